What follows belongs to an exercise in optimizing a design on an open flow for small area; a production flow would make more cautious choices.
In this exercise RTL edits were held to simulation tests only and were not proved equivalent to the original.
The runs stand in the order in which they began. Some may have run side by side, so a run need not build on the results above it, and the first need not be the original design.
The series may have gaps, and a smaller design here may also do less where the tests do not look.
The flow treats the clock pin as an ideal source, which a real chip does not have.

<file path="design/flow/run.sh">
#!/bin/bash
# synth_recipe.tcl (not shown) runs the flow's synth.tcl, then flattens the netlist and writes it again
# the make line also repeats each setting of config.mk as NAME=value (left out here)
make -C /OpenROAD-flow-scripts/flow DESIGN_CONFIG=/design/flow/config.mk WORK_HOME=/design/flow/orfs CLKGATE_MAP_FILE= SYNTH_SCRIPT=/design/flow/synth_recipe.tcl finish
</file>
<file path="design/flow/config.mk">
export PLATFORM = sky130hd
export DESIGN_NAME = SlaveFPGA
export DESIGN_NICKNAME = SlaveFPGA
export VERILOG_FILES = /design/flow/design.v
export SDC_FILE = /design/flow/constraint.sdc
export NUM_CORES = 4
export LEC_CHECK = 0
export CAP_MARGIN = 20
export CORE_MARGIN = 2
export CORE_UTILIZATION = 45
export SLEW_MARGIN = 20
</file>
<file path="design/flow/constraint.sdc">
create_clock -name core_clock -period 8.0 [get_ports {clk}]
set_input_delay 1.6000 -clock core_clock [delete_from_list [all_inputs] [get_ports {clk}]]
set_output_delay 1.6000 -clock core_clock [all_outputs]
set_load 0.01 [all_outputs]
</file>
<file path="design/flow/design.v">
module ReadoutConfigurator(
           SMT_MD, PDZ, NAPZ, ENTRI, INTUPZ, PGA
       );
output SMT_MD, PDZ, NAPZ, ENTRI, INTUPZ;
output [2:0] PGA;
assign SMT_MD = 0;  
assign PDZ = 1;  
assign NAPZ = 1;  
assign ENTRI = 0;  
assign INTUPZ = 0;  
assign PGA = 3;  
endmodule
module AdcController(
           clk, reset, start_acquisition, data_enable, is_error, data_out,
           SCLK, CNVST, RD, CS, RESET, OB2C, PD, SDOUT, RDERROR, BUSY
       );
localparam T2 = 100;
localparam T9 = 3;
localparam MODE_ERROR_RDERROR = 0;
localparam MODE_ERROR_NOT_READY = 1;
localparam MODE_RESETTING = 2;
localparam MODE_RESET_WAIT_BUSY_UP = 3;
localparam MODE_RESET_WAIT_BUSY_DOWN = 4;
localparam MODE_READY = 5;
localparam MODE_CONV_WAIT_BUSY_UP = 6;
localparam MODE_CONV_WAIT_BUSY_DOWN = 7;
localparam MODE_ACQUISITION = 8;
localparam MODE_AFTER_ACQUISITION = 9;
input clk, reset, start_acquisition;
input RDERROR, BUSY, SDOUT;
output data_enable, is_error;
output [15:0] data_out;
reg [17:0] data;
output reg SCLK, CNVST, CS, RESET;
output RD, OB2C, PD;
reg [31:0] counter;
reg counter_on;
reg [31:0] reset_counter;
reg [4:0] data_index;
reg [3:0] mode;
always @(posedge clk) begin
    if (reset) begin
        data <= 0;
        SCLK <= 1;  
        CNVST <= 1;
        CS <= 1;
        counter <= 0;
        counter_on <= 0;
        data_index <= 17;
        RESET <= 1;
        mode <= MODE_RESETTING;
        reset_counter <= 1;
    end else if (RDERROR) begin
        mode <= MODE_ERROR_RDERROR;
    end else if (mode == !MODE_READY && start_acquisition) begin
        mode <= MODE_ERROR_NOT_READY;
    end else begin
        if (mode == MODE_RESETTING) begin
            reset_counter <= reset_counter + 1;
            if (reset_counter == T9) begin
                RESET <= 0;
                mode <= MODE_RESET_WAIT_BUSY_UP;
            end
        end
        if (mode == MODE_RESET_WAIT_BUSY_UP) begin
            if (BUSY) begin
                mode <= MODE_RESET_WAIT_BUSY_DOWN;
            end
        end
        if (mode == MODE_RESET_WAIT_BUSY_DOWN) begin
            if (!BUSY) begin
                mode <= MODE_READY;
            end
        end
        if (mode == MODE_READY) begin
            if (start_acquisition) begin
                CNVST <= 0;
                counter <= 0;
                counter_on <= 1;
                mode <= MODE_CONV_WAIT_BUSY_UP;
            end
        end
        if (mode == MODE_CONV_WAIT_BUSY_UP) begin
            if (BUSY) begin
                mode <= MODE_CONV_WAIT_BUSY_DOWN;
            end
        end
        if (mode == MODE_CONV_WAIT_BUSY_DOWN) begin
            if (!BUSY) begin
                mode <= MODE_ACQUISITION;
                CS <= 0;  
                data_index <= 17;  
            end
        end
        if (mode == MODE_ACQUISITION) begin
            SCLK <= !SCLK;  
            if (SCLK == 0) begin
                data[data_index] <= SDOUT;
                if (data_index >= 1) begin
                    data_index <= data_index - 1;
                end else begin
                    mode <= MODE_AFTER_ACQUISITION;
                    CS <= 1;
                end
            end
        end
        if (mode == MODE_AFTER_ACQUISITION) begin
            if (counter >= T2) begin
                mode <= MODE_READY;
                counter_on <= 0;
            end
        end
        if (counter_on) begin
            counter <= counter + 1;
        end
    end
end
assign data_out = data[17:2];
assign data_enable = (mode == MODE_AFTER_ACQUISITION);
assign is_error = (mode == MODE_ERROR_NOT_READY || mode == MODE_ERROR_RDERROR);
assign RD = 0;
assign OB2C = 0;  
assign PD = 0;
endmodule
module DataSerializer(
           clk, reset, lower_adc_data, upper_adc_data,
           lower_adc_data_enable, upper_adc_data_enable, out_bit
       );
localparam MODE_WAIT_ADC_DATA_ENABLE_UP = 0;
localparam MODE_NOTIFY_START_SERIALIZING = 1;
localparam MODE_NOTIFY_CHANNEL = 2;
localparam MODE_SERIALIZING = 3;
localparam MODE_AFTER_SERIALIZING = 4;
input clk, reset, lower_adc_data_enable, upper_adc_data_enable;
input [15:0] lower_adc_data, upper_adc_data;
output reg out_bit;
reg [15:0] data;
reg [3:0] data_index;
reg [2:0] mode;
reg channel;  
reg lower_adc_data_next_ready;
reg upper_adc_data_next_ready;
always @(posedge clk) begin
    if (reset) begin
        out_bit <= 0;  
        data <= 0;
        data_index <= 0;
        mode <= MODE_WAIT_ADC_DATA_ENABLE_UP;
        channel <= 0;
        lower_adc_data_next_ready <= 1;
        upper_adc_data_next_ready <= 1;
    end else begin
        if (mode == MODE_WAIT_ADC_DATA_ENABLE_UP) begin
            if ((lower_adc_data_enable && lower_adc_data_next_ready) || (upper_adc_data_enable && upper_adc_data_next_ready)) begin
                mode <= MODE_NOTIFY_START_SERIALIZING;
                out_bit <= 1;
            end
            if (lower_adc_data_enable && lower_adc_data_next_ready) begin
                data <= lower_adc_data;
                channel <= 0;
                lower_adc_data_next_ready <= 0;
            end else if (upper_adc_data_enable && upper_adc_data_next_ready) begin
                data <= upper_adc_data;
                channel <= 1;
                upper_adc_data_next_ready <= 0;
            end
        end
        if (mode == MODE_NOTIFY_START_SERIALIZING) begin
            out_bit <= channel;
            mode <= MODE_NOTIFY_CHANNEL;
            data_index <= 15;
        end
        if (mode == MODE_NOTIFY_CHANNEL) begin
            out_bit <= data[data_index];
            data_index <= data_index - 1;
            mode <= MODE_SERIALIZING;
        end
        if (mode == MODE_SERIALIZING) begin
            out_bit <= data[data_index];
            if (data_index >= 1) begin
                data_index <= data_index - 1;
            end else begin
                mode <= MODE_AFTER_SERIALIZING;
            end
        end
        if (mode == MODE_AFTER_SERIALIZING) begin
            out_bit <= 0;
            mode <= MODE_WAIT_ADC_DATA_ENABLE_UP;
        end
        if (!lower_adc_data_next_ready && !lower_adc_data_enable) begin
            lower_adc_data_next_ready <= 1;
        end
        if (!upper_adc_data_next_ready && !upper_adc_data_enable) begin
            upper_adc_data_next_ready <= 1;
        end
    end
end
endmodule
module SlaveFPGA(
           clk, reset, start_lower_adc, start_upper_adc, serial_data_out,
           lower_adc_error, upper_adc_error,
           SMT_MD, PDZ, NAPZ, ENTRI, INTUPZ, PGA,
           SCLK0, CNVST0, RD0, CS0, RESET0, OB2C0, PD0, SDOUT0, RDERROR0, BUSY0,
           SCLK1, CNVST1, RD1, CS1, RESET1, OB2C1, PD1, SDOUT1, RDERROR1, BUSY1
       );
input clk, reset;
input start_lower_adc, start_upper_adc;
output serial_data_out;
output lower_adc_error, upper_adc_error;
output SMT_MD, PDZ, NAPZ, ENTRI, INTUPZ;
output [2:0] PGA;
output SCLK0, CNVST0, RD0, CS0, RESET0, OB2C0, PD0;
input SDOUT0, RDERROR0, BUSY0;
output SCLK1, CNVST1, RD1, CS1, RESET1, OB2C1, PD1;
input SDOUT1, RDERROR1, BUSY1;
wire [15:0] lower_adc_data_wire, upper_adc_data_wire;
wire lower_adc_data_enable_wire, upper_adc_data_enable_wire;
ReadoutConfigurator readout_configurator(
                        SMT_MD, PDZ, NAPZ, ENTRI, INTUPZ, PGA
                    );
AdcController lower_adc_controller(
                  clk, reset, start_lower_adc, lower_adc_data_enable_wire, lower_adc_error, lower_adc_data_wire,
                  SCLK0, CNVST0, RD0, CS0, RESET0, OB2C0, PD0, SDOUT0, RDERROR0, BUSY0
              );
AdcController upper_adc_controller(
                  clk, reset, start_upper_adc, upper_adc_data_enable_wire, upper_adc_error, upper_adc_data_wire,
                  SCLK1, CNVST1, RD1, CS1, RESET1, OB2C1, PD1, SDOUT1, RDERROR1, BUSY1
              );
DataSerializer data_serializer(
                   clk, reset, lower_adc_data_wire, upper_adc_data_wire, lower_adc_data_enable_wire,
                   upper_adc_data_enable_wire, serial_data_out
               );
endmodule
</file>
==> notes.md, run 1 <==
* Post-Layout Cell Count at 1607
* TritonCTS Buffers at 25
* Total of max-cap violations at 0
* Critical Path Sink Type: register
* FP Rows at 56
* Tot GR Track Use at 0.187
* Crit Path Category: input port to register
* HPWL Detailed at 16000 um
* CP arrival at 4.49 ns
* Slew margin rel. at 0.289
* Post-DRT Antenna Nets at 0
* Register area share after synthesis at 0.400
* First-pass GRT wire length at 39600 um
* RSZ-0062 raised after global routing: false
* Routed WL at 23700 um
* Initial Utilization at 0.458
* Hold depth at 2
* Skew final at 0.0227 ns
* Vias in the first global route at 8184
* Via-per-instance ratio at 5.63
* CTS H-tree lvls at 1
* Ys Warns at 2
* Antenna cells at 0
* Die Ht at 159 um
* Die ar. at 0.0252 mm^2
* Via count at 9048
* Reg area at 0.00430 mm^2
* Synth top area share at 0.400
* Number of detailed-route iterations in the first pass at 5
* Post-synth EDFFs at 0
* Synthesis-to-finish area growth at 10.5%
* Fin util at 0.506
* Final worst-path cycle share at 0.509
* Multi-input gate area at 0.00604 mm^2
* IO buf count at 20
* Setup bufs post-CTS at 0
* Synthesis-stage register bit count at 215
* Slew Limit Fails at 0
* CTS max path bufs at 3
* Largest net degree at the start of global routing at 65
* CP Launch Type: input port
* # resized after CTS at 0
* CTS tree: built
* DP Cell Count at 1565
* CP required at 8.42 ns
* CTS root buf: clkbuf_16
* Placeable Area at 0.0235 mm^2
* DRC at 0
* Setup violators final at 0
* GRT Residual Overflow at 0
* Antenna violations before repair at 0
* Initial DRC Count at 498
* Crit-path max FO at 21
* Nets at 1300
* Post-synth ARST share at 0
* Synth unique cells at 74
* Worst min-delay path class: register to register
* Status: no timing/DRC/antenna violations
* Syn Inst Count at 1289
* Synth Area per Inst at 8.35 um^2
* Main area contributors after synthesis: dfxtp_1 40%, nor2_1 4.3%, nand2_1 4.2%
* Fmax at 246 MHz
* Setup TNS at 0 ns
* Die width at 159 um
* Mapped Area at 0.0108 mm^2
* Main synth FF type: dfxtp_1
* IO Count at 35
* Share of cells above drive strength 1 at 0.0613
* Clock Latency Late Sink at 0.54 ns
* Fill count at 2268
* CTS Sinks at 215
* Most common cell in the netlist: dfxtp_1
* GP Congestion at 0.852
* CTS clk-pin slew, worst paths at 0.06 ns
* Slew of the pin with the lowest slew margin at 1.05 ns
* Reg2Reg Depth at 5
* Tmin final at 4.07 ns
* Routed len/inst at 14.7 um
* Hold buffer count at CTS at 0
* Area leader, netlist: dfxtp_1
* Post-synth top cells: 215 x dfxtp_1, 122 x nor2_1, 121 x nand2_1
* Final Hold Fails at 0
-- critical path: stages --
cell and delay (ns):
clkdlybuf4s50_1 0.48, nor4bb_1 0.42, nand3_1 0.63, a2111oi_0 1.00, nand4_1 0.20, mux2i_1 0.16
-- area by class of cell --
type                    count  area share
inverters                  36      0.0114
repair buffers             27      0.0211
clock buffers              38      0.0609
multi-input cells         968       0.508
flip-flops and latches    215       0.362
well taps                 319      0.0336
clock inverters             4     0.00295
-- cell families (layout without fill, tap and decap cells) --
group,after synthesis,in the layout,synth area share
other,2,14,0.000698
adder cells (fa/ha/maj),17,17,0.0198
buffers and inverters,118,105,0.0463
AO/OA/AOI/OAI,256,256,0.158
multiplexers,35,35,0.0387
XOR/XNOR,75,75,0.0611
AND/OR/NAND/NOR,571,571,0.275
flip-flops,215,215,0.400
-- sequential cells by signal (all words and copies together) (netlist names), 3 cells and up --
name                                count
upper_adc_controller.data              16
lower_adc_controller.reset_counter     32
data_serializer.mode                    3
upper_adc_controller.reset_counter     32
data_serializer.data_index              4
upper_adc_controller.data_index         5
upper_adc_controller.mode               4
lower_adc_controller.counter           32
lower_adc_controller.data_index         5
upper_adc_controller.counter           32
lower_adc_controller.data              16
data_serializer.data                   16
lower_adc_controller.mode               4
-- per-stage QoR --
stage / instance area [um^2] / setup slack [ns] / hold WS [ns]
2_1_floorplan: 10800 / 4.31 / 0.438
3_3_place_gp: 11100 / 3.37 / 0.438
3_5_place_dp: 11100 / 3.38 / 0.439
4_1_cts: 11900 / 3.93 / 0.447
5_1_grt: 11900 / 3.60 / 0.463
6_report: 11900 / 3.93 / 0.447
-- layer usage --
metal / GRT usage / share of wire / up-vias
li1: - / - / 4646
met1: 0.272 / 0.52 / 4271
met2: 0.299 / 0.44 / 98
met3: 0.0250 / 0.029 / 33
met4: 0.0373 / 0.018 / 0
met5: 0 / 0 / -
-- placed cells by master, fill, tap and decap left out, drive strengths merged, types with 7 or more instances in the layout --
cell type      count
a211oi            29
a21oi             74
a32o              20
and2               9
and3              16
and4              11
buf                8
clkbuf            38
clkdlybuf4s50     19
conb              14
dfxtp            215
ha                17
inv               37
mux2i             27
nand2            121
nand2b            12
nand3             61
nand4             38
nor2             122
nor3              49
nor4              35
o2111ai            7
o21ai             60
or2                8
or3               40
or4               11
xnor2             35
xor2              40
-- path summary, 6_finish.rpt --
path         slack, ns                          endpoint                          from
min               0.45        upper_adc_controller.CNVST    upper_adc_controller.CNVST
max               3.93  lower_adc_controller.counter[25]               start_lower_adc
max reg2reg       4.82  lower_adc_controller.counter[25]  lower_adc_controller.mode[0]
min reg2reg       0.45        upper_adc_controller.CNVST    upper_adc_controller.CNVST
Power of run 1 is not shown: the default activity estimate is doubtful for this run.
==> inputs of run 2 (changes only) <==
==> design/flow/design.v (replaced) <==
module ReadoutConfigurator(
           SMT_MD, PDZ, NAPZ, ENTRI, INTUPZ, PGA
       );
output SMT_MD, PDZ, NAPZ, ENTRI, INTUPZ;
output [2:0] PGA;
assign SMT_MD = 0;  
assign PDZ = 1;  
assign NAPZ = 1;  
assign ENTRI = 0;
assign INTUPZ = 0;
assign PGA = 3;
endmodule
module AdcController(
           clk, reset, start_acquisition, data_enable, is_error, data_out,
           SCLK, CNVST, RD, CS, RESET, OB2C, PD, SDOUT, RDERROR, BUSY
       );
localparam T2 = 100;
localparam M_ERROR     = 4'd0;
localparam M_RESETTING = 4'd2;
localparam M_RST_UP    = 4'd3;
localparam M_RST_DOWN  = 4'd4;
localparam M_READY     = 4'd5;
localparam M_CONV_UP   = 4'd6;
localparam M_CONV_DOWN = 4'd7;
localparam M_ACQ       = 4'd8;
localparam M_AFTER     = 4'd9;
input clk, reset, start_acquisition;
input RDERROR, BUSY, SDOUT;
output data_enable, is_error;
output [15:0] data_out;
output reg SCLK, CNVST, CS, RESET;
output RD, OB2C, PD;
reg [15:0] data;
reg [6:0] counter;
reg [1:0] reset_counter;
reg [4:0] data_index;
reg [3:0] mode;
wire counter_done = (counter >= T2);
always @(posedge clk) begin
    if (mode == M_READY && start_acquisition)
        counter <= 0;
    else if (!counter_done)
        counter <= counter + 1'b1;
end
integer i;
always @(posedge clk) begin
    if (mode == M_ACQ && !SCLK)
        for (i = 0; i < 16; i = i + 1)
            if (data_index == i + 2) data[i] <= SDOUT;
end
always @(posedge clk) begin
    if (reset) begin
        SCLK <= 1;
        CNVST <= 1;
        CS <= 1;
        RESET <= 1;
        mode <= M_RESETTING;
        reset_counter <= 1;
    end else if (RDERROR) begin
        mode <= M_ERROR;
    end else begin
        case (mode)
        M_RESETTING: begin
            reset_counter <= reset_counter + 1'b1;
            if (reset_counter == 3) begin
                RESET <= 0;
                mode <= M_RST_UP;
            end
        end
        M_RST_UP:   if (BUSY) mode <= M_RST_DOWN;
        M_RST_DOWN: if (!BUSY) mode <= M_READY;
        M_READY: if (start_acquisition) begin
            CNVST <= 0;
            mode <= M_CONV_UP;
        end
        M_CONV_UP:   if (BUSY) mode <= M_CONV_DOWN;
        M_CONV_DOWN: if (!BUSY) begin
            mode <= M_ACQ;
            CS <= 0;
            data_index <= 17;
        end
        M_ACQ: begin
            SCLK <= !SCLK;
            if (!SCLK) begin
                if (data_index != 0) begin
                    data_index <= data_index - 1'b1;
                end else begin
                    mode <= M_AFTER;
                    CS <= 1;
                end
            end
        end
        M_AFTER: if (counter_done) mode <= M_READY;
        default: ;
        endcase
    end
end
assign data_out = data;
assign data_enable = (mode == M_AFTER);
assign is_error = (mode == M_ERROR);
assign RD = 0;
assign OB2C = 0;
assign PD = 0;
endmodule
module DataSerializer(
           clk, reset, lower_adc_data, upper_adc_data,
           lower_adc_data_enable, upper_adc_data_enable, out_bit
       );
input clk, reset, lower_adc_data_enable, upper_adc_data_enable;
input [15:0] lower_adc_data, upper_adc_data;
output out_bit;
reg [4:0] phase;
reg channel;
reg lower_next_ready, upper_next_ready;
wire idle = (phase == 0);
wire take_lower = lower_adc_data_enable && lower_next_ready;
wire take_upper = upper_adc_data_enable && upper_next_ready;
always @(posedge clk) begin
    if (reset)
        phase <= 0;
    else if (!idle)
        phase <= phase + 1'b1;
    else if (take_lower || take_upper)
        phase <= 14;
    if (idle)
        channel <= !take_lower;
    lower_next_ready <= !lower_adc_data_enable || (lower_next_ready && !idle);
    upper_next_ready <= !upper_adc_data_enable || (upper_next_ready && (!idle || take_lower));
end
wire [15:0] data = channel ? upper_adc_data : lower_adc_data;
wire [3:0] index = ~phase[3:0];
assign out_bit = phase[4] ? data[index] : (phase == 14 || (phase == 15 && channel));
endmodule
module SlaveFPGA(
           clk, reset, start_lower_adc, start_upper_adc, serial_data_out,
           lower_adc_error, upper_adc_error,
           SMT_MD, PDZ, NAPZ, ENTRI, INTUPZ, PGA,
           SCLK0, CNVST0, RD0, CS0, RESET0, OB2C0, PD0, SDOUT0, RDERROR0, BUSY0,
           SCLK1, CNVST1, RD1, CS1, RESET1, OB2C1, PD1, SDOUT1, RDERROR1, BUSY1
       );
input clk, reset;
input start_lower_adc, start_upper_adc;
output serial_data_out;
output lower_adc_error, upper_adc_error;
output SMT_MD, PDZ, NAPZ, ENTRI, INTUPZ;
output [2:0] PGA;
output SCLK0, CNVST0, RD0, CS0, RESET0, OB2C0, PD0;
input SDOUT0, RDERROR0, BUSY0;
output SCLK1, CNVST1, RD1, CS1, RESET1, OB2C1, PD1;
input SDOUT1, RDERROR1, BUSY1;
wire [15:0] lower_adc_data_wire, upper_adc_data_wire;
wire lower_adc_data_enable_wire, upper_adc_data_enable_wire;
ReadoutConfigurator readout_configurator(
                        SMT_MD, PDZ, NAPZ, ENTRI, INTUPZ, PGA
                    );
AdcController lower_adc_controller(
                  clk, reset, start_lower_adc, lower_adc_data_enable_wire, lower_adc_error, lower_adc_data_wire,
                  SCLK0, CNVST0, RD0, CS0, RESET0, OB2C0, PD0, SDOUT0, RDERROR0, BUSY0
              );
AdcController upper_adc_controller(
                  clk, reset, start_upper_adc, upper_adc_data_enable_wire, upper_adc_error, upper_adc_data_wire,
                  SCLK1, CNVST1, RD1, CS1, RESET1, OB2C1, PD1, SDOUT1, RDERROR1, BUSY1
              );
DataSerializer data_serializer(
                   clk, reset, lower_adc_data_wire, upper_adc_data_wire, lower_adc_data_enable_wire,
                   upper_adc_data_enable_wire, serial_data_out
               );
endmodule
==> run 2 against run 1 <==
  * Area after synthesis decreased by 59%
  * Sequential cell count shrank 131
  * Register-to-register slack improved by 0.72 ns
  * Final area fell by 59%
  * Routed wire length is 65% lower
  * Die area shrank 58%
  * First-iteration DRC count down 76%
  * Core utilization decreased by 0.78 points
  * Critical endpoint is now serial_data_out
  * Largest cell class is now registers
==> notes.md, run 2 <==
* Tmin final at 4.40 ns
* Synth Area per Inst at 10.2 um^2
* Clock Latency Late Sink at 0.35 ns
* # resized after CTS at 0
* Main synth FF type: edfxtp_1
* Syn Inst Count at 437
* Busiest layer in global routing: met2
* IO Count at 35
* Hold buffer count at CTS at 0
* Setup TNS at 0 ns
* Worst R2R End: upper_adc_controller.mode[2]
* RSZ-0062 raised after global routing: false
* Register area share after synthesis at 0.476
* Setup violators final at 0
* Routed WL at 8180 um
* Via-per-instance ratio at 5.23
* First-pass GRT wire length at 13800 um
* Die width at 103 um
* Reg2Reg Depth at 6
* GR Layer Usage met1 at 0.229
* GP Congestion at 0.780
* DRC at 0
* Tot GR Track Use at 0.168
* Most common cell in the netlist: nor2_1
* Area leader, netlist: edfxtp_1
* Grt met3 use at 0.0228
* Antenna cells at 0
* Placeable Area at 0.00968 mm^2
* Crit Path Category: register to output pin
* Synth top area share at 0.291
* Post-synth ARST share at 0
* Initial DRC Count at 121
* Hold Path Sink: data_serializer.upper_next_ready
* Post-synth EDFFs at 43
* Via count at 3033
* Crit-path max FO at 9
* Hold depth at 2
* Fin util at 0.499
* HPWL Detailed at 5740 um
* Top flop regs: lower_adc_controller.data: 16 flops, upper_adc_controller.data: 16 flops
* Status: no timing/DRC/antenna violations
* Vias in the first global route at 2931
* IO buf count at 20
* Mapped Area at 0.00444 mm^2
* Critical path's slowest cell: edfxtp_1
* Critical Path Sink Type: output pin
* CTS root buf: clkbuf_8
* Synthesis-to-finish area growth at 8.77%
* Ys Warns at 2
* CP Launch Type: register
* Skew final at 0.0109 ns
* Fmax at 227 MHz
* CTS tree: built
* CP dominant cell by count: mux4_2
* Antenna violations before repair at 0
* TritonCTS Buffers at 9
* Critical path depth at 5
* CTS max path bufs at 2
* Main area contributors after synthesis: edfxtp_1 29%, dfxtp_1 18%, ha_1 5.6%
* Worst r2r src: upper_adc_controller.mode[2]
* Slew of the pin with the lowest slew margin at 0.972 ns
* Hold Startpoint: data_serializer.upper_next_ready
* Initial Utilization at 0.458
* R2R setup slack at 5.54 ns
* Setup bufs post-CTS at 0
* Slew margin rel. at 0.350
* Die Ht at 103 um
* Share of cells above drive strength 1 at 0.0828
* Slew Limit Fails at 0
* Nets at 472
* CP cell instances: mux4_2 -> mux4_2 -> mux2i_1 -> a22oi_1 -> clkdlybuf4s50_1
* CTS Sinks at 84
* GRT Residual Overflow at 0
* CTS H-tree lvls at 3
* Largest net degree at the start of global routing at 23
* Worst min-delay path class: register to register
* Worst path bufs/invs at 1
* Crit-path max cell delay at 0.66 ns
* Final worst-path cycle share at 0.550
* Synth unique cells at 62
* CTS clk-pin slew, worst paths at 0.08 ns
* Most frequent cells in the layout: 57 x nor2_1, 43 x edfxtp_1, 41 x dfxtp_1
* FP Rows at 36
* Post-synth top cells: 57 x nor2_1, 43 x edfxtp_1, 41 x dfxtp_1
* Most common cell after layout, fill and taps aside: nor2_1
* Number of detailed-route iterations in the first pass at 4
* CP arrival at 2.80 ns
* Crit-path leading delay family: multiplexers
* Die ar. at 0.0107 mm^2
* Fill count at 938
* Synthesis-stage register bit count at 84
* Routed len/inst at 14.1 um
* CP required at 6.40 ns
* Final Hold Fails at 0
* Post-DRT Antenna Nets at 0
* Total of max-cap violations at 0
* Met2 usage at 0.270
## run 2: how the worst max path moves through the flow
stage                            startpoint         endpoint  slack (ns)
finish              data_serializer.channel  serial_data_out        3.60
global route        data_serializer.channel  serial_data_out        3.44
CTS                 data_serializer.channel  serial_data_out        3.55
detailed placement  data_serializer.channel  serial_data_out        3.95
global placement    data_serializer.channel  serial_data_out        4.04
floorplan           data_serializer.channel  serial_data_out        4.62
## run 2: worst min-delay path: stages (launching register included)
cell     delay (ns)
dfxtp_1        0.31
nand2_1        0.05
nand2_1        0.04
## run 2: final cells by class
cell class	count	area, um^2	area share
Multi-Input combinational cell	308	2090	0.432
Inverter	19	71.3	0.0148
Sequential cell	84	2110	0.437
Clock buffer	9	124	0.0257
Clock inverter	7	67.6	0.0140
Timing Repair Buffer	20	200	0.0415
Tap cell	133	166	0.0345
## run 2: cell families after synthesis
kind of cell               count (synthesis)  synth area share
AOI/OAI and AO/OA                         65            0.0933
xor gates and xnor gates                  15            0.0296
adders and majority gates                 20            0.0564
buffers and inverters                     57            0.0657
DFF                                       84             0.476
muxes                                     17            0.0668
other                                      2           0.00169
and+or+nand+nor                          177             0.211
## run 2: layer usage
layer / share of wire / wire length [um]
met2: 0.47 / 3830
met1: 0.49 / 4010
met3: 0.025 / 201
met4: 0.018 / 144
met5: 0 / 0
## run 2: metrics by stage
stage,hold WS (ns),setup slack [ns],area [um^2],cells
after detailed placement,0.434,3.95,4630,564
final,0.443,3.60,4830,580
after global placement,0.431,4.04,4630,564
after global routing,0.477,3.44,4830,580
after CTS,0.446,3.55,4820,580
after floorplan,0.422,4.62,4480,449
Power of run 2 is not shown: the default activity estimate is doubtful for this run.
==> inputs of run 3 (changes only) <==
--- a/design/flow/design.v
+++ b/design/flow/design.v
@@ -15,88 +15,99 @@
            SCLK, CNVST, RD, CS, RESET, OB2C, PD, SDOUT, RDERROR, BUSY
        );
-localparam T2 = 100;
-localparam M_ERROR     = 4'd0;
-localparam M_RESETTING = 4'd2;
-localparam M_RST_UP    = 4'd3;
-localparam M_RST_DOWN  = 4'd4;
-localparam M_READY     = 4'd5;
-localparam M_CONV_UP   = 4'd6;
-localparam M_CONV_DOWN = 4'd7;
-localparam M_ACQ       = 4'd8;
-localparam M_AFTER     = 4'd9;
+localparam M_RST1   = 4'd0;    
+localparam M_RST2   = 4'd1;
+localparam M_RST3   = 4'd2;
+localparam M_RUP    = 4'd3;    
+localparam M_RDOWN  = 4'd4;    
+localparam M_READY0 = 4'd5;    
+localparam M_READY  = 4'd6;
+localparam M_CUP    = 4'd7;    
+localparam M_CDOWN  = 4'd8;    
+localparam M_ACQ    = 4'd9;
+localparam M_AFTER  = 4'd10;
+localparam [6:0] CNT_SEED = 7'b0001111;
+localparam [4:0] IDX_SEED = 5'b01010;
 input clk, reset, start_acquisition;
 input RDERROR, BUSY, SDOUT;
 output data_enable, is_error;
 output [15:0] data_out;
-output reg SCLK, CNVST, CS, RESET;
+output reg SCLK;
+output CNVST, CS, RESET;
 output RD, OB2C, PD;
 reg [15:0] data;
 reg [6:0] counter;
-reg [1:0] reset_counter;
-reg [4:0] data_index;
+reg counter_done;
+reg [4:0] index;
 reg [3:0] mode;
-wire counter_done = (counter >= T2);
+reg error;
+wire run = !error && !RDERROR;
+wire start_go = (mode == M_READY0 || mode == M_READY) && start_acquisition;
 always @(posedge clk) begin
-    if (mode == M_READY && start_acquisition)
-        counter <= 0;
-    else if (!counter_done)
-        counter <= counter + 1'b1;
+    if (start_go) begin
+        counter <= CNT_SEED;
+        counter_done <= 0;
+    end else begin
+        counter <= {counter[5:0], counter[6] ^ counter[5]};
+        if (&counter) counter_done <= 1;
+    end
 end
-integer i;
+function [4:0] idx_state;
+    input integer steps;
+    integer k;
+    reg [4:0] s;
+    begin
+        s = IDX_SEED;
+        for (k = 0; k < steps; k = k + 1) s = {s[3:0], s[4] ^ s[2]};
+        idx_state = s;
+    end
+endfunction
+wire sample = (mode == M_ACQ) && !SCLK;
+wire last_bit = &index;
+genvar g;
+generate
+    for (g = 0; g < 16; g = g + 1) begin : gen_data
+        localparam [4:0] P = idx_state(15 - g);
+        always @(posedge clk)
+            if (sample && index == P) data[g] <= SDOUT;
+    end
+endgenerate
 always @(posedge clk) begin
-    if (mode == M_ACQ && !SCLK)
-        for (i = 0; i < 16; i = i + 1)
-            if (data_index == i + 2) data[i] <= SDOUT;
+    if (mode == M_CDOWN)
+        index <= IDX_SEED;
+    else if (sample && run)
+        index <= {index[3:0], index[4] ^ index[2]};
 end
 always @(posedge clk) begin
     if (reset) begin
+        error <= 0;
         SCLK <= 1;
-        CNVST <= 1;
-        CS <= 1;
-        RESET <= 1;
-        mode <= M_RESETTING;
-        reset_counter <= 1;
+        mode <= M_RST1;
     end else if (RDERROR) begin
-        mode <= M_ERROR;
-    end else begin
+        error <= 1;
+    end else if (!error) begin
         case (mode)
-        M_RESETTING: begin
-            reset_counter <= reset_counter + 1'b1;
-            if (reset_counter == 3) begin
-                RESET <= 0;
-                mode <= M_RST_UP;
-            end
-        end
-        M_RST_UP:   if (BUSY) mode <= M_RST_DOWN;
-        M_RST_DOWN: if (!BUSY) mode <= M_READY;
-        M_READY: if (start_acquisition) begin
-            CNVST <= 0;
-            mode <= M_CONV_UP;
-        end
-        M_CONV_UP:   if (BUSY) mode <= M_CONV_DOWN;
-        M_CONV_DOWN: if (!BUSY) begin
-            mode <= M_ACQ;
-            CS <= 0;
-            data_index <= 17;
-        end
+        M_RST1:   mode <= M_RST2;
+        M_RST2:   mode <= M_RST3;
+        M_RST3:   mode <= M_RUP;
+        M_RUP:    if (BUSY) mode <= M_RDOWN;
+        M_RDOWN:  if (!BUSY) mode <= M_READY0;
+        M_READY0, M_READY: if (start_acquisition) mode <= M_CUP;
+        M_CUP:    if (BUSY) mode <= M_CDOWN;
+        M_CDOWN:  if (!BUSY) mode <= M_ACQ;
         M_ACQ: begin
             SCLK <= !SCLK;
-            if (!SCLK) begin
-                if (data_index != 0) begin
-                    data_index <= data_index - 1'b1;
-                end else begin
-                    mode <= M_AFTER;
-                    CS <= 1;
-                end
-            end
+            if (!SCLK && last_bit) mode <= M_AFTER;
         end
-        M_AFTER: if (counter_done) mode <= M_READY;
-        default: ;
+        M_AFTER:  if (counter_done) mode <= M_READY;
+        default:  mode <= 4'bxxxx;
         endcase
     end
 end
 assign data_out = data;
-assign data_enable = (mode == M_AFTER);
-assign is_error = (mode == M_ERROR);
+assign data_enable = (mode == M_AFTER) && !error;
+assign is_error = error;
+assign RESET = (mode == M_RST1 || mode == M_RST2 || mode == M_RST3);
+assign CNVST = (mode <= M_READY0);
+assign CS = (mode != M_ACQ);
 assign RD = 0;
 assign OB2C = 0;
==> run 3 against run 2 <==
  * Routed wire length is 11% lower
  * Largest cell class unchanged
  * Via count decreased by 14%
  * Count of clock-buffer cells in the layout is 2 higher
  * Critical endpoint unchanged
  * Synthesized cell count down 16%
  * Cell count is 16% lower
==> notes.md, run 3 <==
* Status: no timing/DRC/antenna violations
* CTS Sinks at 78
* CTS clk-pin slew, worst paths at 0.08 ns
* Setup violators final at 0
* Area leader, netlist: edfxtp_1
* Nets at 392
* Synthesis-stage register bit count at 78
* First-pass GRT wire length at 11800 um
* Skew final at 0.00861 ns
* Crit-path leading delay family: flip-flops
* Die ar. at 0.00912 mm^2
* Placeable Area at 0.00818 mm^2
* Routed WL at 7270 um
* Worst path bufs/invs at 1
* Crit Path Category: register to output pin
* Share of cells above drive strength 1 at 0.0888
* IO Count at 35
* Tmin final at 4.38 ns
* Post-synth top cells: 45 x dfxtp_1, 43 x nor2_1, 33 x edfxtp_1
* Fin util at 0.504
* Post-Layout Cell Count at 488
* HPWL Detailed at 5100 um
* TritonCTS Buffers at 9
* Number of detailed-route iterations in the first pass at 4
* Total of max-cap violations at 0
* Hold slack final at 0.434 ns
* Antenna cells at 0
* GRT Residual Overflow at 0
* DRC at 0
* CP Launch Type: register
* Tot GR Track Use at 0.169
* Most frequent cells in the layout: 45 x dfxtp_1, 43 x nor2_1, 33 x edfxtp_1
* Initial DRC Count at 139
* Final Hold Fails at 0
* Die Ht at 95.5 um
* Mapped Area at 0.00377 mm^2
* Crit-path max FO at 9
* Main synth FF type: dfxtp_1
* IO buf count at 20
* Crit-path max cell delay at 0.68 ns
* Most common cell after layout, fill and taps aside: dfxtp_1
* CP required at 6.40 ns
* Slew Limit Fails at 0
* Die width at 95.5 um
* GP Congestion at 0.865
* Main area contributors after synthesis: edfxtp_1 26%, dfxtp_1 24%, mux4_2 4.8%
* Initial Utilization at 0.461
* Via-per-instance ratio at 5.37
* CTS tree: built
* Critical path's slowest cell: edfxtp_1
* Top flop regs: lower_adc_controller.data: 16 flops, upper_adc_controller.data: 16 flops
* Fmax at 228 MHz
* Post-DRT Antenna Nets at 0
* Ys Warns at 2
* Critical Path Sink Type: output pin
* Slew of the pin with the lowest slew margin at 0.788 ns
* Post-synth ARST share at 0
* Register area share after synthesis at 0.502
* Routed len/inst at 14.9 um
* Syn Inst Count at 369
* Synth unique cells at 55
* Hold buffer count at CTS at 0
* Setup TNS at 0 ns
* Most common cell in the netlist: dfxtp_1
* Post-synth EDFFs at 33
* FP Rows at 33
* Vias in the first global route at 2311
* Synthesis-to-finish area growth at 9.37%
* # resized after CTS at 0
* CTS H-tree lvls at 3
* Antenna violations before repair at 0
* Worst min-delay path class: register to register
* Synth Area per Inst at 10.2 um^2
* DP Cell Count at 472
* Largest net degree at the start of global routing at 19
* CP cell instances: mux4_2 -> a22o_1 -> nor3_1 -> o21ai_0 -> and4_1 -> clkdlybuf4s50_1
* CTS max path bufs at 2
* Via count at 2622
* CTS root buf: clkbuf_8
* Synth top area share at 0.263
* CP arrival at 2.78 ns
* RSZ-0062 raised after global routing: false
* Setup bufs post-CTS at 0
* Slew margin rel. at 0.473
* Final worst-path cycle share at 0.547
* Clock Latency Late Sink at 0.35 ns
## run 3: cell types whose count changed after synthesis, moves of 10 or more
| cell | previous run | this run |
|---|---|---|
| ha_1 | 20 | 4 |
| nor2_1 | 57 | 43 |
| inv_1 | 19 | 7 |
| edfxtp_1 | 43 | 33 |
## run 3: routing by layer
layer / track usage / vias to the layer above / part of all wire
li1: - / 1324 / -
met1: 0.245 / 1242 / 0.50
met2: 0.248 / 47 / 0.46
met3: 0.0300 / 9 / 0.027
met4: 0.0726 / 0 / 0.016
met5: 0 / - / 0
## run 3: worst paths after layout
kind	startpoint	to	slack [ns]	depth (start not counted)
min	lower_adc_controller.counter[2]	lower_adc_controller.counter[3]	0.43	1
min reg2reg	lower_adc_controller.counter[2]	lower_adc_controller.counter[3]	0.43	1
max reg2reg	data_serializer.phase[0]	data_serializer.phase[2]	5.41	7
max	data_serializer.channel	serial_data_out	3.62	6
## run 3: kinds of logic after synthesis
family                   count (synthesis)  synth area share
XOR/XNOR                                 7            0.0183
other                                    2           0.00199
AO/OA/AOI/OAI                           50            0.0877
adder cells (fa/ha/maj)                  4            0.0133
flip-flops                              78             0.502
buffers and inverters                   41            0.0621
AND/OR/NAND/NOR                        172             0.248
multiplexers                            15            0.0664
## run 3: per-stage QoR
step / worst slack (ns) / cell area [um^2]
finish: 3.62 / 4120
global route: 3.42 / 4120
CTS: 3.59 / 4120
detailed placement: 3.98 / 3940
global placement: 4.05 / 3940
floorplan: 4.67 / 3810
## run 3: final cells by class
type                       instances  area (um^2)
clock buffer                      11          153
clock inverter                     5         31.3
fill                             764         4060
inverter                           7         26.3
multi-input combinational        262         1690
sequential                        78         1890
tap                              105          131
timing repair buffer              20          200
## run 3: worst register-to-register path, cell delays in order, from the launching register on
cell and delay, ns:
dfxtp_1 0.46, inv_1 0.21, ha_1 0.16, nor4b_2 0.64, o41ai_1 0.27, a21oi_1 0.47, or3_1 0.19, a21oi_1 0.06
Power of run 3 is not shown: the default activity estimate is doubtful for this run.
==> inputs of run 4 (changes only) <==
--- a/design/flow/design.v
+++ b/design/flow/design.v
@@ -15,17 +15,7 @@
            SCLK, CNVST, RD, CS, RESET, OB2C, PD, SDOUT, RDERROR, BUSY
        );
-localparam M_RST1   = 4'd0;    
-localparam M_RST2   = 4'd1;
-localparam M_RST3   = 4'd2;
-localparam M_RUP    = 4'd3;    
-localparam M_RDOWN  = 4'd4;    
-localparam M_READY0 = 4'd5;    
-localparam M_READY  = 4'd6;
-localparam M_CUP    = 4'd7;    
-localparam M_CDOWN  = 4'd8;    
-localparam M_ACQ    = 4'd9;
-localparam M_AFTER  = 4'd10;
-localparam [6:0] CNT_SEED = 7'b0001111;
-localparam [4:0] IDX_SEED = 5'b01010;
+localparam [4:0] S_RST1 = 5'd5;
+localparam [4:0] S_CUP  = 5'd14;
+localparam [6:0] CNT_SEED = 7'b1001000;
 input clk, reset, start_acquisition;
 input RDERROR, BUSY, SDOUT;
@@ -37,77 +27,48 @@
 reg [15:0] data;
 reg [6:0] counter;
-reg counter_done;
-reg [4:0] index;
-reg [3:0] mode;
+reg [4:0] s;
 reg error;
-wire run = !error && !RDERROR;
-wire start_go = (mode == M_READY0 || mode == M_READY) && start_acquisition;
+wire counter_low = |counter[5:0];
+wire counter_done = !counter_low && !counter[6];
+wire in_acq   = s[4] || s[4:1] == 4'b0000;
+wire is_rst   = !s[4] && !s[3] && s[2];                  
+wire is_wait  = !s[4] && s[3] && (s[2] || !s[1]);        
+wire is_ready = s == 5'd3 || s == 5'd10;
+wire is_after = s == 5'd2;
 always @(posedge clk) begin
-    if (start_go) begin
+    if (is_ready && start_acquisition)
         counter <= CNT_SEED;
-        counter_done <= 0;
-    end else begin
-        counter <= {counter[5:0], counter[6] ^ counter[5]};
-        if (&counter) counter_done <= 1;
-    end
+    else
+        counter <= {counter[5:0], (counter[6] ^ counter[5]) & counter_low};
 end
-function [4:0] idx_state;
-    input integer steps;
-    integer k;
-    reg [4:0] s;
-    begin
-        s = IDX_SEED;
-        for (k = 0; k < steps; k = k + 1) s = {s[3:0], s[4] ^ s[2]};
-        idx_state = s;
-    end
-endfunction
-wire sample = (mode == M_ACQ) && !SCLK;
-wire last_bit = &index;
 genvar g;
 generate
     for (g = 0; g < 16; g = g + 1) begin : gen_data
-        localparam [4:0] P = idx_state(15 - g);
         always @(posedge clk)
-            if (sample && index == P) data[g] <= SDOUT;
+            if (s[4] && !SCLK && s[3:0] == 15 - g) data[g] <= SDOUT;
     end
 endgenerate
-always @(posedge clk) begin
-    if (mode == M_CDOWN)
-        index <= IDX_SEED;
-    else if (sample && run)
-        index <= {index[3:0], index[4] ^ index[2]};
-end
+wire advance = !SCLK || is_rst || (is_wait && (BUSY ^ s[0])) ||
+               (is_ready && start_acquisition) || (is_after && counter_done);
 always @(posedge clk) begin
     if (reset) begin
         error <= 0;
         SCLK <= 1;
-        mode <= M_RST1;
     end else if (RDERROR) begin
         error <= 1;
-    end else if (!error) begin
-        case (mode)
-        M_RST1:   mode <= M_RST2;
-        M_RST2:   mode <= M_RST3;
-        M_RST3:   mode <= M_RUP;
-        M_RUP:    if (BUSY) mode <= M_RDOWN;
-        M_RDOWN:  if (!BUSY) mode <= M_READY0;
-        M_READY0, M_READY: if (start_acquisition) mode <= M_CUP;
-        M_CUP:    if (BUSY) mode <= M_CDOWN;
-        M_CDOWN:  if (!BUSY) mode <= M_ACQ;
-        M_ACQ: begin
-            SCLK <= !SCLK;
-            if (!SCLK && last_bit) mode <= M_AFTER;
-        end
-        M_AFTER:  if (counter_done) mode <= M_READY;
-        default:  mode <= 4'bxxxx;
-        endcase
+    end else if (!error && in_acq) begin
+        SCLK <= !SCLK;
     end
 end
+always @(posedge clk) begin
+    if (reset || !error && !RDERROR && advance)
+        s <= reset ? S_RST1 : is_ready ? S_CUP : s + 1'b1;
+end
 assign data_out = data;
-assign data_enable = (mode == M_AFTER) && !error;
+assign data_enable = is_after && !error;
 assign is_error = error;
-assign RESET = (mode == M_RST1 || mode == M_RST2 || mode == M_RST3);
-assign CNVST = (mode <= M_READY0);
-assign CS = (mode != M_ACQ);
+assign RESET = is_rst;
+assign CNVST = !s[4] && (is_rst || s[3:1] == 3'b100 || s[3:0] == 4'b1010);
+assign CS = !in_acq;
 assign RD = 0;
 assign OB2C = 0;
==> design/flow/flow/run.sh (new file) <==
#!/bin/bash
# Standard layout (standard.sh, standard synthesis) with two changes:
# - port buffers use the smallest buffer (buf_1) instead of ORFS's default choice;
# - clock tree from clkbuf_4 buffers, without CTS dummy loads.
# make's output goes to standard_flow.log; each ORFS step keeps its own log
# under orfs/logs/.
set -euo pipefail
bash standard.sh \
  'BUFFER_PORTS_ARGS=-buffer_cell sky130_fd_sc_hd__buf_1' \
  'CTS_ARGS=-sink_clustering_enable -repair_clock_nets -buf_list sky130_fd_sc_hd__clkbuf_4 -dont_use_dummy_load' \
  finish > standard_flow.log 2>&1
==> design/flow/standard.sh (new file) <==
#!/bin/bash
# synth_recipe.tcl (not shown) runs the flow's synth.tcl, then flattens the netlist and writes it again
# the make line also repeats each setting of config.mk as NAME=value (left out here)
make -C /OpenROAD-flow-scripts/flow DESIGN_CONFIG=/design/flow/config.mk WORK_HOME=/design/flow/orfs CLKGATE_MAP_FILE= SYNTH_SCRIPT=/design/flow/synth_recipe.tcl "${@:-finish}"
removed: design/flow/run.sh
==> run 4 against run 3 <==
  * Critical endpoint unchanged
  * Worst hold slack improved by 0.031 ns
  * Routed wire length decreased by 15%
  * Non-clock buffer count increased by 1
  * Critical path type unchanged
  * Highest routed layer unchanged
==> notes.md, run 4 <==
* Setup TNS at 0 ns
* # resized after CTS at 0
* IO Count at 35
* Mux cell area share after synthesis at 0.0752
* Main synth FF type: edfxtp_1
* Vias in the first global route at 2082
* DRC at 0
* CTS clk-pin slew, worst paths at 0.09 ns
* Post-route cell area at 0.00356 mm^2
* Main combinational cell family by area after synthesis: simple AND/OR/NAND/NOR gates
* Number of detailed-route iterations in the first pass at 4
* Antenna cells at 0
* CP dominant cell by count: ha_1
* Status: no timing/DRC/antenna violations
* Final Hold Fails at 0
* Die Ht at 90.8 um
* Post-synth ARST share at 0
* Hold buffer count at CTS at 0
* CTS H-tree lvls at 3
* Via count at 2133
* Clock Latency Late Sink at 0.40 ns
* Tmin final at 3.99 ns
* CP Launch Type: register
* Slew of the pin with the lowest slew margin at 0.630 ns
* Placeable Area at 0.00729 mm^2
* Nets at 348
* IO buf count at 20
* CTS Sinks at 68
* Tot GR Track Use at 0.158
* Via-per-instance ratio at 5.04
* Ys Warns at 2
* GP Congestion at 0.760
* Initial DRC Count at 121
* Placed inst area at 0.00349 mm^2
* Simple-gate area share of the yosys netlist at 0.197
* Most frequent cells in the layout: 54 x nor2_1, 43 x edfxtp_1, 25 x dfxtp_1
* CP required at 6.40 ns
* First-pass GRT wire length at 10200 um
* Worst min-delay path class: register to register
* Share of cells above drive strength 1 at 0.0833
* Area leader, netlist: edfxtp_1
* Total of max-cap violations at 0
* Setup violators final at 0
* Crit-path leading delay family: compound AO/OA/AOI/OAI gates
* Critical path's slowest cell: dfxtp_1
* Fill count at 717
* Top flop regs: lower_adc_controller.data: 16 flops, upper_adc_controller.data: 16 flops
* Adder-cell area share of the yosys netlist at 0.0443
* Slew Limit Fails at 0
* Synth top area share at 0.381
* Main area contributors after synthesis: edfxtp_1 38%, dfxtp_1 15%, nor2_1 6.0%
* Synth Area in Compound Gates at 0.0598
* Synthesis-to-finish area growth at 4.87%
* Synth unique cells at 47
* Routed WL at 6190 um
* Slew margin rel. at 0.580
* Fin util at 0.488
* CTS tree: built
* Crit-path max FO at 11
* DP Cell Count at 414
* Fmax at 251 MHz
* Die ar. at 0.00825 mm^2
* Skew final at 0.0278 ns
* CTS root buf: clkbuf_4
* Die width at 90.8 um
* Largest net degree at the start of global routing at 22
* Crit-path max cell delay at 0.56 ns
* Most common cell in the netlist: nor2_1
* Critical Path Sink Type: output pin
* Worst path bufs/invs at 1
* RSZ-0062 raised after global routing: false
* Post-DRT Antenna Nets at 0
* Synth Area per Inst at 11.1 um^2
* Setup bufs post-CTS at 0
* Synthesis-stage register bit count at 68
* Register area share after synthesis at 0.528
* Post-synth EDFFs at 43
* HPWL Detailed at 4600 um
* Post-synth top cells: 54 x nor2_1, 43 x edfxtp_1, 25 x dfxtp_1
* Syn Inst Count at 306
* Final worst-path cycle share at 0.499
* XOR/XNOR Fraction of Synth Area at 0.0310
* Routed len/inst at 14.6 um
* Mapped Area at 0.00339 mm^2
* Antenna violations before repair at 0
* TritonCTS Buffers at 9
* CP arrival at 2.39 ns
* CTS max path bufs at 2
* Most common cell after layout, fill and taps aside: nor2_1
* Initial Utilization at 0.465
* FP Rows at 31
* Post-Layout Cell Count at 423
* Crit Path Category: register to output pin
* CP cell instances: ha_1 -> and3_2 -> ha_1 -> a21oi_1 -> a2111oi_0 -> a311o_1 -> buf_1
* GRT Residual Overflow at 0
==> run 4: changes by cell type in the layout (fill, tap and decap cells not counted), moves of 9 or more <==
| cell | before | now |
|---|---|---|
| clkbuf_4 | 0 | 9 |
| nand2_1 | 31 | 16 |
| edfxtp_1 | 33 | 43 |
| clkdlybuf4s50_1 | 20 | 0 |
| dfxtp_1 | 45 | 25 |
| nor2_1 | 43 | 54 |
| buf_1 | 0 | 20 |
| clkbuf_8 | 9 | 0 |
| a21oi_1 | 18 | 5 |
==> run 4: worst reg2reg max path, stage by stage (launching register included) <==
cell and delay [ns]:
edfxtp_1 0.51, inv_1 0.12, ha_1 0.26, or4b_1 0.53, or3_1 0.37, a31oi_1 0.45
==> run 4: area by class of cell <==
type | count | area, um^2 | area share
clock buffer | 9 | 67.6 | 0.0190
inverter | 14 | 57.6 | 0.0162
multi-input combinational | 212 | 1430 | 0.403
sequential | 68 | 1790 | 0.504
tap | 99 | 124 | 0.0348
timing repair buffer | 21 | 82.6 | 0.0232
==> run 4: kinds of logic after synthesis <==
logic type / after synthesis
muxes: 16
other: 2
adders and majority gates: 12
xor gates and xnor gates: 12
AOI/OAI and AO/OA: 25
buffers and inverters: 38
DFF: 68
and+or+nand+nor: 133
==> run 4: path summary, 6_finish.rpt <==
check / start / end / slack (ns) / cells past startpoint
setup reg to reg: upper_adc_controller.s[0] / upper_adc_controller.s[4] / 5.38 / 5
setup / recovery: data_serializer.phase[1] / serial_data_out / 4.01 / 7
hold / removal: lower_adc_controller.counter[2] / lower_adc_controller.counter[3] / 0.46 / 1
hold reg to reg: lower_adc_controller.counter[2] / lower_adc_controller.counter[3] / 0.46 / 1
==> run 4: routing by layer <==
| layer | global-route usage | vias up | routed length [um] | share of wire |
|---|---|---|---|---|
| li1 | - | 1079 | - | - |
| met1 | 0.214 | 1019 | 2990 | 0.48 |
| met2 | 0.249 | 29 | 2900 | 0.47 |
| met3 | 0.0476 | 6 | 231 | 0.037 |
| met4 | 0.0417 | 0 | 72 | 0.012 |
| met5 | 0 | - | 0 | 0 |
==> run 4: stage by stage <==
stage                     worst slack [ns]  hold slack, ns
after floorplan                       4.80           0.413
final                                 4.01           0.465
after detailed placement              4.42           0.443
after CTS                             3.98           0.465
after global routing                  3.77           0.471
after global placement                4.46           0.435
Power of run 4 is not shown: the default activity estimate is doubtful for this run.
==> inputs of run 5 (changes only) <==
--- a/design/flow/design.v
+++ b/design/flow/design.v
@@ -85,14 +85,15 @@
 reg channel;
 reg lower_next_ready, upper_next_ready;
-wire idle = (phase == 0);
+wire idle = phase[4] && !phase[3];
 wire take_lower = lower_adc_data_enable && lower_next_ready;
 wire take_upper = upper_adc_data_enable && upper_next_ready;
+wire take = take_lower || take_upper;
 always @(posedge clk) begin
     if (reset)
-        phase <= 0;
-    else if (!idle)
+        phase <= 5'd16;
+    else if (idle)
+        phase <= {1'b1, take, take, take, 1'b0};
+    else
         phase <= phase + 1'b1;
-    else if (take_lower || take_upper)
-        phase <= 14;
     if (idle)
         channel <= !take_lower;
@@ -100,7 +101,8 @@
     upper_next_ready <= !upper_adc_data_enable || (upper_next_ready && (!idle || take_lower));
 end
-wire [15:0] data = channel ? upper_adc_data : lower_adc_data;
-wire [3:0] index = ~phase[3:0];
-assign out_bit = phase[4] ? data[index] : (phase == 14 || (phase == 15 && channel));
+wire [3:0] idx = ~phase[3:0];
+wire lo = lower_adc_data[idx];
+wire up = upper_adc_data[idx];
+assign out_bit = phase[4] ? (phase[3] && (!phase[0] || channel)) : (channel ? up : lo);
 endmodule
 module SlaveFPGA(
==> run 5 against run 4 <==
  * First-iteration DRC count shrank 5.0%
  * Still clean on timing, DRC and antenna
  * Critical path type unchanged
  * Critical endpoint unchanged
  * Core utilization shrank 0.79 points
  * Register-to-register slack gained 0.14 ns
  * Sequential share of layout area grew 1.4 points
==> notes.md, run 5 <==
* CTS tree: built
* Most common cell in the netlist: nor2_1
* CTS root buf: clkbuf_4
* HPWL Detailed at 4390 um
* Hold Path Sink: upper_adc_controller.counter[3]
* DRC at 0
* CTS H-tree lvls at 3
* Area leader, netlist: edfxtp_1
* Slew margin rel. at 0.611
* Largest net degree at the start of global routing at 17
* Setup bufs post-CTS at 0
* Most frequent cells in the layout: 44 x nor2_1, 43 x edfxtp_1, 25 x dfxtp_1
* CTS clk-pin slew, worst paths at 0.09 ns
* Multi-input gate area at 0.00134 mm^2
* Reg area at 0.00179 mm^2
* CP required at 6.40 ns
* Post-synth ARST share at 0
* Synth top area share at 0.389
* Worst min-delay path class: register to register
* First-pass GRT wire length at 10000 um
* Fin util at 0.480
* Crit Path Category: register to output pin
* Placed inst area at 0.00339 mm^2
* Main area contributors after synthesis: edfxtp_1 39%, dfxtp_1 15%, nor2_1 5.0%
* Top flop regs: lower_adc_controller.data: 16 flops, upper_adc_controller.data: 16 flops
* Synthesis-stage register bit count at 68
* Post-synth EDFFs at 43
* CP Launch Type: register
* CP arrival at 2.25 ns
* Ys Warns at 2
* Initial DRC Count at 115
* Number of detailed-route iterations in the first pass at 4
* Antenna violations before repair at 0
* R2R setup slack at 5.52 ns
* Register area share after synthesis at 0.540
* Setup violators final at 0
* Hold Startpoint: upper_adc_controller.counter[2]
* Skew final at 0.0280 ns
* Antenna cells at 0
* FP Rows at 31
* IO Count at 35
* # resized after CTS at 0
* Reg2Reg Depth at 6
* Synthesis-to-finish area growth at 4.30%
* Slew Limit Fails at 0
* Main synth FF type: edfxtp_1
* CTS Sinks at 68
* Critical path's slowest cell: edfxtp_1
* CP cell instances: mux4_1 -> a22oi_1 -> a311o_1 -> o31ai_1 -> buf_1
* Worst path bufs/invs at 1
* Fmax at 260 MHz
* Synth unique cells at 46
* Placeable Area at 0.00721 mm^2
* Setup TNS at 0 ns
* Mapped Area at 0.00332 mm^2
* Fill count at 703
* Nets at 340
* Hold depth at 1
* Die ar. at 0.00808 mm^2
* Syn Inst Count at 304
* Vias in the first global route at 2013
* Via-per-instance ratio at 5.03
* Share of cells above drive strength 1 at 0.0408
* Worst R2R End: lower_adc_controller.s[4]
* Hold slack final at 0.454 ns
* Die Ht at 89.9 um
* Worst r2r src: lower_adc_controller.s[0]
* Crit-path leading delay family: flip-flops
* IO buf count at 20
* Via count at 2103
* Critical Path Sink Type: output pin
* Tot GR Track Use at 0.159
* Final Hold Fails at 0
* Clock Latency Late Sink at 0.38 ns
* Post-synth top cells: 44 x nor2_1, 43 x edfxtp_1, 25 x dfxtp_1
* Total of max-cap violations at 0
* Crit-path max cell delay at 0.69 ns
* RSZ-0062 raised after global routing: false
* GRT Residual Overflow at 0
* TritonCTS Buffers at 9
* Crit-path max FO at 11
* GP Congestion at 0.794
* Status: no timing/DRC/antenna violations
* Post-DRT Antenna Nets at 0
* Post-route cell area at 0.00346 mm^2
* Routed len/inst at 14.3 um
* CTS max path bufs at 2
* Tmin final at 3.85 ns
* Die width at 89.9 um
* Synth Area per Inst at 10.9 um^2
* Most common cell after layout, fill and taps aside: nor2_1
* Slew of the pin with the lowest slew margin at 0.575 ns
* Hold buffer count at CTS at 0
* Routed WL at 5980 um
* Final worst-path cycle share at 0.481
* Initial Utilization at 0.460
[run 5: cell types whose count changed after synthesis, sizes merged, moves of 3 or more]
cell   previous run  this run
or3               6         2
nor2b             0         3
o21ai             3         9
nand3             8        16
mux2i             9         6
ha               12         9
nor4b             2         5
nor2             54        44
or2               4         1
[run 5: worst max path at each step]
stage          cells past startpoint              end                    start  slack (ns)
2_1_floorplan                      4  serial_data_out  data_serializer.channel        4.88
3_3_place_gp                       4  serial_data_out  data_serializer.channel        4.56
3_5_place_dp                       5  serial_data_out  data_serializer.channel        4.54
4_1_cts                            5  serial_data_out  data_serializer.channel        4.12
5_1_grt                            5  serial_data_out  data_serializer.channel        3.98
6_report                           5  serial_data_out  data_serializer.channel        4.15
[run 5: area by class of cell]
cell class,count,area share
clock buffers,9,0.0195
multi-input cells,206,0.388
well taps,99,0.0358
inverters,16,0.0173
repair buffers,20,0.0217
flip-flops and latches,68,0.518
[run 5: kinds of logic after synthesis]
kind of cell / after synthesis / share of synthesized area
buffers and inverters: 42 / 0.0690
and+or+nand+nor: 129 / 0.196
xor gates and xnor gates: 15 / 0.0396
adders and majority gates: 9 / 0.0339
muxes: 12 / 0.0645
AOI/OAI and AO/OA: 27 / 0.0554
DFF: 68 / 0.540
other: 2 / 0.00226
[run 5: metrics by stage]
step | cells | worst slack, ns
global route | 418 | 3.98
CTS | 418 | 4.12
global placement | 409 | 4.56
detailed placement | 409 | 4.54
floorplan | 316 | 4.88
finish | 418 | 4.15
[run 5: per-layer routing]
metal,GRT usage,wire length (um),up-vias
met4,0.0654,29,0
met2,0.250,2920,26
met3,0.0360,154,2
met5,0,0,-
li1,-,-,1074
met1,0.215,2870,1001
Power of run 5 is not shown: the default activity estimate is doubtful for this run.
==> inputs of run 6 (changes only) <==
--- a/design/flow/design.v
+++ b/design/flow/design.v
@@ -17,5 +17,5 @@
 localparam [4:0] S_RST1 = 5'd5;
 localparam [4:0] S_CUP  = 5'd14;
-localparam [6:0] CNT_SEED = 7'b1001000;
+localparam [6:0] CNT_SEED = 7'b0011101;
 input clk, reset, start_acquisition;
 input RDERROR, BUSY, SDOUT;
@@ -29,6 +29,6 @@
 reg [4:0] s;
 reg error;
-wire counter_low = |counter[5:0];
-wire counter_done = !counter_low && !counter[6];
+wire counter_low = counter[5] || !counter[4] || counter[3] || !counter[2] || counter[1] || !counter[0];
+wire counter_done = !counter_low && counter[6];
 wire in_acq   = s[4] || s[4:1] == 4'b0000;
 wire is_rst   = !s[4] && !s[3] && s[2];                  
@@ -40,5 +40,5 @@
         counter <= CNT_SEED;
     else
-        counter <= {counter[5:0], (counter[6] ^ counter[5]) & counter_low};
+        counter <= {~counter[5:0], !((counter[6] ~^ counter[5]) && counter_low)};
 end
 genvar g;
==> design/flow/flow/run.sh (replaced) <==
#!/bin/bash
# Standard layout (standard.sh, standard synthesis) with three changes:
# - after floorplan, combinational cells get the smallest drive strength of
#   their family (flow/downsize.tcl); later repair steps size up as needed;
# - port buffers use the smallest buffer (buf_1) instead of ORFS's default choice;
# - clock tree from clkbuf_4 buffers, without CTS dummy loads.
# make's output goes to standard_flow.log; each ORFS step keeps its own log
# under orfs/logs/.
set -euo pipefail
bash standard.sh \
  "POST_FLOORPLAN_TCL=$(pwd)/flow/downsize.tcl" \
  'BUFFER_PORTS_ARGS=-buffer_cell sky130_fd_sc_hd__buf_1' \
  'CTS_ARGS=-sink_clustering_enable -repair_clock_nets -buf_list sky130_fd_sc_hd__clkbuf_4 -dont_use_dummy_load' \
  finish > standard_flow.log 2>&1
==> design/flow/flow/downsize.tcl (new file) <==
# POST_FLOORPLAN hook: give every combinational cell the smallest-area cell of
# its family (same name but for the drive strength) with the same function.
# Timing has several ns of slack here; later steps (repair_design, repair_timing)
# still size up whatever needs it. Registers and tie cells are left alone.
set n 0
foreach inst [get_cells *] {
  set lc [get_lib_cells -of_objects $inst]
  set name [get_name $lc]
  if {[string match "*df*" $name] || [string match "*conb*" $name]} continue
  if {![regexp {^(sky130_fd_sc_hd__.+)_[0-9]+$} $name -> fam]} continue
  set best $lc
  set ba [get_property $lc area]
  foreach e [get_lib_cells ${fam}_*] {
    if {![regexp "^${fam}_\[0-9\]+\$" [get_name $e]]} continue
    if {[lsearch -exact $::env(DONT_USE_CELLS) [get_name $e]] >= 0} continue
    if {![sta::equiv_cells $lc $e]} continue
    set a [get_property $e area]
    if {$a < $ba - 0.001} { set best $e; set ba $a }
  }
  if {$best != $lc} {
    replace_cell $inst $best
    incr n
  }
}
puts "downsize: replaced $n cells"
==> run 6 against run 5 <==
  * Still clean
  * Non-clock buffer count unchanged
  * Worst hold slack got worse by 0.058 ns
  * Critical path depth down 1
  * Maximum frequency decreased by 3.0%
  * Largest cell class unchanged
  * Highest routed layer unchanged
==> notes.md, run 6 <==
* Fill count at 687
* Tmin final at 3.97 ns
* Slew Limit Fails at 0
* Worst r2r src: upper_adc_controller.s[0]
* Number of detailed-route iterations in the first pass at 4
* Share of cells above drive strength 1 at 0.0575
* Post-route cell area at 0.00341 mm^2
* Clock Latency Late Sink at 0.40 ns
* Fin util at 0.475
* Hold Startpoint: upper_adc_controller.counter[2]
* DP Cell Count at 403
* Die ar. at 0.00800 mm^2
* Hold Path Sink: upper_adc_controller.counter[3]
* Tot GR Track Use at 0.163
* First-pass GRT wire length at 9550 um
* Crit-path max FO at 11
* DRC at 0
* Post-DRT Antenna Nets at 0
* CTS clk-pin slew, worst paths at 0.12 ns
* Mapped Area at 0.00328 mm^2
* Post-synth EDFFs at 43
* Setup bufs post-CTS at 0
* Slew margin rel. at 0.412
* Synthesis-stage register bit count at 68
* Ys Warns at 2
* CTS root buf: clkbuf_4
* Placeable Area at 0.00718 mm^2
* CP cell instances: mux4_2 -> a2111oi_0 -> o31ai_1 -> buf_1
* IO Count at 35
* Placed inst area at 0.00334 mm^2
* Main synth FF type: edfxtp_1
* Routed len/inst at 14.4 um
* IO buf count at 20
* CTS H-tree lvls at 3
* Initial Utilization at 0.458
* Top flop regs: lower_adc_controller.data: 16 flops, upper_adc_controller.data: 16 flops
* Crit-path max cell delay at 0.72 ns
* Final Hold Fails at 0
* Via count at 2046
* Most frequent cells in the layout: 53 x nor2_1, 43 x edfxtp_1, 25 x dfxtp_1
* Most common cell in the netlist: nor2_1
* HPWL Detailed at 4420 um
* Antenna cells at 0
* Die width at 89.4 um
* TritonCTS Buffers at 9
* Critical path's slowest cell: edfxtp_1
* Worst min-delay path class: register to register
* Routed WL at 5940 um
* Post-Layout Cell Count at 412
* Initial DRC Count at 111
* Vias in the first global route at 1962
* GR Layer Usage met1 at 0.215
* Register area share after synthesis at 0.546
* Fmax at 252 MHz
* CP Launch Type: register
* GP Congestion at 0.824
* Post-synth ARST share at 0
* CTS tree: built
* Syn Inst Count at 298
* FP Rows at 31
* Area leader, netlist: edfxtp_1
* Synth Area per Inst at 11.0 um^2
* Nets at 334
* Hold depth at 1
* Worst R2R End: upper_adc_controller.s[0]
* Skew final at 0.0367 ns
* Grt met3 use at 0.0591
* Status: no timing/DRC/antenna violations
* CP arrival at 2.37 ns
* Total of max-cap violations at 0
* Synth top area share at 0.393
* Synth unique cells at 45
* CTS max path bufs at 2
* Setup TNS at 0 ns
* # resized after CTS at 0
* Crit-path leading delay family: flip-flops
* Largest net degree at the start of global routing at 20
* CP required at 6.40 ns
* Synthesis-to-finish area growth at 3.81%
* Met2 usage at 0.251
* Most common cell after layout, fill and taps aside: nor2_1
* Setup violators final at 0
* Antenna violations before repair at 0
* RSZ-0062 raised after global routing: false
* R2R setup slack at 5.48 ns
* Crit Path Category: register to output pin
* Final worst-path cycle share at 0.496
* Slew of the pin with the lowest slew margin at 0.882 ns
* Worst path bufs/invs at 1
* Reg2Reg Depth at 6
* Main area contributors after synthesis: edfxtp_1 39%, dfxtp_1 15%, nor2_1 6.1%
* Critical Path Sink Type: output pin
* Busiest layer in global routing: met2
* GRT Residual Overflow at 0
* Hold buffer count at CTS at 0
* CTS Sinks at 68
* Post-synth top cells: 53 x nor2_1, 43 x edfxtp_1, 25 x dfxtp_1
* Die Ht at 89.4 um
* Via-per-instance ratio at 4.97
run 6: cell type report:
cell class / instances / area, um^2 / area share
clock buffers: 9 / 67.6 / 0.0198
inverters: 11 / 41.3 / 0.0121
multi-input cells: 205 / 1310 / 0.384
flip-flops and latches: 68 / 1790 / 0.526
well taps: 99 / 124 / 0.0363
repair buffers: 20 / 75.1 / 0.0220
run 6: cells by family after synthesis:
family          Yosys count  share of synthesized area
fa+ha+maj                 9                     0.0343
flops                    68                      0.546
simple gates            129                      0.194
xor+xnor                 15                     0.0400
buf+inv                  37                     0.0617
mux                      12                     0.0652
compound gates           26                     0.0568
other cells               2                    0.00229
run 6: worst max-delay path by stage:
| stage | from | to | cells past startpoint |
|---|---|---|---|
| finish | data_serializer.channel | serial_data_out | 4 |
| CTS | data_serializer.channel | serial_data_out | 4 |
| floorplan | data_serializer.channel | serial_data_out | 4 |
| detailed placement | data_serializer.channel | serial_data_out | 4 |
| global placement | data_serializer.channel | serial_data_out | 4 |
| global route | data_serializer.channel | serial_data_out | 4 |
run 6: worst reg2reg max path: stages (launching register included):
cell,delay [ns]
edfxtp_1,0.51
inv_1,0.12
ha_1,0.23
mux2i_1,0.10
nor3_1,0.46
nand2_1,0.23
a31oi_1,0.52
run 6: metrics by stage:
step / worst slack [ns] / hold WS [ns]
6_report: 4.03 / 0.395
5_1_grt: 3.75 / 0.413
4_1_cts: 3.97 / 0.400
3_5_place_dp: 4.39 / 0.365
3_3_place_gp: 4.47 / 0.368
2_1_floorplan: 4.88 / 0.353
run 6: routing by layer:
metal	up-vias	share of wire	wire (um)
met2	42	0.48	2850
met1	958	0.47	2780
met5	-	0	0
met3	6	0.034	204
met4	0	0.018	104
li1	1040	-	-
Power of run 6 is not shown: the default activity estimate is doubtful for this run.
==> inputs of run 7 (changes only) <==
--- a/design/flow/design.v
+++ b/design/flow/design.v
@@ -15,6 +15,4 @@
            SCLK, CNVST, RD, CS, RESET, OB2C, PD, SDOUT, RDERROR, BUSY
        );
-localparam [4:0] S_RST1 = 5'd5;
-localparam [4:0] S_CUP  = 5'd14;
 localparam [6:0] CNT_SEED = 7'b0011101;
 input clk, reset, start_acquisition;
@@ -31,9 +29,12 @@
 wire counter_low = counter[5] || !counter[4] || counter[3] || !counter[2] || counter[1] || !counter[0];
 wire counter_done = !counter_low && counter[6];
-wire in_acq   = s[4] || s[4:1] == 4'b0000;
-wire is_rst   = !s[4] && !s[3] && s[2];                  
-wire is_wait  = !s[4] && s[3] && (s[2] || !s[1]);        
-wire is_ready = s == 5'd3 || s == 5'd10;
-wire is_after = s == 5'd2;
+wire in_acq   = (s[4]) || (s[1] && s[2] && s[3]) || (s[0] && s[1] && s[2]);
+wire is_rst   = (s[0] && !s[2] && !s[3] && !s[4]) || (!s[0] && s[2] && !s[3] && !s[4]);
+wire is_up    = (!s[0] && !s[1] && !s[4]) || (!s[1] && s[2] && !s[3] && !s[4]);
+wire is_down  = (s[0] && !s[2] && s[3] && !s[4]);
+wire is_ready = (!s[0] && !s[2] && !s[4]);
+wire is_after = (s[0] && s[2] && s[3] && !s[4]);
+wire g        = (!s[2] && !s[3] && s[4]) || (!s[0] && s[2] && s[3]) || (s[0] && !s[1] && !s[3]) || (!s[0] && !s[2] && !s[4]) || (s[0] && !s[3] && s[4]) || (s[0] && s[1] && !s[2] && s[4]);
+wire h        = (s[2] && s[4]) || (s[3] && s[4]) || (!s[1] && s[4]) || (!s[0] && s[4]) || (s[0] && s[1] && s[3]);
 always @(posedge clk) begin
     if (is_ready && start_acquisition)
@@ -42,12 +43,21 @@
         counter <= {~counter[5:0], !((counter[6] ~^ counter[5]) && counter_low)};
 end
-genvar g;
-generate
-    for (g = 0; g < 16; g = g + 1) begin : gen_data
-        always @(posedge clk)
-            if (s[4] && !SCLK && s[3:0] == 15 - g) data[g] <= SDOUT;
-    end
-endgenerate
-wire advance = !SCLK || is_rst || (is_wait && (BUSY ^ s[0])) ||
+always @(posedge clk) if (!SCLK && s == 5'd22) data[15] <= SDOUT;
+always @(posedge clk) if (!SCLK && s == 5'd28) data[14] <= SDOUT;
+always @(posedge clk) if (!SCLK && s == 5'd25) data[13] <= SDOUT;
+always @(posedge clk) if (!SCLK && s == 5'd18) data[12] <= SDOUT;
+always @(posedge clk) if (!SCLK && s == 5'd21) data[11] <= SDOUT;
+always @(posedge clk) if (!SCLK && s == 5'd27) data[10] <= SDOUT;
+always @(posedge clk) if (!SCLK && s == 5'd23) data[9] <= SDOUT;
+always @(posedge clk) if (!SCLK && s == 5'd31) data[8] <= SDOUT;
+always @(posedge clk) if (!SCLK && s == 5'd30) data[7] <= SDOUT;
+always @(posedge clk) if (!SCLK && s == 5'd29) data[6] <= SDOUT;
+always @(posedge clk) if (!SCLK && s == 5'd26) data[5] <= SDOUT;
+always @(posedge clk) if (!SCLK && s == 5'd20) data[4] <= SDOUT;
+always @(posedge clk) if (!SCLK && s == 5'd24) data[3] <= SDOUT;
+always @(posedge clk) if (!SCLK && s == 5'd16) data[2] <= SDOUT;
+always @(posedge clk) if (!SCLK && s == 5'd17) data[1] <= SDOUT;
+always @(posedge clk) if (!SCLK && s == 5'd19) data[0] <= SDOUT;
+wire advance = !SCLK || is_rst || (is_up && BUSY) || (is_down && !BUSY) ||
                (is_ready && start_acquisition) || (is_after && counter_done);
 always @(posedge clk) begin
@@ -63,5 +73,5 @@
 always @(posedge clk) begin
     if (reset || !error && !RDERROR && advance)
-        s <= reset ? S_RST1 : is_ready ? S_CUP : s + 1'b1;
+        s <= reset ? 5'd1 : {h, s[2:0], g};
 end
 assign data_out = data;
@@ -69,5 +79,5 @@
 assign is_error = error;
 assign RESET = is_rst;
-assign CNVST = !s[4] && (is_rst || s[3:1] == 3'b100 || s[3:0] == 4'b1010);
+assign CNVST = (!s[2] && !s[3] && !s[4]) || (!s[0] && !s[1] && !s[4]) || (!s[1] && !s[2] && !s[4]) || (!s[0] && !s[3] && !s[4]);
 assign CS = !in_acq;
 assign RD = 0;
==> design/flow/flow/run.sh (replaced) <==
#!/bin/bash
# Standard layout (standard.sh, standard synthesis) with these changes:
# - after floorplan, combinational cells get the smallest drive strength of
#   their family (flow/downsize.tcl); later repair steps size up as needed;
# - port buffers use the smallest buffer (buf_1) instead of ORFS's default choice;
# - clock tree from clkbuf_4 buffers, without CTS dummy loads; a clock
#   buffer whose flip-flops would see a slow clock edge becomes a clkbuf_8
#   (flow/clock_slew.tcl).
# make's output goes to standard_flow.log; each ORFS step keeps its own log
# under orfs/logs/.
set -euo pipefail
bash standard.sh \
  "POST_FLOORPLAN_TCL=$(pwd)/flow/downsize.tcl" \
  "POST_CTS_TCL=$(pwd)/flow/clock_slew.tcl" \
  'BUFFER_PORTS_ARGS=-buffer_cell sky130_fd_sc_hd__buf_1' \
  'CTS_ARGS=-sink_clustering_enable -repair_clock_nets -buf_list sky130_fd_sc_hd__clkbuf_4 -dont_use_dummy_load' \
  finish > standard_flow.log 2>&1
==> design/flow/flow/clock_slew.tcl (new file) <==
estimate_parasitics -placement
set changed 0
foreach buf [get_cells *] {
  if {[get_property $buf ref_name] ne "sky130_fd_sc_hd__clkbuf_4"} continue
  set worst 0
  foreach opin [get_pins -of_objects $buf -filter "direction == output"] {
    foreach p [get_pins -of_objects [get_nets -of_objects $opin] -filter "direction == input"] {
      if {![string match "*df*" [get_property [get_cells -of_objects $p] ref_name]]} continue
      foreach prop {slew_max_rise slew_max_fall} {
        set s [get_property $p $prop]
        if {$s > $worst} { set worst $s }
      }
    }
  }
  puts "clock_slew: [get_name $buf] [format %.1f [expr {$worst * 1000}]] ps"
  if {$worst > 0.105} {
    replace_cell $buf sky130_fd_sc_hd__clkbuf_8
    incr changed
  }
}
puts "clock_slew: upsized $changed clock buffers"
if {$changed} {
  detailed_placement
  estimate_parasitics -placement
}
==> run 7 against run 6 <==
  * Count of clock-buffer cells in the layout did not move
  * Worst setup slack got worse by 0.18 ns
  * Die area fell by 3.9%
  * Final area fell by 3.7%
  * Cell count fell by 2.4%
  * Non-clock buffer count did not move
  * Sequential share of layout area rose by 2.0 points
  * Still clean
  * Maximum frequency fell by 4.4%
  * Via count rose by 0.54%
==> notes.md, run 7 <==
* Status: no timing/DRC/antenna violations
* Crit-path max cell delay at 0.79 ns
* Mapped Area at 0.00315 mm^2
* Worst R2R End: upper_adc_controller.s[3]
* Post-synth EDFFs at 43
* End of the critical path: serial_data_out
* HPWL Detailed at 4210 um
* Worst r2r src: upper_adc_controller.s[2]
* Synthesis-to-finish area growth at 4.17%
* Crit Path Category: register to output pin
* Crit-path max FO at 14
* Via-per-instance ratio at 5.12
* Post-DRT Antenna Nets at 0
* CTS Sinks at 68
* Number of detailed-route iterations in the first pass at 4
* Share of cells above drive strength 1 at 0.0588
* Fmax at 241 MHz
* Tot GR Track Use at 0.167
* Routed len/inst at 14.6 um
* Nets at 319
* Most frequent cells in the layout: 49 x nor2_1, 43 x edfxtp_1, 26 x nand2_1
* Tmin final at 4.15 ns
* Crit-path leading delay family: flip-flops
* CP arrival at 2.55 ns
* Vias in the first global route at 1873
* Most common cell after layout, fill and taps aside: nor2_1
* Post-synth top cells: 49 x nor2_1, 43 x edfxtp_1, 26 x nand2_1
* Setup violators final at 0
* Placeable Area at 0.00679 mm^2
* Main area contributors after synthesis: edfxtp_1 41%, dfxtp_1 16%, nor2_1 5.8%
* Synth unique cells at 46
* R2R setup slack at 5.93 ns
* DRC at 0
* Most common cell in the netlist: nor2_1
* Critical path's slowest cell: edfxtp_1
* Ys Warns at 2
* Largest net degree at the start of global routing at 20
* Worst min-delay path class: register to register
* IO Count at 35
* Synth Area per Inst at 10.7 um^2
* Die width at 87.7 um
* Final Hold Fails at 0
* Top flop regs: lower_adc_controller.data: 16 flops, upper_adc_controller.data: 16 flops
* CP cell instances: mux4_2 -> nand2_1 -> a21oi_1 -> a2111oi_0 -> a221oi_1 -> buf_1
* Initial DRC Count at 147
* Synth top area share at 0.410
* Via count at 2057
* Fill count at 639
* RSZ-0062 raised after global routing: false
* Total of max-cap violations at 0
* Antenna violations before repair at 0
* Die ar. at 0.00768 mm^2
* Die Ht at 87.7 um
* Crit. Startpoint: data_serializer.channel
* Register area share after synthesis at 0.569
* Main synth FF type: edfxtp_1
* Antenna cells at 0
* Clock Latency Late Sink at 0.40 ns
* Synthesis-stage register bit count at 68
* Slew margin rel. at 0.556
* Critical Path Sink Type: output pin
* CTS tree: built
* Final worst-path cycle share at 0.519
* First-pass GRT wire length at 9500 um
* Syn Inst Count at 294
* CP Launch Type: register
* GRT Residual Overflow at 0
* Area leader, netlist: edfxtp_1
* FP Rows at 30
* Critical path depth at 6
* Slew of the pin with the lowest slew margin at 0.666 ns
* CTS clk-pin slew, worst paths at 0.10 ns
* Reg2Reg Depth at 3
* Slew Limit Fails at 0
* CP required at 6.40 ns
* Post-synth ARST share at 0
* Worst path bufs/invs at 1
* IO buf count at 20
* Routed WL at 5870 um
* GP Congestion at 0.841
* Initial Utilization at 0.464
* Setup TNS at 0 ns
* Skew final at 0.0217 ns
run 7: cell type report:
class | instances | area, um^2 | share of cell area
clock buffer | 9 | 73.8 | 0.0225
inverter | 6 | 22.5 | 0.00686
multi-input combinational | 203 | 1200 | 0.365
sequential | 68 | 1790 | 0.546
tap | 96 | 120 | 0.0366
timing repair buffer | 20 | 75.1 | 0.0229
run 7: worst min path at each step:
| stage | start | to | slack [ns] | depth (start not counted) |
|---|---|---|---|---|
| finish | lower_adc_controller.counter[1] | lower_adc_controller.counter[2] | 0.39 | 1 |
| global route | lower_adc_controller.counter[2] | lower_adc_controller.counter[3] | 0.40 | 1 |
| detailed placement | lower_adc_controller.counter[2] | lower_adc_controller.counter[3] | 0.37 | 1 |
| global placement | lower_adc_controller.counter[2] | lower_adc_controller.counter[3] | 0.36 | 1 |
| floorplan | lower_adc_controller.counter[2] | lower_adc_controller.counter[3] | 0.35 | 1 |
run 7: per-stage QoR:
step	hold WS (ns)	setup WS (ns)	instance area, um^2	std cells	util
2_1_floorplan	0.353	4.91	3190	306	-
3_3_place_gp	0.361	4.32	3210	393	0.472
3_5_place_dp	0.369	4.28	3210	393	0.472
5_1_grt	0.400	3.55	3280	402	0.483
6_report	0.387	3.85	3280	402	0.483
run 7: worst register-to-register path, cell delays in order, from the launching register on:
cell and delay [ns]:
edfxtp_1 0.60, or4b_2 0.75, o2111ai_1 0.14, o22a_1 0.26
run 7: layer usage:
layer,track usage,vias up,share of wire
met5,0,-,0
met4,0.0867,0,0.011
met3,0.0311,4,0.037
met2,0.242,43,0.47
met1,0.237,966,0.48
li1,-,1044,-
run 7: cells by family (layout without fill, tap and decap cells):
logic type | count (synthesis) | after routing | synth area share
AO/OA/AOI/OAI | 34 | 34 | 0.0775
flip-flops | 68 | 68 | 0.569
buffers and inverters | 35 | 35 | 0.0648
XOR/XNOR | 10 | 10 | 0.0278
multiplexers | 13 | 13 | 0.0580
other | 2 | 14 | 0.00238
adder cells (fa/ha/maj) | 1 | 1 | 0.00397
AND/OR/NAND/NOR | 131 | 131 | 0.197
Power of run 7 is not shown: the default activity estimate is doubtful for this run.
==> inputs of run 8 (changes only) <==
--- a/design/flow/flow/run.sh
+++ b/design/flow/flow/run.sh
@@ -1,4 +1,6 @@
 #!/bin/bash
-# Standard layout (standard.sh, standard synthesis) with these changes:
+# Standard layout (standard.sh) with these changes:
+# - synthesis is the standard flow's own script (synth_recipe.tcl, unchanged) except that ABC
+#   maps with flow/abc_area.script (flow/synth.tcl); the registers are the same;
 # - after floorplan, combinational cells get the smallest drive strength of
 #   their family (flow/downsize.tcl); later repair steps size up as needed;
@@ -11,4 +13,5 @@
 set -euo pipefail
 bash standard.sh \
+  "SYNTH_SCRIPT=$(pwd)/flow/synth.tcl" \
   "POST_FLOORPLAN_TCL=$(pwd)/flow/downsize.tcl" \
   "POST_CTS_TCL=$(pwd)/flow/clock_slew.tcl" \
==> design/flow/flow/abc_area.script (new file) <==
&get -n
&st
&syn2
&dch
&nf -R 1000
&put
mfs2
&get -n
&st
&dch
&nf -R 1000
&put
dnsize -c
==> design/flow/flow/synth.tcl (new file) <==
# The standard flow's synthesis script (synth_recipe.tcl, sourced unchanged) with one change:
# ABC maps the logic with flow/abc_area.script, which recovers area under the
# (loose) clock period, instead of ORFS's abc_speed.script. Flip-flops are
# mapped before ABC runs, so the registers are those of the standard synthesis.
set flow_dir [file dirname [file normalize [info script]]]
set ::my_abc_script [file join $flow_dir abc_area.script]
proc abc {args} {
  set i [lsearch -exact $args -script]
  if {$i >= 0} { lset args [expr {$i + 1}] $::my_abc_script }
  yosys abc {*}$args
}
source [file join [file dirname $flow_dir] synth_recipe.tcl]
==> run 8 against run 7 <==
  * Sequential share of layout area grew 1.8 points
  * Sequential cell count is the same
  * Largest cell class unchanged
  * Critical path type unchanged
  * Critical path depth shrank 1
  * Non-clock buffer count unchanged
  * Maximum frequency is 4.9% higher
  * Final area fell by 3.2%
==> notes.md, run 8 <==
* Status: no timing/DRC/antenna violations
* IO buf count at 20
* HPWL Detailed at 4050 um
* First-pass GRT wire length at 9390 um
* Number of detailed-route iterations in the first pass at 4
* Register area share after synthesis at 0.599
* Hold depth at 1
* FP Rows at 29
* Main synth FF type: edfxtp_1
* Worst R2R End: lower_adc_controller.s[0]
* Slew of the pin with the lowest slew margin at 0.964 ns
* Post-synth EDFFs at 43
* Ys Warns at 2
* Die Ht at 85.5 um
* Most common cell in the netlist: nor2_1
* CTS Sinks at 68
* Initial DRC Count at 114
* Critical Path Sink Type: output pin
* Fmax at 253 MHz
* Main area contributors after synthesis: edfxtp_1 43%, dfxtp_1 17%, mux4_2 6.8%
* Clock Latency Late Sink at 0.39 ns
* Syn Inst Count at 269
* GRT Residual Overflow at 0
* Setup TNS at 0 ns
* Synth unique cells at 31
* Crit-path leading delay family: multiplexers
* GP Congestion at 0.810
* Post-DRT Antenna Nets at 0
* CP required at 6.40 ns
* Nets at 309
* Die ar. at 0.00731 mm^2
* Critical path's slowest cell: edfxtp_1
* Most common cell after layout, fill and taps aside: nor2_1
* Placeable Area at 0.00639 mm^2
* Fin util at 0.497
* Final worst slack at 4.04 ns
* Final Hold Fails at 0
* Post-place setup slack at 4.42 ns
* RSZ-0062 raised after global routing: false
* Synth Area per Inst at 11.1 um^2
* Routed WL at 5690 um
* Crit Path Category: register to output pin
* Area leader, netlist: edfxtp_1
* CTS tree: built
* CP dominant cell by count: mux4_2
* Fill count at 609
* Most frequent cells in the layout: 45 x nor2_1, 43 x edfxtp_1, 32 x nand2_1
* Hold slack final at 0.382 ns
* Synth top area share at 0.432
* Crit-path max FO at 9
* Setup violators final at 0
* Initial Utilization at 0.468
* CP arrival at 2.36 ns
* Total of max-cap violations at 0
* CTS clk-pin slew, worst paths at 0.09 ns
* Slew Limit Fails at 0
* Die width at 85.5 um
* Antenna violations before repair at 0
* Tot GR Track Use at 0.170
* Hold Path Sink: lower_adc_controller.counter[3]
* Skew final at 0.0278 ns
* IO Count at 35
* CP cell instances: mux4_2 -> mux4_2 -> nand2b_1 -> o21ai_0 -> buf_1
* Antenna cells at 0
* DRC at 0
* Synthesis-to-finish area growth at 6.19%
* Routed len/inst at 15.3 um
* Worst min-delay path class: register to register
* Vias in the first global route at 1809
* Worst path bufs/invs at 1
* Post-synth ARST share at 0
* Reg2Reg Depth at 4
* Final worst-path cycle share at 0.495
* Share of cells above drive strength 1 at 0.0608
* Slew margin rel. at 0.357
* Tmin final at 3.96 ns
* Crit-path max cell delay at 0.66 ns
* Mapped Area at 0.00299 mm^2
* Top flop regs: lower_adc_controller.data: 16 flops, upper_adc_controller.data: 16 flops
* Hold Startpoint: lower_adc_controller.counter[2]
* Worst r2r src: lower_adc_controller.s[0]
* R2R setup slack at 5.69 ns
* Via count at 1984
* Largest net degree at the start of global routing at 22
* CP Launch Type: register
* Via-per-instance ratio at 5.32
* Synthesis-stage register bit count at 68
* Post-synth top cells: 45 x nor2_1, 43 x edfxtp_1, 32 x nand2_1
[run 8: changes by cell type after synthesis, sizes merged, moves of 5 or more]
cell	previous run	this run
a21oi	3	13
buf	22	14
clkbuf	7	0
inv	6	0
mux2i	7	1
mux4	4	9
nand2	26	32
xnor2	7	2
[run 8: per-stage QoR]
stage	area, um^2	std cells
2_1_floorplan	3030	281
3_3_place_gp	3100	364
3_5_place_dp	3100	364
5_1_grt	3170	373
6_report	3170	373
[run 8: cells by family (layout without fill, tap and decap cells)]
group | count (synthesis) | count (layout) | share of synthesized area
buf+inv | 16 | 31 | 0.0377
other cells | 2 | 14 | 0.00251
xor+xnor | 4 | 4 | 0.0117
mux | 10 | 10 | 0.0712
simple gates | 134 | 134 | 0.208
compound gates | 34 | 34 | 0.0649
fa+ha+maj | 1 | 1 | 0.00419
flops | 68 | 68 | 0.599
[run 8: worst max-delay path by stage]
stage                            startpoint               to  cells past startpoint
finish              data_serializer.channel  serial_data_out                      5
global route        data_serializer.channel  serial_data_out                      5
detailed placement  data_serializer.channel  serial_data_out                      5
global placement    data_serializer.channel  serial_data_out                      5
floorplan           data_serializer.channel  serial_data_out                      4
[run 8: worst reg2reg max path, stage by stage (launching register included)]
cell and delay [ns]:
edfxtp_1 0.59, and2_0 0.27, nor4_1 0.48, nor4b_1 0.12, a31oi_1 0.50
[run 8: layout make-up]
cell class,instances,area (um^2),share of cell area
well taps,77,96.3,0.0304
flip-flops and latches,68,1790,0.564
clock buffers,9,73.8,0.0233
inverters,2,7.51,0.00237
multi-input cells,197,1130,0.356
repair buffers,20,75.1,0.0237
[run 8: per-layer routing]
metal / track usage / routed length, um
met5: 0 / 0
met4: 0.0895 / 90
met3: 0.0346 / 188
met2: 0.247 / 2610
met1: 0.241 / 2800
Power of run 8 is not shown: the default activity estimate is doubtful for this run.
==> inputs of run 9 (changes only) <==
--- a/design/flow/design.v
+++ b/design/flow/design.v
@@ -27,6 +27,6 @@
 reg [4:0] s;
 reg error;
-wire counter_low = counter[5] || !counter[4] || counter[3] || !counter[2] || counter[1] || !counter[0];
-wire counter_done = !counter_low && counter[6];
+wire counter_low = !counter[4] || counter[3] || !counter[2] || counter[1] || !counter[0];
+wire counter_done = counter[6] && !counter[3] && counter[2] && !counter[1] && counter[0];
 wire in_acq   = (s[4]) || (s[1] && s[2] && s[3]) || (s[0] && s[1] && s[2]);
 wire is_rst   = (s[0] && !s[2] && !s[3] && !s[4]) || (!s[0] && s[2] && !s[3] && !s[4]);
--- a/design/flow/flow/run.sh
+++ b/design/flow/flow/run.sh
@@ -3,6 +3,8 @@
 # - synthesis is the standard flow's own script (synth_recipe.tcl, unchanged) except that ABC
 #   maps with flow/abc_area.script (flow/synth.tcl); the registers are the same;
-# - after floorplan, combinational cells get the smallest drive strength of
-#   their family (flow/downsize.tcl); later repair steps size up as needed;
+# - after floorplan (flow/post_floorplan.tcl), combinational cells get the
+#   smallest drive strength of their family (later repair steps size up as
+#   needed), and tie cells that use only HI are paired with ones that use only
+#   LO, each pair becoming one conb_1 using both outputs;
 # - port buffers use the smallest buffer (buf_1) instead of ORFS's default choice;
 # - clock tree from clkbuf_4 buffers, without CTS dummy loads; a clock
@@ -14,5 +16,5 @@
 bash standard.sh \
   "SYNTH_SCRIPT=$(pwd)/flow/synth.tcl" \
-  "POST_FLOORPLAN_TCL=$(pwd)/flow/downsize.tcl" \
+  "POST_FLOORPLAN_TCL=$(pwd)/flow/post_floorplan.tcl" \
   "POST_CTS_TCL=$(pwd)/flow/clock_slew.tcl" \
   'BUFFER_PORTS_ARGS=-buffer_cell sky130_fd_sc_hd__buf_1' \
==> design/flow/flow/post_floorplan.tcl (new file) <==
# POST_FLOORPLAN hook.
#
# 1. Give every combinational cell the smallest-area cell of its family (same
#    name but for the drive strength) with the same function. Timing has
#    several ns of slack here; later steps (repair_design, repair_timing)
#    still size up whatever needs it. Registers and tie cells are left alone.
set n 0
foreach inst [get_cells *] {
  set lc [get_lib_cells -of_objects $inst]
  set name [get_name $lc]
  if {[string match "*df*" $name] || [string match "*conb*" $name]} continue
  if {![regexp {^(sky130_fd_sc_hd__.+)_[0-9]+$} $name -> fam]} continue
  set best $lc
  set ba [get_property $lc area]
  foreach e [get_lib_cells ${fam}_*] {
    if {![regexp "^${fam}_\[0-9\]+\$" [get_name $e]]} continue
    if {[lsearch -exact $::env(DONT_USE_CELLS) [get_name $e]] >= 0} continue
    if {![sta::equiv_cells $lc $e]} continue
    set a [get_property $e area]
    if {$a < $ba - 0.001} { set best $e; set ba $a }
  }
  if {$best != $lc} {
    replace_cell $inst $best
    incr n
  }
}
puts "post_floorplan: downsized $n cells"

# 2. A conb_1 tie cell has a HI and a LO output, and repair_tie_fanout gives
#    each constant port a tie cell of its own, using one of the two. Pair the
#    ones that use only HI with ones that use only LO, so that each pair is
#    one cell driving both nets; every constant port still has its own tie
#    output.
set block [ord::get_db_block]
set hi_only {}
set lo_only {}
foreach inst [$block getInsts] {
  if {[[$inst getMaster] getName] ne "sky130_fd_sc_hd__conb_1"} continue
  set hn [[$inst findITerm HI] getNet]
  set ln [[$inst findITerm LO] getNet]
  if {$hn ne "NULL" && $ln eq "NULL"} { lappend hi_only $inst }
  if {$ln ne "NULL" && $hn eq "NULL"} { lappend lo_only $inst }
}
set merged 0
foreach h $hi_only l $lo_only {
  if {$h eq "" || $l eq ""} break
  set hterm [$h findITerm HI]
  set net [$hterm getNet]
  $hterm disconnect
  [$l findITerm HI] connect $net
  odb::dbInst_destroy $h
  incr merged
}
puts "post_floorplan: merged $merged tie cells"
removed: design/flow/flow/downsize.tcl
==> run 9 against run 8 <==
  * Final area fell by 0.39%
  * Die area shrank 0.15%
  * Non-clock buffer count increased by 1
  * Core utilization down 0.20 points
  * Count of clock-buffer cells in the layout unchanged
  * Clock skew is 0.0060 ns higher
  * Critical endpoint unchanged
  * Highest routed layer unchanged
==> notes.md, run 9 <==
* Crit-path leading delay family: multiplexers
* Die ar. at 0.00730 mm^2
* Synthesis-stage register bit count at 68
* Fill count at 605
* Slew margin rel. at 0.531
* Via count at 2042
* Number of detailed-route iterations in the first pass at 4
* HPWL Detailed at 4050 um
* Synth Area per Inst at 11.0 um^2
* Die Ht at 85.4 um
* Via-per-instance ratio at 5.49
* Fmax at 242 MHz
* Most common cell after layout, fill and taps aside: nor2_1
* First-pass GRT wire length at 9130 um
* Largest net degree at the start of global routing at 23
* Critical path's slowest cell: edfxtp_1
* GRT Residual Overflow at 0
* Most frequent cells in the layout: 53 x nor2_1, 43 x edfxtp_1, 36 x nand2_1
* Syn Inst Count at 271
* Post-synth top cells: 53 x nor2_1, 43 x edfxtp_1, 36 x nand2_1
* Crit-path max cell delay at 0.66 ns
* CP arrival at 2.53 ns
* Synthesis-to-finish area growth at 5.95%
* CP cell instances: mux4_2 -> mux4_2 -> o221ai_1 -> o21ai_0 -> buf_1
* Skew final at 0.0338 ns
* Setup TNS at 0 ns
* Crit-path max FO at 9
* Antenna violations before repair at 0
* CTS tree: built
* Worst min-delay path class: register to register
* CP Launch Type: register
* Setup violators final at 0
* Mapped Area at 0.00298 mm^2
* FP Rows at 29
* Post-synth EDFFs at 43
* Die width at 85.4 um
* Worst path bufs/invs at 1
* Post-route cell area at 0.00316 mm^2
* Synth top area share at 0.433
* IO buf count at 20
* CTS Sinks at 68
* CP required at 6.40 ns
* Critical Path Sink Type: output pin
* Main area contributors after synthesis: edfxtp_1 43%, dfxtp_1 17%, mux4_2 7.5%
* Antenna cells at 0
* Nets at 312
* Slew of the pin with the lowest slew margin at 0.702 ns
* Main synth FF type: edfxtp_1
* Tot GR Track Use at 0.165
* IO Count at 35
* Share of cells above drive strength 1 at 0.0678
* Routed len/inst at 15.1 um
* Clock Latency Late Sink at 0.40 ns
* GP Congestion at 0.749
* DRC at 0
* Hold slack final at 0.363 ns
* Multi-input gate area at 0.00111 mm^2
* Post-DRT Antenna Nets at 0
* CP dominant cell by count: mux4_2
* Final Hold Fails at 0
* Initial DRC Count at 146
* Most common cell in the netlist: nor2_1
* Post-synth ARST share at 0
* Routed WL at 5600 um
* RSZ-0062 raised after global routing: false
* CTS clk-pin slew, worst paths at 0.10 ns
* Vias in the first global route at 1875
* Reg area at 0.00179 mm^2
* Initial Utilization at 0.467
* Synth unique cells at 30
* Slew Limit Fails at 0
* Top flop regs: lower_adc_controller.data: 16 flops, upper_adc_controller.data: 16 flops
* Register area share after synthesis at 0.600
* Placed inst area at 0.00309 mm^2
* Placeable Area at 0.00639 mm^2
* Status: no timing/DRC/antenna violations
* Final worst-path cycle share at 0.516
* Total of max-cap violations at 0
* Ys Warns at 2
* Tmin final at 4.13 ns
* Crit Path Category: register to output pin
* Area leader, netlist: edfxtp_1
-- run 9: layout make-up --
cell class,instances,area share
clock buffers,9,0.0233
inverters,1,0.00119
multi-input cells,196,0.352
flip-flops and latches,68,0.567
well taps,77,0.0305
repair buffers,21,0.0261
-- run 9: cells by family (layout without fill, tap and decap cells) --
| logic type | count (synthesis) | in the layout | synth area share |
|---|---|---|---|
| adders and majority gates | 1 | 1 | 0.00419 |
| DFF | 68 | 68 | 0.600 |
| other | 2 | 10 | 0.00252 |
| xor gates and xnor gates | 2 | 2 | 0.00587 |
| buffers and inverters | 15 | 31 | 0.0365 |
| AOI/OAI and AO/OA | 34 | 34 | 0.0637 |
| muxes | 10 | 10 | 0.0755 |
| and+or+nand+nor | 139 | 139 | 0.211 |
-- run 9: routing by layer --
| layer | vias up | track usage | part of all wire |
|---|---|---|---|
| met5 | - | 0 | 0 |
| met4 | 0 | 0.0390 | 0.0091 |
| met3 | 5 | 0.0593 | 0.042 |
| met2 | 50 | 0.256 | 0.49 |
| met1 | 974 | 0.222 | 0.46 |
| li1 | 1013 | - | - |
-- run 9: through the flow --
step / setup slack [ns] / instances / utilization
after floorplan: 4.46 / 283 / -
after global placement: 4.30 / 363 / 0.484
after detailed placement: 4.26 / 363 / 0.484
after global routing: 3.64 / 372 / 0.495
final: 3.87 / 372 / 0.495
-- run 9: final timing paths --
kind	slack, ns	depth (start not counted)	to	from
max reg2reg	5.75	5	lower_adc_controller.s[4]	lower_adc_controller.s[0]
min reg2reg	0.36	1	lower_adc_controller.counter[4]	lower_adc_controller.counter[3]
min	0.36	1	lower_adc_controller.counter[4]	lower_adc_controller.counter[3]
max	3.87	5	serial_data_out	data_serializer.channel
Power of run 9 is not shown: the default activity estimate is doubtful for this run.
==> inputs of run 10 (changes only) <==
--- a/design/flow/design.v
+++ b/design/flow/design.v
@@ -15,5 +15,4 @@
            SCLK, CNVST, RD, CS, RESET, OB2C, PD, SDOUT, RDERROR, BUSY
        );
-localparam [6:0] CNT_SEED = 7'b0011101;
 input clk, reset, start_acquisition;
 input RDERROR, BUSY, SDOUT;
@@ -24,9 +23,8 @@
 output RD, OB2C, PD;
 reg [15:0] data;
-reg [6:0] counter;
+reg [31:0] counter;
 reg [4:0] s;
 reg error;
-wire counter_low = !counter[4] || counter[3] || !counter[2] || counter[1] || !counter[0];
-wire counter_done = counter[6] && !counter[3] && counter[2] && !counter[1] && counter[0];
+wire counter_done = (counter >= 100);
 wire in_acq   = (s[4]) || (s[1] && s[2] && s[3]) || (s[0] && s[1] && s[2]);
 wire is_rst   = (s[0] && !s[2] && !s[3] && !s[4]) || (!s[0] && s[2] && !s[3] && !s[4]);
@@ -39,7 +37,7 @@
 always @(posedge clk) begin
     if (is_ready && start_acquisition)
-        counter <= CNT_SEED;
+        counter <= 0;
     else
-        counter <= {~counter[5:0], !((counter[6] ~^ counter[5]) && counter_low)};
+        counter <= counter + 1'b1;
 end
 always @(posedge clk) if (!SCLK && s == 5'd22) data[15] <= SDOUT;
==> run 10 against run 9 <==
  * Worst setup slack worse by 0.078 ns
  * Cell count rose by 90%
  * Highest routed layer unchanged
  * Largest cell class unchanged
  * Critical path depth increased by 3
  * Count of clock-buffer cells in the layout rose by 8
  * Global-route usage grew 1.5 points
  * Synthesized cell count increased by 95%
  * Routed wire length up 92%
  * Critical path type unchanged
==> notes.md, run 10 <==
* Largest net degree at the start of global routing at 30
* Worst r2r src: lower_adc_controller.counter[2]
* Fmax at 238 MHz
* CTS tree: built
* Vias in the first global route at 3795
* Main area contributors after synthesis: dfxtp_1 29%, edfxtp_1 25%, nor2_1 4.7%
* Die Ht at 112 um
* Slew Limit Fails at 0
* Slew of the pin with the lowest slew margin at 0.663 ns
* Initial DRC Count at 189
* Syn Inst Count at 529
* Multi-input gate area at 0.00236 mm^2
* Ys Warns at 2
* Initial Utilization at 0.460
* Worst min-delay path class: register to register
* CTS Sinks at 118
* Via-per-instance ratio at 5.73
* First-pass GRT wire length at 18000 um
* Crit Path Category: register to output pin
* HPWL Detailed at 7430 um
* Final worst-path cycle share at 0.526
* FP Rows at 39
* CP Launch Type: register
* Reg area at 0.00279 mm^2
* Antenna cells at 0
* Area leader, netlist: dfxtp_1
* Nets at 584
* Post-synth ARST share at 0
* Number of detailed-route iterations in the first pass at 5
* Status: no timing/DRC/antenna violations
* Setup violators final at 0
* IO Count at 35
* Synth top area share at 0.286
* Register area share after synthesis at 0.532
* CP arrival at 2.61 ns
* Most common cell after layout, fill and taps aside: dfxtp_1
* CP required at 6.40 ns
* Post-synth top cells: 75 x dfxtp_1, 66 x nor2_1, 43 x a21oi_1, 43 x edfxtp_1, 39 x nor3_1
* Share of cells above drive strength 1 at 0.0462
* Crit. Startpoint: data_serializer.phase[0]
* Clock Latency Late Sink at 0.51 ns
* Slew margin rel. at 0.558
* Tmin final at 4.21 ns
* Top flop regs: lower_adc_controller.counter: 32 flops, upper_adc_controller.counter: 32 flops
* Crit-path max FO at 13
* DRC at 0
* Post-synth EDFFs at 43
* Synth unique cells at 41
* Placeable Area at 0.0114 mm^2
* Fill count at 1117
* Skew final at 0.0220 ns
* Synthesis-stage register bit count at 118
* Synth Area per Inst at 9.92 um^2
* Post-DRT Antenna Nets at 0
* Synthesis-to-finish area growth at 6.27%
* Tot GR Track Use at 0.180
* RSZ-0062 raised after global routing: false
* Most common cell in the netlist: dfxtp_1
* GP Congestion at 0.839
* Antenna violations before repair at 0
* Die ar. at 0.0125 mm^2
* IO buf count at 20
* Critical Path Sink Type: output pin
* Routed WL at 10700 um
* Final Hold Fails at 0
* Routed len/inst at 15.2 um
* Most frequent cells in the layout: 75 x dfxtp_1, 66 x nor2_1, 43 x a21oi_1, 43 x edfxtp_1, 39 x nor3_1
* Via count at 4047
* Mapped Area at 0.00525 mm^2
* Hold Startpoint: data_serializer.upper_next_ready
* Setup TNS at 0 ns
* GRT Residual Overflow at 0
* Total of max-cap violations at 0
* CTS clk-pin slew, worst paths at 0.08 ns
* Main synth FF type: dfxtp_1
* Die width at 112 um
==> run 10: cell types whose count changed in the layout (fill, tap and decap cells not counted), moves of 8 or more <==
cell      previous run  this run
and4_1               0         9
clkbuf_4             8        17
nand3_1              4        16
dfxtp_1             25        75
and3_1               0        32
nor2_1              53        66
a31oi_1              3        17
a211oi_1             0        17
a21oi_1             15        43
nor4_1               3        12
and2_0               2        14
nor3_1              15        39
a311oi_1             1         9
==> run 10: logic make-up after synthesis <==
family | Yosys count | share of synthesized area
buffers and inverters | 20 | 0.0243
flip-flops | 118 | 0.532
multiplexers | 9 | 0.0320
other | 2 | 0.00143
XOR/XNOR | 9 | 0.0150
adder cells (fa/ha/maj) | 5 | 0.0119
AND/OR/NAND/NOR | 249 | 0.243
AO/OA/AOI/OAI | 117 | 0.140
==> run 10: worst paths after layout <==
kind | endpoint | slack [ns] | cells after the start
max reg2reg | lower_adc_controller.counter[31] | 5.24 | 10
min reg2reg | data_serializer.upper_next_ready | 0.44 | 2
min | data_serializer.upper_next_ready | 0.44 | 2
max | serial_data_out | 3.79 | 8
==> run 10: worst max-delay path: stages, from the launching register on <==
cell and delay [ns]:
dfxtp_1 0.63, mux2_1 0.37, a222oi_1 0.34, nor2_1 0.07
a211oi_1 0.22, a211oi_1 0.08, a31oi_1 0.16, o22ai_1 0.10
buf_1 0.14
==> run 10: layout make-up <==
cell class	instances	share of cell area
clock buffers	17	0.0229
flip-flops and latches	118	0.501
inverters	6	0.00404
repair buffers	23	0.0175
well taps	143	0.0321
multi-input cells	399	0.423
==> run 10: per-stage QoR <==
| step | area (um^2) | util | hold slack (ns) | setup slack (ns) | std cells |
|---|---|---|---|---|---|
| global placement | 5450 | 0.477 | 0.423 | 4.36 | 689 |
| floorplan | 5290 | - | 0.414 | 4.62 | 541 |
| global route | 5580 | 0.488 | 0.469 | 3.54 | 706 |
| detailed placement | 5450 | 0.477 | 0.437 | 4.32 | 689 |
| finish | 5580 | 0.488 | 0.444 | 3.79 | 706 |
==> run 10: routing by layer <==
layer,share of wire,vias to the layer above,GRT usage
li1,-,2064,-
met1,0.47,1918,0.222
met2,0.49,56,0.297
met3,0.029,9,0.0550
met4,0.011,0,0.0699
met5,0,-,0
Power of run 10 is not shown: the default activity estimate is doubtful for this run.
==> inputs of run 11 (changes only) <==
--- a/design/flow/design.v
+++ b/design/flow/design.v
@@ -15,4 +15,5 @@
            SCLK, CNVST, RD, CS, RESET, OB2C, PD, SDOUT, RDERROR, BUSY
        );
+localparam [6:0] CNT_SEED = 7'b0011101;
 input clk, reset, start_acquisition;
 input RDERROR, BUSY, SDOUT;
@@ -23,8 +24,10 @@
 output RD, OB2C, PD;
 reg [15:0] data;
-reg [31:0] counter;
+reg [6:0] counter;
+reg [31:0] wrap;
 reg [4:0] s;
 reg error;
-wire counter_done = (counter >= 100);
+wire counter_low = !counter[4] || counter[3] || !counter[2] || counter[1] || !counter[0];
+wire counter_done = counter[6] && !counter[3] && counter[2] && !counter[1] && counter[0];
 wire in_acq   = (s[4]) || (s[1] && s[2] && s[3]) || (s[0] && s[1] && s[2]);
 wire is_rst   = (s[0] && !s[2] && !s[3] && !s[4]) || (!s[0] && s[2] && !s[3] && !s[4]);
@@ -35,9 +38,17 @@
 wire g        = (!s[2] && !s[3] && s[4]) || (!s[0] && s[2] && s[3]) || (s[0] && !s[1] && !s[3]) || (!s[0] && !s[2] && !s[4]) || (s[0] && !s[3] && s[4]) || (s[0] && s[1] && !s[2] && s[4]);
 wire h        = (s[2] && s[4]) || (s[3] && s[4]) || (!s[1] && s[4]) || (!s[0] && s[4]) || (s[0] && s[1] && s[3]);
+wire wrap_low_zero = wrap[30:0] == 31'd0;
+wire wrap_last = wrap[31] && wrap_low_zero;
 always @(posedge clk) begin
     if (is_ready && start_acquisition)
-        counter <= 0;
+        wrap <= 32'd0;
     else
-        counter <= counter + 1'b1;
+        wrap <= {wrap[30:0], wrap[31] ^ wrap[21] ^ wrap[1] ^ wrap[0] ^ wrap_low_zero};
+end
+always @(posedge clk) begin
+    if (is_ready && start_acquisition || wrap_last)
+        counter <= CNT_SEED;
+    else
+        counter <= {~counter[5:0], !((counter[6] ~^ counter[5]) && counter_low)};
 end
 always @(posedge clk) if (!SCLK && s == 5'd22) data[15] <= SDOUT;
==> run 11 against run 10 <==
  * Core utilization hardly changed
  * Register-to-register slack better by 0.35 ns
  * Maximum frequency is essentially flat
  * Die area decreased by 6.8%
  * Global-route usage decreased by 2.4 points
  * Via count down 25%
  * Cell count decreased by 15%
  * Routed wire length fell by 23%
  * Synthesized cell count shrank 19%
  * Sequential share of layout area up 8.7 points
  * Critical path depth fell by 3
  * Non-clock buffer count down 1
  * Critical path type unchanged
==> notes.md, run 11 <==
* Status: no timing/DRC/antenna violations
* Synth unique cells at 35
* Ys Warns at 2
* Synth top area share at 0.365
* Area leader, netlist: dfxtp_1
* Main area contributors after synthesis: dfxtp_1 37%, edfxtp_1 26%, nor2b_1 9.7%
* Final worst-path cycle share at 0.526
* Setup TNS at 0 ns
* Final Hold Fails at 0
* Syn Inst Count at 429
* Largest net degree at the start of global routing at 34
* CP Launch Type: register
* Routed len/inst at 13.7 um
* Initial DRC Count at 117
* CP required at 6.40 ns
* IO Count at 35
* GRT Residual Overflow at 0
* Tmin final at 4.21 ns
* IO buf count at 20
* FP Rows at 38
* Main synth FF type: dfxtp_1
* Via-per-instance ratio at 5.05
* Post-synth top cells: 89 x dfxtp_1, 76 x nor2b_1, 44 x nor2_1
* Hold Startpoint: upper_adc_controller.counter[3]
* Most common cell after layout, fill and taps aside: dfxtp_1
* Number of detailed-route iterations in the first pass at 4
* Initial Utilization at 0.456
* Skew final at 0.0343 ns
* Worst min-delay path class: register to register
* Crit Path Category: register to output pin
* Hold depth at 1
* CTS clk-pin slew, worst paths at 0.08 ns
* Post-DRT Antenna Nets at 0
* Total of max-cap violations at 0
* DRC at 0
* Die ar. at 0.0117 mm^2
* Clock Latency Late Sink at 0.52 ns
* Fmax at 238 MHz
* Setup violators final at 0
* GP Congestion at 0.829
* Post-synth ARST share at 0
* Synthesis-to-finish area growth at 7.05%
* Slew margin rel. at 0.532
* R2R setup slack at 5.59 ns
* Mapped Area at 0.00488 mm^2
* Share of cells above drive strength 1 at 0.0649
* Routed WL at 8270 um
* Reg2Reg Depth at 5
* Nets at 479
* Hold Path Sink: upper_adc_controller.counter[4]
* Tot GR Track Use at 0.156
* Most common cell in the netlist: dfxtp_1
* HPWL Detailed at 5630 um
* Die Ht at 108 um
* Antenna cells at 0
* CTS Sinks at 132
* First-pass GRT wire length at 13700 um
* Antenna violations before repair at 0
* Critical Path Sink Type: output pin
* CTS tree: built
* Post-synth EDFFs at 43
* Placeable Area at 0.0107 mm^2
* Synth Area per Inst at 11.4 um^2
* Synthesis-stage register bit count at 132
* RSZ-0062 raised after global routing: false
* Most frequent cells in the layout: 89 x dfxtp_1, 76 x nor2b_1, 43 x nor2_1, 43 x edfxtp_1, 36 x nand2_1
* Fill count at 992
* Die width at 108 um
* Slew Limit Fails at 0
* Worst r2r src: upper_adc_controller.s[0]
* Register area share after synthesis at 0.630
* Via count at 3040
* Worst R2R End: upper_adc_controller.s[0]
* Vias in the first global route at 2912
* Top flop regs: lower_adc_controller.wrap: 32 flops, upper_adc_controller.wrap: 32 flops
* CP arrival at 2.61 ns
* Slew of the pin with the lowest slew margin at 0.701 ns
* Crit-path max FO at 9
run 11: cell count changes after synthesis, sizes merged, moves of 14 or more:
cell	change
and3	-32
nor3	-20
and2	-14
a21oi	-28
dfxtp	+14
a211oi	-16
a31oi	-14
nor2b	+66
nor2	-22
run 11: area by class of cell:
type                            count  area (um^2)  area share
Multi-Input combinational cell    287         1730       0.331
Tap cell                          140          175      0.0335
Inverter                            4         15.0     0.00287
Timing Repair Buffer               22         90.1      0.0172
Clock buffer                       17          140      0.0268
Sequential cell                   132         3070       0.588
run 11: worst max path at each step:
stage / from / depth (start not counted) / endpoint / slack, ns
global route: data_serializer.channel / 5 / serial_data_out / 3.53
global placement: data_serializer.channel / 5 / serial_data_out / 4.34
detailed placement: data_serializer.channel / 5 / serial_data_out / 4.30
floorplan: start_lower_adc / 3 / lower_adc_controller.s[0] / 3.02
finish: data_serializer.channel / 5 / serial_data_out / 3.79
run 11: cell families (layout without fill, tap and decap cells):
family,Yosys count,after routing,share of synthesized area
AOI/OAI and AO/OA,38,38,0.0456
DFF,132,132,0.630
and+or+nand+nor,218,218,0.234
adders and majority gates,1,1,0.00256
muxes,11,11,0.0459
other,2,10,0.00154
buffers and inverters,18,43,0.0246
xor gates and xnor gates,9,9,0.0162
run 11: layer usage:
metal / global-route usage / up-vias / routed length [um]
li1: - / 1552 / -
met1: 0.200 / 1435 / 3930
met2: 0.239 / 41 / 3940
met3: 0.0506 / 12 / 276
met4: 0.0742 / 0 / 123
met5: 0 / - / 0
run 11: critical path, stage by stage, from the launching register on:
cell and delay [ns]:
edfxtp_1 0.65, mux4_2 0.57, mux4_2 0.47, nor3b_1 0.19, nor4_1 0.08, buf_1 0.14
run 11: metrics by stage:
step | cell area [um^2] | setup WS (ns) | hold WS (ns) | instances | utilization
2_1_floorplan | 4920 | 3.02 | 0.358 | 441 | -
3_5_place_dp | 5080 | 4.30 | 0.368 | 585 | 0.475
3_3_place_gp | 5080 | 4.34 | 0.360 | 585 | 0.475
6_report | 5220 | 3.79 | 0.386 | 602 | 0.488
5_1_grt | 5220 | 3.53 | 0.401 | 602 | 0.488
Power of run 11 is not shown: the default activity estimate is doubtful for this run.

## re-timing with driven ports
In the flow no input, the clock included, has a driving cell. The finished layouts below were timed again as built, in two steps. Step 1, drivers: a clkbuf_16 drives clk and a buf_2 each remaining input, both assumed. Step 2, shift: input delay + t, output delay - t, t = (earliest + latest rising clock arrival at the registers) / 2. This alone moves slack from input paths to output paths. a / b / c = ideal ports / drivers / drivers and shift; a / b = the first two.
| run | t (ns) | slack for setup (ns) | worst setup path after step 2 | pins driven straight from the clock port |
|---|---|---|---|---|
| run 1 | 0.572 | 3.927 / 3.952 / 3.380 | input to register | 1 |
| run 2 | 0.383 | 3.597 / 3.561 / 3.944 | register to output | 1 |
| run 3 | 0.372 | 3.622 / 3.591 / 3.963 | register to output | 1 |
| run 4 | 0.414 | 4.008 / 3.981 / 4.395 | register to output | 1 |
| run 5 | 0.392 | 4.149 / 4.122 / 4.515 | register to output | 1 |
| run 6 | 0.410 | 4.031 / 4.003 / 4.414 | register to output | 1 |
| run 7 | 0.412 | 3.849 / 3.823 / 4.235 | register to output | 1 |
| run 8 | 0.403 | 4.041 / 4.015 / 4.418 | register to output | 1 |
| run 9 | 0.405 | 3.873 / 3.846 / 4.252 | register to output | 1 |
| run 10 | 0.532 | 3.795 / 3.763 / 4.295 | register to output | 1 |
| run 11 | 0.536 | 3.794 / 3.765 / 4.300 | register to output | 1 |
After both steps setup and hold are still met in every run listed. For run 1, which loses most, drivers alone change the setup slack by +0.025 ns; drivers and shift together by -0.547 ns.
